This design comes from an exercise in tuning for small area on the open sky130 flow, not from production work.
Where RTL was checked, it was by simulation tests only, not by an equivalence proof against the original.
Order is by start time. A run may have started before the one above it ended, and the first run may already hold edits.
Some runs may be left out. An edit can pass the tests and still lose a function that they never use.
For run 3, only the layout was checked, not whether the RTL still works.
The clock cells of runs 6 to 9 come from the design's own scripts or RTL, not from TritonCTS.
The flow treats the clock pin as an ideal source. Dropping or thinning the clock tree relies on that and would not hold on a real chip.

==> flow/design.v <==
`timescale 1ns / 1ps
module syscon ( 
   wb_clk, wb_rst,
   clk, rst
   ) ;
   input clk;
   input rst;
   output wb_clk;
   output wb_rst;
   wire   locked;
   reg [31:0] wb_rst_shr;
   always @(posedge clk or posedge rst)
	 if (rst)
	   wb_rst_shr <= 32'hffff_ffff;
	 else
	   wb_rst_shr <= {wb_rst_shr[30:0], ~(locked)};
   assign wb_rst = wb_rst_shr[31] | ~locked | rst;
   assign wb_clk = clk;   
   assign locked = 1'b1;
endmodule  
`timescale 1ns / 1ps
module uart(
	    input 	 clk,  
	    input 	 rst,  
	    input 	 rx,  
	    output 	 tx,  
	    input 	 transmit,  
	    input [7:0]  tx_byte,  
	    output 	 received,  
	    output [7:0] rx_byte,  
	    output 	 is_receiving,  
	    output 	 is_transmitting,  
	    output 	 recv_error  
	    );
  parameter CLOCK_DIVIDE = 217;  
   parameter RX_IDLE = 0;
   parameter RX_CHECK_START = 1;
   parameter RX_READ_BITS = 2;
   parameter RX_CHECK_STOP = 3;
   parameter RX_DELAY_RESTART = 4;
   parameter RX_ERROR = 5;
   parameter RX_RECEIVED = 6;
   parameter TX_IDLE = 0;
   parameter TX_SENDING = 1;
   parameter TX_DELAY_RESTART = 2;
   reg [10:0] 		 rx_clk_divider;
   reg [10:0] 		 tx_clk_divider;
   reg [2:0] 		 recv_state;
   reg [5:0] 		 rx_countdown;
   reg [3:0] 		 rx_bits_remaining;
   reg [7:0] 		 rx_data;
   reg 			 tx_out;
   reg [1:0] 		 tx_state;
   reg [5:0] 		 tx_countdown;
   reg [3:0] 		 tx_bits_remaining;
   reg [7:0] 		 tx_data;
   assign received = recv_state == RX_RECEIVED;
   assign recv_error = recv_state == RX_ERROR;
   assign is_receiving = recv_state != RX_IDLE;
   assign rx_byte = rx_data;
   assign tx = tx_out;
   assign is_transmitting = tx_state != TX_IDLE;
   always @(posedge clk) begin
      if (rst) begin
         recv_state = RX_IDLE;
         tx_state = TX_IDLE;
         tx_out = 1'b1;
      end
      rx_clk_divider = rx_clk_divider - 1;
      if (!rx_clk_divider) begin
         rx_clk_divider = CLOCK_DIVIDE;
         rx_countdown = rx_countdown - 1;
      end
      tx_clk_divider = tx_clk_divider - 1;
      if (!tx_clk_divider) begin
         tx_clk_divider = CLOCK_DIVIDE;
         tx_countdown = tx_countdown - 1;
      end
      case (recv_state)
        RX_IDLE: begin
           if (!rx) begin
              rx_clk_divider = CLOCK_DIVIDE;
              rx_countdown = 2;
              recv_state = RX_CHECK_START;
           end
        end
        RX_CHECK_START: begin
           if (!rx_countdown) begin
              if (!rx) begin
                 rx_countdown = 4;
                 rx_bits_remaining = 8;
                 recv_state = RX_READ_BITS;
              end else begin
                 recv_state = RX_ERROR;
              end
           end
        end
        RX_READ_BITS: begin
           if (!rx_countdown) begin
              rx_data = {rx, rx_data[7:1]};
              rx_countdown = 4;
              rx_bits_remaining = rx_bits_remaining - 1;
              recv_state = rx_bits_remaining ? RX_READ_BITS : RX_CHECK_STOP;
           end
        end
        RX_CHECK_STOP: begin
           if (!rx_countdown) begin
              recv_state = rx ? RX_RECEIVED : RX_ERROR;
           end
        end
        RX_DELAY_RESTART: begin
           recv_state = rx_countdown ? RX_DELAY_RESTART : RX_IDLE;
        end
        RX_ERROR: begin
           rx_countdown = 8;
           recv_state = RX_DELAY_RESTART;
        end
        RX_RECEIVED: begin
           recv_state = RX_IDLE;
        end
      endcase
      case (tx_state)
        TX_IDLE: begin
           if (transmit) begin
              tx_data = tx_byte;
              tx_clk_divider = CLOCK_DIVIDE;
              tx_countdown = 4;
              tx_out = 0;
              tx_bits_remaining = 8;
              tx_state = TX_SENDING;
           end
        end
        TX_SENDING: begin
           if (!tx_countdown) begin
              if (tx_bits_remaining) begin
                 tx_bits_remaining = tx_bits_remaining - 1;
                 tx_out = tx_data[0];
                 tx_data = {1'b0, tx_data[7:1]};
                 tx_countdown = 4;
                 tx_state = TX_SENDING;
              end else begin
                 tx_out = 1;
                 tx_countdown = 8;
                 tx_state = TX_DELAY_RESTART;
              end
           end
        end
        TX_DELAY_RESTART: begin
           tx_state = tx_countdown ? TX_DELAY_RESTART : TX_IDLE;
        end
      endcase
   end
endmodule
`timescale 1ns / 1ps
module packet_decode ( 
   cpu_address, cpu_start, cpu_selection, cpu_write, cpu_data_wr,
   transmit, tx_byte,
   clk, rst, rx_byte, received, recv_error, is_transmitting,
   cpu_data_rd, cpu_active
   ) ;
   parameter dw = 32;
   parameter aw = 32;
   parameter DEBUG = 0;
   input clk;
   input rst;
   input [7:0] rx_byte;
   input       received;
   input       recv_error;
   input       is_transmitting;
   output reg [aw-1:0] cpu_address;
   output reg          cpu_start;
   output reg [3:0]    cpu_selection;
   output reg          cpu_write;
   output reg [dw-1:0] cpu_data_wr;
   output reg          transmit;
   output reg [7:0]    tx_byte;
   input [dw-1:0]      cpu_data_rd;
   input               cpu_active;
   reg [7:0]           file_num;
   reg                 file_write;
   reg                 file_read;
   reg [31:0]          file_write_data;
   wire [31:0]         file_read_data = 32'h0;;
   wire                file_active = 1'b0;
   reg [7:0]           state;
   enum {
         STATE_IDLE                    = 8'h00,
         STATE_COMMAND                 = 8'h01,
         STATE_LENGTH                  = 8'h02,
         STATE_READ_START_ADDRESS      = 8'h03,
         STATE_CPU_DOWNLOAD_MEMORY     = 8'h04,
         STATE_CPU_WRITE_MEMORY        = 8'h05,
         STATE_CPU_READ_MEMORY         = 8'h06,
         STATE_CPU_READ_MEMORY_DONE    = 8'h07,
         STATE_CPU_UPLOAD_MEMORY       = 8'h08,
         STATE_CPU_UPLOAD_MEMORY_DONE  = 8'h09
         } packet_state;
   reg [3:0]           size;
   reg [3:0]           command;
   reg [7:0]           length;
   reg [31:0]          start_address;
   reg [7:0]           byte_count;
   reg [7:0]           samples_transferred;
   wire                decode_cpu_command   = (command == 4'h1) | (command == 4'h2);
   wire                decode_read_command  = (command == 4'h2);
   wire                decode_write_command = (command == 4'h1);
   always @(posedge clk)
     begin
        if (rst) begin
           command <= 0;
           length <= 0;
           size <= 0;
           start_address <= 0;
           byte_count <= 0;
           samples_transferred <= 0;
           cpu_address <= 0;
           cpu_start <= 0;
           cpu_selection <= 0;
           cpu_write <= 0;
           cpu_data_wr <= 0;
           transmit <=0;
           tx_byte <= 0;
           file_num <= 0;
           file_write_data <= 32'h0;
           file_write <= 0;
           file_read <= 0;
           packet_state <= STATE_IDLE;
        end else begin
           case (packet_state)
             STATE_IDLE: begin
                if (received && (rx_byte == 8'hCA)) begin
                   command <= 0;
                   length <= 0;
                   size <= 0;
                   start_address <= 0;
                   byte_count <= 0;
                   samples_transferred <= 0;
                   cpu_address <= 0;
                   cpu_start <= 0;
                   cpu_selection <= 0;
                   cpu_write <= 0;
                   cpu_data_wr <= 0;
                   transmit <=0;
                   tx_byte <= 0;
                   file_num <= 0;
                   file_write_data <= 32'h0;
                   file_write <= 0;
                   file_read <= 0;
                   packet_state <= STATE_COMMAND;
                end else begin
                   packet_state <= STATE_IDLE;
                end
             end
             STATE_COMMAND: begin
                if (recv_error) begin
                   packet_state <= STATE_IDLE;
                end else if (received) begin
                   command <= rx_byte[3:0];
                   size <= rx_byte[7:4];
                   packet_state <= STATE_LENGTH;
                end else begin
                   packet_state <= STATE_COMMAND;
                end
             end
             STATE_LENGTH: begin
                if (recv_error) begin
                   packet_state <= STATE_IDLE;
                end else if (received) begin
                   length <= rx_byte;
                   if (decode_cpu_command) begin
                      byte_count <= 0;
                      packet_state <= STATE_READ_START_ADDRESS;
                   end else begin
                      packet_state <= STATE_IDLE;
                   end
                end else begin
                   packet_state <= STATE_LENGTH;
                end
             end
             STATE_READ_START_ADDRESS: begin
                if (recv_error) begin
                   packet_state <= STATE_IDLE;
                end else if (received) begin
                   start_address[(byte_count*8)+:8] <= rx_byte;
                   byte_count <= byte_count + 1;
                   if (byte_count >= 3) begin
                      byte_count <= 0;
                      samples_transferred <= 0;
                      cpu_data_wr <=0;
                      if (decode_write_command) begin
                         packet_state <= STATE_CPU_DOWNLOAD_MEMORY;
                      end else begin
                         byte_count <= 0;
                         packet_state <= STATE_CPU_READ_MEMORY;
                      end
                   end
                end else begin
                   packet_state <= STATE_READ_START_ADDRESS;
                end
             end
             STATE_CPU_DOWNLOAD_MEMORY: begin
                if (recv_error) begin
                   packet_state <= STATE_IDLE;
                end else if (samples_transferred >= length) begin
                   packet_state <= STATE_IDLE;
                end else if (received) begin
                   cpu_data_wr[(byte_count*8)+:8] <= rx_byte;
                   byte_count <= byte_count + 1;
                   if (byte_count >= 3) begin
                      byte_count <= 0;
                      samples_transferred <= samples_transferred + 1;
                      packet_state <= STATE_CPU_WRITE_MEMORY;
                   end
                end else begin
                   packet_state <= STATE_CPU_DOWNLOAD_MEMORY;
                end
             end
             STATE_CPU_WRITE_MEMORY: begin
                cpu_address <= start_address;
                cpu_selection <= size;
                cpu_write <= 1;
                cpu_start <= 1;
                if (!cpu_active) begin
                   packet_state <= STATE_CPU_WRITE_MEMORY;
                end else begin
                   cpu_start <= 0;
                   cpu_write <= 0;
                   start_address <= start_address + 4;  
                   packet_state <= STATE_CPU_DOWNLOAD_MEMORY;
                end
             end
             STATE_CPU_READ_MEMORY: begin
                cpu_address <= start_address;
                cpu_selection <= size;
                cpu_write <= 0;
                cpu_start <= 1;
                if ((byte_count >= 4) && (samples_transferred >= length))begin
                   packet_state <= STATE_IDLE;
                   cpu_start <= 0;
                end else if (!cpu_active) begin
                   packet_state <= STATE_CPU_READ_MEMORY;
                end else begin
                   cpu_start <= 0;
                   packet_state <= STATE_CPU_READ_MEMORY_DONE;
                end
             end  
             STATE_CPU_READ_MEMORY_DONE:begin
                cpu_start <= 0;
                cpu_write <= 0;
                if ((byte_count >= 4) && (samples_transferred >= length))begin
                   packet_state <= STATE_IDLE;
                end else if (cpu_active) begin
                   packet_state <= STATE_CPU_READ_MEMORY_DONE;
                end else begin
                   tx_byte <= 0;
                   transmit <= 0;
                   byte_count <= 0;
                   packet_state <= STATE_CPU_UPLOAD_MEMORY;
                end
             end
             STATE_CPU_UPLOAD_MEMORY:begin
                tx_byte <= cpu_data_rd[(byte_count*8)+:8];
                transmit <= 1;
                if (is_transmitting == 1'b0) begin
                   packet_state <= STATE_CPU_UPLOAD_MEMORY;
                end else begin
                   packet_state <= STATE_CPU_UPLOAD_MEMORY_DONE;
                   transmit <= 0;
                   byte_count <= byte_count + 1;
                end
             end  
             STATE_CPU_UPLOAD_MEMORY_DONE:begin
                if (is_transmitting == 1'b1) begin
                   packet_state <= STATE_CPU_UPLOAD_MEMORY_DONE;
                end else begin
                   if (byte_count >= 4) begin
                      samples_transferred <= samples_transferred + 1;
                      if (samples_transferred >= length) begin
                         packet_state <= STATE_IDLE;
                      end else begin
                         packet_state <= STATE_CPU_READ_MEMORY;
                         start_address <= start_address + 4;
                      end
                   end else begin
                      packet_state <= STATE_CPU_UPLOAD_MEMORY;
                   end
                end
             end  
             default: begin
                packet_state <= STATE_IDLE;
             end
           endcase  
        end
     end  
endmodule  
`timescale 1ns / 1ps
module wb_master_interface (
                            input               wb_clk,
                            input               wb_rst,
                            output reg [31:0]   wb_adr,
                            output reg [31:0]   wb_wdat,
                            output reg [3:0]    wb_sel,
                            output reg          wb_we,
                            output reg          wb_cyc,
                            output reg          wb_stb,
                            input [31:0]        wb_rdat,
                            input               wb_ack,
                            input               wb_err,
                            input               wb_rty,
                            input               start,
                            input [31:0]        address,
                            input [3:0]         selection,
                            input               write,
                            input [31:0]      data_wr,
                            output reg [31:0] data_rd,
                            output wire         active
                            );
   enum                                         logic [1:0] {STATE_IDLE, STATE_WAIT_ACK, STATE_ERROR} state;
   assign active = state != STATE_IDLE;
   always_ff @(posedge wb_clk)
     if (wb_rst) begin
        state <= STATE_IDLE;
        wb_adr  <= 32'h0000_0000;
        wb_wdat <= 0;
        wb_sel  <= 0;
        wb_we   <= 0;
        wb_cyc  <= 0;
        wb_stb  <= 0;
        data_rd   <= 0;
     end else begin  
        case (state)
          STATE_IDLE: begin
             wb_adr  <= 32'h0000_0000;
             wb_wdat <= 0;
             wb_sel  <= 0;
             wb_we   <= 0;
             wb_cyc  <= 0;
             wb_stb  <= 0;
             if (start) begin
                state <= STATE_WAIT_ACK;
                wb_adr <= address;
                wb_wdat <= data_wr;
                wb_sel <= selection;
                wb_we  <= write;
                wb_cyc <= 1;
                wb_stb <= 1;
                data_rd  <=0;
             end else begin
                state <= STATE_IDLE;
             end
          end  
          STATE_WAIT_ACK: begin
             wb_cyc <= 1;
             wb_stb <= 1;
             if (wb_err || wb_rty) begin
                state <= STATE_ERROR;
                wb_stb <= 0;
                wb_cyc <= 0;
             end else if (wb_ack) begin
		if (!write) begin
		   data_rd <= wb_rdat;
		end
                state <= STATE_IDLE;
                wb_stb <= 0;
                wb_cyc <= 0;
             end else begin
                state <= STATE_WAIT_ACK;
             end
          end  
          STATE_ERROR: begin
             state <= STATE_IDLE;
          end
          default: begin
             state <= STATE_IDLE;
          end
        endcase  
     end  
endmodule  
`timescale 1ns / 1ps
module uart_to_wishbone_master(
                               input wire         wb_clk,
                               input wire         wb_rst,
                               output wire [31:0] wb_adr,
                               output wire [31:0] wb_wdat,
                               output wire [3:0]  wb_sel,
                               output wire        wb_we,
                               output wire        wb_cyc,
                               output wire        wb_stb,
                               input wire [31:0]  wb_rdat,
                               input wire         wb_ack,
                               input wire         wb_err,
                               input wire         wb_rty,
                               input wire  rx,
                               output wire tx
                               );
   parameter dw = 32;
   parameter aw = 32;
   parameter DEBUG = 0;
   wire [aw-1:0] cpu_address;
   wire          cpu_start;
   wire [3:0]    cpu_selection;
   wire          cpu_write;
   wire [dw-1:0] cpu_data_wr;
   wire [dw-1:0] cpu_data_rd;
   wire          cpu_active;
   wire       transmit;
   wire [7:0] tx_byte;
   wire       received;
   wire [7:0] rx_byte;
   wire       is_receiving;
   wire       is_transmitting;
   wire       recv_error;
   localparam UART_CLOCK_DIVIDE = 217;
   uart #(.CLOCK_DIVIDE(UART_CLOCK_DIVIDE))
   uart0(
	 .clk(wb_clk),  
	 .rst(wb_rst),  
	 .rx(rx),  
	 .tx(tx),  
	 .transmit(transmit),  
	 .tx_byte(tx_byte),  
	 .received(received),  
	 .rx_byte(rx_byte),  
	 .is_receiving(is_receiving),  
	 .is_transmitting(is_transmitting),  
	 .recv_error(recv_error)  
         );
   packet_decode decode(
                        .clk(wb_clk),
                        .rst(wb_rst),
                        .rx_byte(rx_byte),
                        .received(received),
                        .recv_error(recv_error),
                        .is_transmitting(is_transmitting),
                        .tx_byte(tx_byte),  
                        .transmit(transmit),  
                        .cpu_data_rd(cpu_data_rd),
                        .cpu_active(cpu_active),
                        .cpu_start(cpu_start),
                        .cpu_address(cpu_address),
                        .cpu_selection(cpu_selection),
                        .cpu_write(cpu_write),
                        .cpu_data_wr(cpu_data_wr)
                        ) ;
   wb_master_interface master(
                              .wb_clk(wb_clk),
                              .wb_rst(wb_rst),
                              .wb_adr(wb_adr),
                              .wb_wdat(wb_wdat),
                              .wb_sel(wb_sel),
                              .wb_we(wb_we),
                              .wb_cyc(wb_cyc),
                              .wb_stb(wb_stb),
                              .wb_rdat(wb_rdat),
                              .wb_ack(wb_ack),
                              .wb_err(wb_err),
                              .wb_rty(wb_rty),
                              .start(cpu_start),
                              .address(cpu_address),
                              .selection(cpu_selection),
                              .write(cpu_write),
                              .data_wr(cpu_data_wr),
                              .data_rd(cpu_data_rd),
                              .active(cpu_active)
                              );
endmodule  
`timescale 1ns / 1ps
module uart_wb_bridge (
                       input wire         clk,
                       input wire         rst,
                       input wire         rx,
                       output wire        tx,
                       output wire [31:0] wb_adr_o,
                       output wire [31:0] wb_dat_o,
                       output wire [3:0]  wb_sel_o,
                       output wire        wb_we_o,
                       output wire        wb_cyc_o,
                       output wire        wb_stb_o,
                       input wire [31:0]  wb_dat_i,
                       input wire         wb_ack_i,
                       input wire         wb_err_i,
                       input wire         wb_rty_i
                       );
   wire wb_clk;
   wire wb_rst;
   syscon syscon_inst(
                      .wb_clk(wb_clk),
                      .wb_rst(wb_rst),
                      .clk(clk),
                      .rst(rst)
                      );
   uart_to_wishbone_master uart_wb_master0(
                                           .wb_clk(wb_clk),
                                           .wb_rst(wb_rst),
                                           .wb_adr(wb_adr_o),
                                           .wb_wdat(wb_dat_o),
                                           .wb_sel(wb_sel_o),
                                           .wb_we(wb_we_o),
                                           .wb_cyc(wb_cyc_o),
                                           .wb_stb(wb_stb_o),
                                           .wb_rdat(wb_dat_i),
                                           .wb_ack(wb_ack_i),
                                           .wb_err(wb_err_i),
                                           .wb_rty(wb_rty_i),
                                           .rx(rx),
                                           .tx(tx)
                                           );
endmodule
==> flow/run.sh <==
#!/bin/bash
# synth_recipe.tcl (not shown) runs the flow's synth.tcl, then flattens the netlist and writes it again
# the make line also repeats each setting of config.mk as NAME=value (left out here)
make -C /OpenROAD-flow-scripts/flow DESIGN_CONFIG=/design/flow/config.mk WORK_HOME=/design/flow/orfs CLKGATE_MAP_FILE= SYNTH_SCRIPT=/design/flow/synth_recipe.tcl finish
==> flow/config.mk <==
export PLATFORM = sky130hd
export DESIGN_NAME = uart_wb_bridge
export DESIGN_NICKNAME = uart_wb_bridge
export VERILOG_FILES = /design/flow/design.v
export SDC_FILE = /design/flow/constraint.sdc
export NUM_CORES = 4
export LEC_CHECK = 0
export CAP_MARGIN = 20
export CORE_MARGIN = 2
export CORE_UTILIZATION = 40
export SLEW_MARGIN = 20
==> flow/constraint.sdc <==
create_clock -name core_clock -period 10.0 [get_ports {clk}]
set_input_delay 2.0000 -clock core_clock [delete_from_list [all_inputs] [get_ports {clk}]]
set_output_delay 2.0000 -clock core_clock [all_outputs]
set_load 0.01 [all_outputs]
==> results of run 1 <==
## logic make-up after synthesis
family / count (synthesis) / synth area share (%)
and+or+nand+nor: 769 / 23.4
AOI/OAI and AO/OA: 474 / 18.3
DFF: 347 / 47.4
buffers and inverters: 181 / 4.50
xor gates and xnor gates: 47 / 2.64
adders and majority gates: 22 / 1.77
muxes: 20 / 1.94
other: 1 / 0.0241
## synth_stat cells, types with 20 or more instances
| cell type | n |
|---|---|
| a21oi_1 | 228 |
| a22oi_1 | 24 |
| clkbuf_1 | 119 |
| dfstp_2 | 32 |
| dfxtp_1 | 291 |
| edfxtp_1 | 24 |
| ha_1 | 22 |
| inv_1 | 44 |
| nand2_1 | 277 |
| nand3_1 | 195 |
| nor2_1 | 116 |
| nor3_1 | 32 |
| o21ai_0 | 89 |
| or3_1 | 20 |
| xnor2_1 | 26 |
| xor2_1 | 21 |
## worst register-to-register path, cell delays in order, from the launching register on
cell and delay, ns:
dfxtp_1 0.96, inv_1 0.18, ha_1 0.34, nor2b_1 0.16
o21ai_0 0.16, a31oi_1 0.19, or4_1 0.71, a221oi_1 0.39
o21bai_1 0.29, a22oi_1 0.29, nor2_1 0.06
## metal layers
layer	track usage, %	part of all wire [%]
met5	0	0
met4	5.33	1.9
met3	2.80	4.6
met2	31.8	45
met1	27.2	48
## flip-flops by register name, indices dropped and copies added (netlist names), 32 cells and up
signal                                cells
uart_wb_master0.decode.cpu_address       32
uart_wb_master0.master.data_rd           32
uart_wb_master0.master.wb_adr            32
syscon_inst.wb_rst_shr                   32
uart_wb_master0.decode.cpu_data_wr       32
uart_wb_master0.decode.start_address     32
uart_wb_master0.master.wb_wdat           32
## path summary, 6_finish.rpt
kind,end,slack (ns),depth (start not counted)
max,uart_wb_master0.decode.cpu_data_wr[1],5.39,5
min,syscon_inst.wb_rst_shr[28],0.35,0
max reg2reg,uart_wb_master0.decode.cpu_data_wr[5],6.13,10
min reg2reg,syscon_inst.wb_rst_shr[28],0.35,0
max in group asynchronous,syscon_inst.wb_rst_shr[20],7.58,2
min in group asynchronous,syscon_inst.wb_rst_shr[30],2.38,2
## final cells by class
type	instances	area [um2]	share of cell area (%)
inverter	44	165	0.907
timing repair buffer	127	1230	6.73
clock inverter	13	76.3	0.419
multi-input combinational	1333	7550	41.4
clock buffer	56	1160	6.39
tap	518	648	3.56
sequential	347	7390	40.6
## through the flow
stage               utilization [%]  instances  hold slack (ns)  cell area [um2]  setup WS (ns)
floorplan                         -       1861            0.345            15600           6.17
global placement               44.0       2369            0.347            16900           4.95
detailed placement             44.0       2369            0.347            17000           4.82
CTS                            47.2       2438            0.353            18200           5.37
global route                   47.2       2438            0.357            18200           5.23
finish                         47.2       2438            0.350            18200           5.39
==> impl_metrics.tcl, run 1 <==
set metrics [dict create \
    root_buffer "clkbuf_16" \
    cp.arrival_ns 4.98 \
    cts_tree "built" \
    areaGrowthSynthToFinish_pct 17.0 \
    synth_cells 1861 \
    final_common_cell "dfxtp_1" \
    clock_latency_ns 0.53 \
    cp-end-kind "flip-flop" \
    hpwl_mm 25.5 \
    synth_edf_count 24 \
    synth-main-ff-cell "dfxtp_1" \
    timing.setup.tns_ns 0 \
    syn-num-nets 1921 \
    cp_slowest_cell "buf_4" \
    routabilityCongestion 0.845 \
    yosys_register_bits 347 \
    crit_start "rst" \
    hold_path.startpoint "syscon_inst.wb_rst_shr[27]" \
    die_h_um 201 \
    syn_area_mm2 0.0156 \
    grt_pass1_vias 13000 \
    critPathMaxStageDelay_ns 0.88 \
    io_pins 110 \
    die_w_um 201 \
    hold_path_class "flip-flop to flip-flop" \
    ys_async_sr_fraction_pct 9.22 \
    cts_buffer_depth 3 \
    finalSetupViolCount 0 \
    avgRoutedWirePerCell_um 16.3 \
    min_period_ns 4.61 \
    grtUsageTotal_pct 19.5 \
    rsz0062_at_grt "false" \
    netlist.area_leader.share_pct 37.4 \
    status "timing/DRC/antenna clean" \
    synth.distinct_cells 80 \
    dr.first_iter.drc_count 1039 \
    cpMostUsedCell "buf_4" \
    grt-ovfl-total 0 \
    slew_headroom_pct 30.0 \
    cts.hold.buffers_added 0 \
    hold_violations 0 \
    critPathMaxFanout 97 \
    cts.clk_slew.worst_paths_ns 0.06 \
    core-area_mm2 0.0386 \
    criticalPathCategory "input pin to flip-flop" \
    fin_worst_skew_ns 0.0147 \
    clock.fmax_mhz 217 \
    drc 0 \
    n_fill_cell 3763 \
    synth_top_area_cell "dfxtp_1" \
    drv_cap 0 \
    critical_path_required_ns 10.38 \
    wl_mm 39.8 \
    io_buffer_count 109 \
    post_cts_buffers 0 \
    final_cell_mix "dfxtp_1 (290), nand2_1 (277), a21oi_1 (227), nand3_1 (195), nor2_1 (114)" \
    start_kind "input pin" \
    synth_warnings 4 \
    synth_seq_area_share_pct 47.4 \
    reg2reg_from "uart_wb_master0.decode.byte_count[0]" \
    cts_htree_levels 2 \
    dieArea_mm2 0.0405 \
    dr.pass1.iters 5 \
    grt_pass1_wl_mm 66.5 \
    drv_slew 0 \
    path_delay_family "buffers and inverters" \
    initial_core_util_pct 40.4 \
    drive_gt1_share_pct 7.55 \
    ant_nets 0 \
    cts_buffers 39 \
    cts_resized 0 \
    path_cells "clkdlybuf4s50_1 > or2_4 > buf_4 > buf_4 > nor2_1" \
    max_slew.worst_pin.slew_ns 1.04 \
    placementRows 72 \
    cp_num_buf_inv 3 \
    vias_per_cell 5.50 \
    grt_max_degree 98 \
    grt_antenna_before_repair 1 \
    synthTopCellsByArea "dfxtp_1 (37%), a21oi_1 (7.3%), nand2_1 (6.7%)" \
    fin_nets 1952 \
    period_share_pct 46.1 \
    syn_area_per_cell_um2 8.37 \
    diodes 0 \
    cts_sinks 347 \
    vias 13400 \
]
Power of run 1 is not shown: the default activity estimate is doubtful for this run.
==> run 2, diff against run 1 <==
==> flow/design.v (replaced) <==
`timescale 1ns / 1ps
`timescale 1ns / 1ps
`timescale 1ns / 1ps
`timescale 1ns / 1ps
`timescale 1ns / 1ps
`timescale 1ns / 1ps
`timescale 1ns / 1ps
module uart_wb_bridge (
                       input wire         clk,
                       input wire         rst,
                       input wire         rx,
                       output wire        tx,
                       output wire [31:0] wb_adr_o,
                       output wire [31:0] wb_dat_o,
                       output wire [3:0]  wb_sel_o,
                       output wire        wb_we_o,
                       output wire        wb_cyc_o,
                       output wire        wb_stb_o,
                       input wire [31:0]  wb_dat_i,
                       input wire         wb_ack_i,
                       input wire         wb_err_i,
                       input wire         wb_rty_i
                       );
   localparam [9:0] T_FULL = 10'd867;
   localparam [9:0] T_HALF = 10'd433;
   localparam [2:0] P_IDLE  = 3'd0,   
                    P_HDR   = 3'd1,   
                    P_ADDR  = 3'd2,   
                    P_WDATA = 3'd3,   
                    P_REQ   = 3'd4,   
                    P_TX    = 3'd5;   
   localparam [3:0] B_IDLE  = 4'd0,
                    B_START = 4'd1,   
                    B_STOP  = 4'd10,
                    B_WAIT  = 4'd11;  
   reg [2:0]  pst;
   reg [3:0]  ph;
   reg [9:0]  tmr;
   reg [1:0]  bcnt;
   reg [7:0]  len;
   reg        cy;
   reg        zf;
   reg [31:0] adr;
   reg [31:0] dat;
   reg [3:0]  sel;
   reg        we;
   wire txm  = (pst == P_TX);
   wire tdone = (tmr == 10'd0);
   wire in_data = (ph >= 4'd2) && (ph <= 4'd9);
   wire bitstb = tdone && in_data;
   wire start_go = (ph == B_IDLE) && (txm || !rx);
   wire stop_end = tdone && (ph == B_STOP);
   wire rcv  = stop_end && !txm && rx;
   wire rerr = !txm && tdone && (((ph == B_STOP) && !rx) || ((ph == B_START) && rx));
   wire sent = txm && tdone && (ph == 4'd9);
   wire last = (len[7:1] == 7'd0);
   wire resp = wb_ack_i || wb_err_i || wb_rty_i;
   wire byte4 = (bcnt == 2'd3);
   wire fin  = sent && byte4 && last;
   always @(posedge clk or posedge rst)
     if (rst)
       ph <= B_IDLE;
     else if (ph == B_IDLE) begin
        if (start_go) ph <= B_START;
     end else if (ph == B_WAIT) begin
        if (rx) ph <= B_IDLE;
     end else if (tdone) begin
        if (ph == B_START)
          ph <= (!txm && rx) ? B_WAIT : 4'd2;
        else if (ph == 4'd9)
          ph <= fin ? B_IDLE : B_STOP;
        else if (ph == B_STOP)
          ph <= txm ? B_START : B_WAIT;
        else
          ph <= ph + 4'd1;
     end
   always @(posedge clk)
     if (start_go && !txm)
       tmr <= T_HALF;
     else if (start_go || tdone)
       tmr <= T_FULL;
     else
       tmr <= tmr - 10'd1;
   always @(posedge clk or posedge rst)
     if (rst)
       pst <= P_IDLE;
     else
       case (pst)
         P_IDLE:
           if (rcv && dat[31:24] == 8'hCA) pst <= P_HDR;
         P_HDR:
           if (rerr) pst <= P_IDLE;
           else if (rcv && byte4)
             pst <= (dat[19:16] == 4'h1 || dat[19:16] == 4'h2) ? P_ADDR : P_IDLE;
         P_ADDR:
           if (rerr) pst <= P_IDLE;
           else if (rcv && byte4)
             pst <= !we ? P_REQ : (len == 8'd0) ? P_IDLE : P_WDATA;
         P_WDATA:
           if (rerr) pst <= P_IDLE;
           else if (rcv && byte4) pst <= P_REQ;
         P_REQ:
           if (resp) pst <= !we ? P_TX : last ? P_IDLE : P_WDATA;
         P_TX:
           if (sent && byte4) pst <= last ? P_IDLE : P_REQ;
         default:
           pst <= P_IDLE;
       endcase
   always @(posedge clk)
     if (pst == P_IDLE)
       bcnt <= 2'd2;
     else if (rcv || sent)
       bcnt <= bcnt + 2'd1;
   always @(posedge clk)
     if (pst == P_HDR && rcv && byte4) begin
        len <= dat[31:24];
        sel <= dat[23:20];
        we  <= (dat[19:16] == 4'h1);
     end else if ((pst == P_REQ && resp && we) || (sent && byte4))
       len <= len - 8'd1;
   always @(posedge clk)
     if (pst == P_REQ && wb_ack_i && !we)
       dat <= wb_dat_i;
     else if (bitstb && pst != P_ADDR)
       dat <= {rx, dat[31:1]};
   always @(posedge clk)
     if (pst == P_REQ && resp)
       zf <= !wb_ack_i;
   wire low2 = (bcnt == 2'd0) && (ph == 4'd2 || ph == 4'd3);
   wire ain = (pst == P_ADDR) ? rx : (adr[0] ^ (cy && !low2));
   always @(posedge clk)
     if (bitstb && (pst == P_ADDR || pst == P_WDATA || pst == P_TX))
       adr <= {ain, adr[31:1]};
   always @(posedge clk)
     if (pst == P_REQ && resp)
       cy <= 1'b1;
     else if (pst == P_ADDR)
       cy <= 1'b0;
     else if (bitstb && !low2)
       cy <= cy & adr[0];
   assign tx = !(txm && (ph == B_START || (in_data && (zf || !dat[0]))));
   assign wb_adr_o = adr;
   assign wb_dat_o = dat;
   assign wb_sel_o = sel;
   assign wb_we_o  = we;
   assign wb_cyc_o = (pst == P_REQ);
   assign wb_stb_o = (pst == P_REQ);
endmodule
==> run 2 against run 1 <==
  * Flip-flop and latch count decreased by 249
  * Clock skew shrank 0.0068 ns
  * Critical path depth up 2
  * Count of clock-buffer cells in the layout fell by 47
  * Global-route usage decreased by 2.1 points
  * Hold slack better by 0.050 ns
  * Critical endpoint is now tx
==> impl_metrics.tcl, run 2 <==
set metrics [dict create \
    drv_cap 0 \
    grt_pass1_wl_mm 15.9 \
    max_slew.worst_pin.slew_ns 0.956 \
    cts_htree_levels 3 \
    avgRoutedWirePerCell_um 17.1 \
    multi_input_area_mm2 0.00160 \
    period_share_pct 43.6 \
    die_h_um 110 \
    grtUsageTotal_pct 17.4 \
    routabilityCongestion 0.854 \
    placementRows 38 \
    cts_sinks 98 \
    final_common_cell "clkdlybuf4s50_1" \
    status "timing/DRC/antenna clean" \
    cp-end-kind "output port" \
    syn-num-nets 390 \
    synth_top_area_cell "edfxtp_1" \
    cts.clk_slew.worst_paths_ns 0.07 \
    cts_tree "built" \
    initial_core_util_pct 41.2 \
    dieArea_mm2 0.0121 \
    ff_latch_area_mm2 0.00278 \
    instances_no_fill 592 \
    critical_path_required_ns 8.00 \
    min_to "tmr[0]" \
    final_cell_mix "clkdlybuf4s50_1 (109), edfxtp_1 (78), mux2_2 (36), nor2_1 (23), nand2_1 (19)" \
    cts_resized 0 \
    clock_latency_ns 0.34 \
    grt_pass1_vias 3207 \
    criticalPathCategory "flip-flop to output port" \
    cts_buffers 9 \
    drv_slew 0 \
    syn_area_mm2 0.00450 \
    diodes 0 \
    dr.pass1.iters 4 \
    fin_worst_skew_ns 0.00785 \
    ant_nets 0 \
    yosys_register_bits 98 \
    synth_seq_area_share_pct 61.7 \
    grt-ovfl-total 0 \
    wl_mm 10.1 \
    drive_gt1_share_pct 13.7 \
    ys_top_cells_by_count "edfxtp_1 (78), mux2_2 (36), nor2_1 (23)" \
    finalSetupViolCount 0 \
    timing.setup.tns_ns 0 \
    cts.hold.buffers_added 0 \
    vias 3108 \
    root_buffer "clkbuf_16" \
    cts_buffer_depth 2 \
    yosysMostFrequentCell "edfxtp_1" \
    worst-r2r-setup-slack_ns 7.11 \
    synth-main-ff-cell "edfxtp_1" \
    n_fill_cell 960 \
    crit_start "ph[0]" \
    grt_max_degree 34 \
    placed_cells 576 \
    areaGrowthSynthToFinish_pct 33.4 \
    hold_path.startpoint "tmr[0]" \
    reg2reg_from "tmr[0]" \
    io_buffer_count 109 \
    dr.first_iter.drc_count 120 \
    syn_area_per_cell_um2 13.2 \
    min_path_cells 1 \
    cp.arrival_ns 2.36 \
    critPathMaxFanout 10 \
    synthTopCellsByArea "edfxtp_1 (52%), mux2_2 (9.0%), dfxtp_1 (5.8%)" \
    r2r_cells 6 \
    hold_path_class "flip-flop to flip-flop" \
    synth_edf_count 78 \
    drc 0 \
    slew_headroom_pct 36.1 \
    grt_antenna_before_repair 0 \
    io_pins 110 \
    vias_per_cell 5.25 \
    synth_cells 341 \
    min_period_ns 4.36 \
    synth.distinct_cells 56 \
    post_cts_buffers 0 \
    synth_warnings 1 \
    hpwl_mm 7.20 \
    core-area_mm2 0.0109 \
    r2r-end "len[7]" \
    ys_async_sr_fraction_pct 7.14 \
    fin_nets 496 \
    clock.fmax_mhz 230 \
    reg_top3 "adr (32), dat (32), tmr (10)" \
    die_w_um 110 \
    rsz0062_at_grt "false" \
    netlist.area_leader.share_pct 52.0 \
    hold_violations 0 \
    start_kind "flip-flop" \
]
## run 2: critical path: stages, from the launching register on
cell and delay, ns:
dfrtp_1 0.43, inv_1 0.12, ha_1 0.35, nor3_1 0.18, o22ai_1 0.11, a22o_1 0.20, nand2_1 0.06, clkdlybuf4s50_1 0.55
## run 2: cell type report
type                       count  share of cell area (%)
sequential                    98                    46.2
multi-input combinational    211                    26.7
timing repair buffer         111                    18.4
clock buffer                   9                    3.75
tap                          140                    2.92
clock inverter                 7                    1.00
inverter                      16                    1.00
## run 2: cell families after synthesis
logic type | synth area share [%]
flops | 61.7
simple gates | 11.5
compound gates | 7.78
mux | 9.45
buf+inv | 3.03
xor+xnor | 3.50
fa+ha+maj | 3.06
## run 2: worst max path at each step
stage	to	cells past startpoint
2_1_floorplan	dat[0]	3
3_3_place_gp	len[3]	4
3_5_place_dp	len[5]	4
4_1_cts	tx	7
5_1_grt	tx	7
6_report	tx	7
## run 2: layer usage
| layer | share of wire [%] | global-route usage (%) | vias to the layer above |
|---|---|---|---|
| met2 | 47 | 28.5 | 112 |
| met3 | 7.2 | 5.82 | 12 |
| li1 | - | - | 1485 |
| met1 | 44 | 21.6 | 1499 |
| met5 | 0 | 0 | - |
| met4 | 1.3 | 6.16 | 0 |
## run 2: through the flow
| stage | area [um2] | utilization (%) | hold WS (ns) | setup WS (ns) |
|---|---|---|---|---|
| final | 6010 | 54.9 | 0.400 | 5.64 |
| after global routing | 6010 | 54.9 | 0.447 | 5.49 |
| after CTS | 6010 | 54.9 | 0.403 | 5.64 |
| after detailed placement | 5720 | 52.3 | 0.386 | 5.41 |
| after global placement | 5720 | 52.3 | 0.385 | 5.54 |
| after floorplan | 4500 | - | 0.371 | 5.93 |
Power of run 2 is not shown: the default activity estimate is doubtful for this run.
==> run 3, diff against run 2 <==
==> flow/design.v (replaced) <==
`timescale 1ns / 1ps
`timescale 1ns / 1ps
`timescale 1ns / 1ps
`timescale 1ns / 1ps
`timescale 1ns / 1ps
`timescale 1ns / 1ps
`timescale 1ns / 1ps
module uart_wb_bridge (
                       input wire         clk,
                       input wire         rst,
                       input wire         rx,
                       output wire        tx,
                       output wire [31:0] wb_adr_o,
                       output wire [31:0] wb_dat_o,
                       output wire [3:0]  wb_sel_o,
                       output wire        wb_we_o,
                       output wire        wb_cyc_o,
                       output wire        wb_stb_o,
                       input wire [31:0]  wb_dat_i,
                       input wire         wb_ack_i,
                       input wire         wb_err_i,
                       input wire         wb_rty_i
                       );
   localparam [9:0] T_END  = 10'b0010100110;
   localparam [9:0] T_HALF = 10'b0010111111;
   localparam [9:0] T_FULL = 10'b0011111111;
   localparam [2:0] P_IDLE  = 3'b000,   
                    P_HDR   = 3'b001,   
                    P_ADDR  = 3'b011,   
                    P_WDATA = 3'b010,   
                    P_REQ   = 3'b100,   
                    P_TX    = 3'b101;   
   localparam [3:0] B_IDLE  = 4'b0000,
                    B_START = 4'b0001,   
                    B_D0    = 4'b1000,
                    B_D7    = 4'b1111,
                    B_STOP  = 4'b0010,
                    B_WAIT  = 4'b0011;   
   reg [2:0]  pst;
   reg [3:0]  ph;
   reg [9:0]  tmr;
   reg [1:0]  bcnt;
   reg [7:0]  len;
   reg        cy;      
   reg        bw;      
   reg [31:0] adr;
   reg [31:0] dat;
   reg [3:0]  sel;
   reg        we;
   wire txm    = (pst == P_TX);
   wire tdone  = (tmr == T_END);
   wire bitstb = tdone && ph[3];
   wire bend   = tdone && (ph == B_D7);
   wire rcv    = tdone && (ph == B_STOP) && rx;
   wire rerr   = tdone && (((ph == B_STOP) && !rx) || ((ph == B_START) && rx));
   wire last   = (len == 8'd0) || bw;
   wire resp   = wb_ack_i || wb_err_i || wb_rty_i;
   wire rx4    = (bcnt == 2'd0);         
   wire tx4    = (bcnt == 2'd3);         
   wire fin    = txm && tx4 && last;
   always @(posedge clk or posedge rst)
     if (rst)
       ph <= B_IDLE;
     else if (ph == B_IDLE) begin
        if (txm || !rx) ph <= B_START;
     end else if (ph == B_WAIT) begin
        if (rx) ph <= B_IDLE;
     end else if (tdone) begin
        if (ph == B_START)
          ph <= (!txm && rx) ? B_WAIT : B_D0;
        else if (ph == B_D7)
          ph <= fin ? B_WAIT : B_STOP;
        else if (ph == B_STOP)
          ph <= B_WAIT;
        else
          ph <= ph + 4'd1;
     end
   always @(posedge clk)
     if (ph == B_IDLE && !txm)
       tmr <= T_HALF;
     else if (ph == B_IDLE || tdone)
       tmr <= T_FULL;
     else
       tmr <= {tmr[8:0], tmr[9] ^ tmr[6]};
   always @(posedge clk or posedge rst)
     if (rst)
       pst <= P_IDLE;
     else
       case (pst)
         P_IDLE:
           if (rcv && dat[31:24] == 8'hCA) pst <= P_HDR;
         P_HDR:
           if (rerr) pst <= P_IDLE;
           else if (rcv && rx4)
             pst <= (dat[19:16] == 4'h1 || dat[19:16] == 4'h2) ? P_ADDR : P_IDLE;
         P_ADDR:
           if (rerr) pst <= P_IDLE;
           else if (rcv && rx4)
             pst <= !we ? P_REQ : last ? P_IDLE : P_WDATA;
         P_WDATA:
           if (rerr) pst <= P_IDLE;
           else if (rcv && rx4) pst <= P_REQ;
         P_REQ:
           if (resp) pst <= !we ? P_TX : last ? P_IDLE : P_WDATA;
         P_TX:
           if (bend && tx4) pst <= last ? P_IDLE : P_REQ;
         default:
           pst <= P_IDLE;
       endcase
   always @(posedge clk)
     if (pst == P_IDLE)
       bcnt <= 2'd2;
     else if (bend)
       bcnt <= bcnt + 2'd1;
   always @(posedge clk)
     if (pst == P_HDR) begin
        sel <= dat[23:20];
        we  <= (dat[19:16] == 4'h1);
     end
   wire din = rx && (pst == P_IDLE || pst == P_HDR || pst == P_WDATA);
   wire dld = (pst == P_REQ) && wb_ack_i && !we;
   wire nsh = !bitstb;
   always @(posedge clk)
     dat <= ({32{bitstb}} & {din, dat[31:1]}) | ({32{nsh}} & dat) |
            ({32{dld}} & wb_dat_i);
   wire byte0 = (bcnt == 2'd0);
   wire lin = (pst == P_IDLE || pst == P_HDR) ? rx : (len[0] ^ (bw && byte0));
   always @(posedge clk)
     if (bitstb)
       len <= {lin, len[7:1]};
   always @(posedge clk)
     if ((pst == P_ADDR && rcv && rx4) || (pst == P_REQ && resp))
       bw <= 1'b1;
     else if (pst == P_IDLE)
       bw <= 1'b0;
     else if (bitstb && byte0)
       bw <= bw & !len[0];
   wire low2 = byte0 && (ph[3:1] == 3'b100);
   wire ain = (pst == P_ADDR) ? rx : (adr[0] ^ (cy && !low2));
   always @(posedge clk)
     if (bitstb)
       adr <= {ain, adr[31:1]};
   always @(posedge clk)
     if (pst == P_REQ && resp)
       cy <= 1'b1;
     else if (pst == P_ADDR)
       cy <= 1'b0;
     else if (bitstb && !low2)
       cy <= cy & adr[0];
   assign tx = !(txm && (ph == B_START || (ph[3] && !dat[0])));
   assign wb_adr_o = adr;
   assign wb_dat_o = dat;
   assign wb_sel_o = sel;
   assign wb_we_o  = we;
   assign wb_cyc_o = (pst == P_REQ);
   assign wb_stb_o = (pst == P_REQ);
endmodule
==> flow/flow/run.sh (new file) <==
#!/bin/bash
# Own layout flow: the standard layout (standard.sh, unchanged synthesis
# and steps), except that the port buffers use the smallest buffer cell
# (sky130_fd_sc_hd__buf_1) instead of the default pick.  Every port still
# gets its own buffer.  The full tool output goes to standard.log here; the
# per-step ORFS logs stay under orfs/logs/.
set -euo pipefail
bash standard.sh \
  "BUFFER_PORTS_ARGS=-buffer_cell sky130_fd_sc_hd__buf_1" \
  finish > standard.log 2>&1
==> flow/standard.sh (new file) <==
#!/bin/bash
# synth_recipe.tcl (not shown) runs the flow's synth.tcl, then flattens the netlist and writes it again
# the make line also repeats each setting of config.mk as NAME=value (left out here)
make -C /OpenROAD-flow-scripts/flow DESIGN_CONFIG=/design/flow/config.mk WORK_HOME=/design/flow/orfs CLKGATE_MAP_FILE= SYNTH_SCRIPT=/design/flow/synth_recipe.tcl "${@:-finish}"
removed: flow/run.sh
==> run 3 against run 2 <==
  * Critical path depth decreased by 2
  * Non-clock buffer count stayed put
  * Count of clock-buffer cells in the layout is 1 higher
  * Hold slack better by 0.042 ns
  * Clock skew increased by 0.0012 ns
  * Via count up 1.9%
  * First-iteration DRC count increased by 91%
  * Register-to-register slack lost 0.12 ns
  * Wire length is 12% lower
  * Synthesized area fell by 11%
  * Global-route usage decreased by 0.90 points
==> impl_metrics.tcl, run 3 <==
set metrics [dict create \
    status "timing/DRC/antenna clean" \
    max_slew.worst_pin.slew_ns 0.715 \
    core-area_mm2 0.00977 \
    synth_top_family_by_area "simple AND/OR/NAND/NOR gates" \
    reg2reg_from "tmr[6]" \
    diodes 0 \
    reg_top3 "adr (32), dat (32), tmr (10)" \
    dieArea_mm2 0.0109 \
    synth_top_area_cell "edfxtp_1" \
    post_cts_buffers 0 \
    rsz0062_at_grt "false" \
    path_delay_family "flip-flops" \
    grt_pass1_wl_mm 14.6 \
    synth_xor_area_share_pct 1.09 \
    syn_area_per_cell_um2 10.1 \
    cts_sinks 98 \
    cts.hold.buffers_added 0 \
    critPathMaxStageDelay_ns 0.44 \
    areaGrowthSynthToFinish_pct 17.0 \
    synth_mux_area_share_pct 0.529 \
    placementRows 36 \
    drc 0 \
    avgRoutedWirePerCell_um 14.0 \
    grt_pass1_vias 3006 \
    ff_latch_area_mm2 0.00245 \
    yosys_register_bits 98 \
    cp-end-kind "output port" \
    wl_mm 8.92 \
    hold_violations 0 \
    fin_worst_skew_ns 0.00907 \
    die_h_um 104 \
    slew_headroom_pct 52.3 \
    timing.setup.tns_ns 0 \
    fin_nets 543 \
    synthSimpleGateAreaFrac_pct 23.4 \
    vias_per_cell 4.97 \
    vias 3167 \
    drive_gt1_share_pct 6.15 \
    instances_no_fill 637 \
    worst-r2r-setup-slack_ns 6.99 \
    ys_top_cells_by_count "nand2_1 (114), dfxtp_1 (46), edfxtp_1 (45)" \
    r2r-end "bw" \
    routabilityCongestion 0.848 \
    fin_hold_ws_ns 0.442 \
    clock.fmax_mhz 263 \
    hold_path_class "flip-flop to flip-flop" \
    cts.clk_slew.worst_paths_ns 0.09 \
    r2r_cells 9 \
    synth-compound-area-share_pct 7.84 \
    period_share_pct 38.0 \
    yosysMostFrequentCell "nand2_1" \
    netlist.area_leader.share_pct 33.6 \
    cts_resized 0 \
    grt-ovfl-total 0 \
    syn-num-nets 442 \
    syn_area_mm2 0.00402 \
    grtUsageTotal_pct 16.5 \
    synth_fa_ha_area_share_pct 1.87 \
    grt_max_degree 61 \
    finalSetupViolCount 0 \
    min_period_ns 3.80 \
    min_path_cells 1 \
    cts_htree_levels 3 \
    path_cells "inv_1 > ha_1 > a21oi_1 > or2_2 > buf_1" \
    synth.distinct_cells 53 \
    ys_async_sr_fraction_pct 7.14 \
    placed_cells 621 \
    n_fill_cell 955 \
    critPathMaxFanout 8 \
    grt_antenna_before_repair 0 \
    cp_num_buf_inv 2 \
    cp.arrival_ns 1.80 \
    synthTopCellsByArea "edfxtp_1 (34%), dfxtp_1 (23%), nand2_1 (11%)" \
    critical_path_required_ns 8.00 \
    synth_seq_area_share_pct 60.8 \
    root_buffer "clkbuf_8" \
    cts_buffer_depth 2 \
    start_kind "flip-flop" \
    io_buffer_count 109 \
    criticalPathCategory "flip-flop to output port" \
    synth_warnings 1 \
    cts_tree "built" \
    synth_edf_count 45 \
    drv_cap 0 \
    cp_slowest_cell "dfrtp_1" \
    final_cell_mix "nand2_1 (114), buf_1 (109), dfxtp_1 (46), edfxtp_1 (45), nand3_1 (38)" \
    initial_core_util_pct 41.2 \
    ant_nets 0 \
    dr.pass1.iters 4 \
    min_to "tmr[2]" \
    dr.first_iter.drc_count 229 \
    cts_buffers 9 \
    hpwl_mm 6.25 \
    synth-main-ff-cell "dfxtp_1" \
    hold_path.startpoint "tmr[1]" \
    clock_latency_ns 0.36 \
    io_pins 110 \
    drv_slew 0 \
    multi_input_area_mm2 0.00140 \
    synth_cells 398 \
    final_common_cell "nand2_1" \
    die_w_um 104 \
]
==> run 3: cell count changes after synthesis, sizes merged, moves of 6 or more <==
cell	before	now
a21oi	18	12
nand2	19	114
nor3	10	4
edfxtp	78	45
nand3	5	38
dfxtp	13	46
mux2	36	1
nor2	23	11
xnor2	13	3
clkbuf	10	16
==> run 3: how the worst max path moves through the flow <==
stage                     depth (start not counted)     end  startpoint  slack, ns
after floorplan                                   6  pst[1]          rx       6.66
after global placement                            6  pst[1]          rx       6.38
after detailed placement                          6  pst[1]          rx       6.32
after CTS                                         5      tx       ph[1]       6.19
after global routing                              3      tx      pst[2]       6.07
final                                             5      tx       ph[1]       6.20
==> run 3: per-layer routing <==
layer | part of all wire, % | global-route usage [%] | up-vias | wire length [um]
met4 | 2.1 | 7.82 | 0 | 189
li1 | - | - | 1570 | -
met5 | 0 | 0 | - | 0
met2 | 45 | 24.1 | 103 | 4010
met1 | 46 | 22.6 | 1479 | 4120
met3 | 6.8 | 4.70 | 15 | 602
==> run 3: stage by stage <==
| stage | area, um2 | util (%) | setup WS, ns |
|---|---|---|---|
| floorplan | 4020 | - | 6.66 |
| global placement | 4490 | 45.9 | 6.38 |
| global route | 4710 | 48.2 | 6.07 |
| CTS | 4710 | 48.2 | 6.19 |
| detailed placement | 4490 | 45.9 | 6.32 |
| finish | 4710 | 48.2 | 6.20 |
==> run 3: layout make-up <==
type                            count  share of cell area [%]
Timing Repair Buffer              111                    9.01
Clock inverter                      6                    1.91
Sequential cell                    98                    52.0
Clock buffer                       10                    2.71
Tap cell                          133                    3.53
Multi-Input combinational cell    264                    29.7
Inverter                           15                    1.20
==> run 3: logic make-up after synthesis <==
logic type | after synthesis
DFF | 98
adders and majority gates | 6
muxes | 2
buffers and inverters | 36
and+or+nand+nor | 202
xor gates and xnor gates | 5
AOI/OAI and AO/OA | 49
Power of run 3 is not shown: the default activity estimate is doubtful for this run.
==> run 4, diff against run 3 <==
--- a/flow/design.v
+++ b/flow/design.v
@@ -25,15 +25,17 @@
    localparam [9:0] T_HALF = 10'b0010111111;
    localparam [9:0] T_FULL = 10'b0011111111;
    localparam [2:0] P_IDLE  = 3'b000,   
-                    P_HDR   = 3'b001,   
-                    P_ADDR  = 3'b011,   
-                    P_WDATA = 3'b010,   
-                    P_REQ   = 3'b100,   
-                    P_TX    = 3'b101;   
+                    P_RADDR = 3'b001,   
+                    P_RTX   = 3'b010,   
+                    P_RREQ  = 3'b011,   
+                    P_HDR   = 3'b100,   
+                    P_WADDR = 3'b101,   
+                    P_WDATA = 3'b110,   
+                    P_WREQ  = 3'b111;   
    localparam [3:0] B_IDLE  = 4'b0000,
-                    B_START = 4'b0001,   
-                    B_D0    = 4'b1000,
-                    B_D7    = 4'b1111,
+                    B_START = 4'b0001,
+                    B_D0 = 4'b1000, B_D1 = 4'b1001, B_D2 = 4'b1010, B_D3 = 4'b1011,
+                    B_D4 = 4'b1100, B_D5 = 4'b1101, B_D6 = 4'b1110, B_D7 = 4'b1111,
                     B_STOP  = 4'b0010,
                     B_WAIT  = 4'b0011;   
    reg [2:0]  pst;
@@ -46,10 +48,11 @@
    reg [31:0] adr;
    reg [31:0] dat;
    reg [3:0]  sel;
-   reg        we;
-   wire txm    = (pst == P_TX);
+   wire txm    = (pst == P_RTX);
    wire tdone  = (tmr == T_END);
-   wire bitstb = tdone && ph[3];
+   wire indata = (ph == B_D0) || (ph == B_D1) || (ph == B_D2) || (ph == B_D3) ||
+                 (ph == B_D4) || (ph == B_D5) || (ph == B_D6) || (ph == B_D7);
+   wire bitstb = tdone && indata;
    wire bend   = tdone && (ph == B_D7);
    wire rcv    = tdone && (ph == B_STOP) && rx;
    wire rerr   = tdone && (((ph == B_STOP) && !rx) || ((ph == B_START) && rx));
@@ -72,8 +75,11 @@
           ph <= fin ? B_WAIT : B_STOP;
         else if (ph == B_STOP)
           ph <= B_WAIT;
-        else
-          ph <= ph + 4'd1;
+        else case (ph)
+          B_D0: ph <= B_D1; B_D1: ph <= B_D2; B_D2: ph <= B_D3; B_D3: ph <= B_D4;
+          B_D4: ph <= B_D5; B_D5: ph <= B_D6; B_D6: ph <= B_D7;
+          default: ph <= B_IDLE;
+        endcase
      end
    always @(posedge clk)
      if (ph == B_IDLE && !txm)
@@ -82,6 +88,7 @@
        tmr <= T_FULL;
      else
        tmr <= {tmr[8:0], tmr[9] ^ tmr[6]};
+   wire [3:0] cmd = dat[19:16];
    always @(posedge clk or posedge rst)
      if (rst)
        pst <= P_IDLE;
@@ -92,20 +99,22 @@
          P_HDR:
            if (rerr) pst <= P_IDLE;
            else if (rcv && rx4)
-             pst <= (dat[19:16] == 4'h1 || dat[19:16] == 4'h2) ? P_ADDR : P_IDLE;
-         P_ADDR:
+             pst <= (cmd == 4'h1) ? P_WADDR : (cmd == 4'h2) ? P_RADDR : P_IDLE;
+         P_WADDR:
            if (rerr) pst <= P_IDLE;
-           else if (rcv && rx4)
-             pst <= !we ? P_REQ : last ? P_IDLE : P_WDATA;
+           else if (rcv && rx4) pst <= last ? P_IDLE : P_WDATA;
+         P_RADDR:
+           if (rerr) pst <= P_IDLE;
+           else if (rcv && rx4) pst <= P_RREQ;
          P_WDATA:
            if (rerr) pst <= P_IDLE;
-           else if (rcv && rx4) pst <= P_REQ;
-         P_REQ:
-           if (resp) pst <= !we ? P_TX : last ? P_IDLE : P_WDATA;
-         P_TX:
-           if (bend && tx4) pst <= last ? P_IDLE : P_REQ;
-         default:
-           pst <= P_IDLE;
+           else if (rcv && rx4) pst <= P_WREQ;
+         P_WREQ:
+           if (resp) pst <= last ? P_IDLE : P_WDATA;
+         P_RREQ:
+           if (resp) pst <= P_RTX;
+         P_RTX:
+           if (bend && tx4) pst <= last ? P_IDLE : P_RREQ;
        endcase
    always @(posedge clk)
      if (pst == P_IDLE)
@@ -113,12 +122,10 @@
      else if (bend)
        bcnt <= bcnt + 2'd1;
    always @(posedge clk)
-     if (pst == P_HDR) begin
-        sel <= dat[23:20];
-        we  <= (dat[19:16] == 4'h1);
-     end
+     if (pst == P_HDR)
+       sel <= dat[23:20];
    wire din = rx && (pst == P_IDLE || pst == P_HDR || pst == P_WDATA);
-   wire dld = (pst == P_REQ) && wb_ack_i && !we;
+   wire dld = (pst == P_RREQ) && wb_ack_i;
    wire nsh = !bitstb;
    always @(posedge clk)
      dat <= ({32{bitstb}} & {din, dat[31:1]}) | ({32{nsh}} & dat) |
@@ -129,29 +136,29 @@
      if (bitstb)
        len <= {lin, len[7:1]};
    always @(posedge clk)
-     if ((pst == P_ADDR && rcv && rx4) || (pst == P_REQ && resp))
+     if (((pst == P_WADDR || pst == P_RADDR) && rcv && rx4) || (wb_cyc_o && resp))
        bw <= 1'b1;
      else if (pst == P_IDLE)
        bw <= 1'b0;
      else if (bitstb && byte0)
        bw <= bw & !len[0];
-   wire low2 = byte0 && (ph[3:1] == 3'b100);
-   wire ain = (pst == P_ADDR) ? rx : (adr[0] ^ (cy && !low2));
+   wire low2 = byte0 && (ph == B_D0 || ph == B_D1);
+   wire ain = (pst == P_WADDR || pst == P_RADDR) ? rx : (adr[0] ^ (cy && !low2));
    always @(posedge clk)
      if (bitstb)
        adr <= {ain, adr[31:1]};
    always @(posedge clk)
-     if (pst == P_REQ && resp)
+     if (wb_cyc_o && resp)
        cy <= 1'b1;
-     else if (pst == P_ADDR)
+     else if (pst == P_IDLE)
        cy <= 1'b0;
      else if (bitstb && !low2)
        cy <= cy & adr[0];
-   assign tx = !(txm && (ph == B_START || (ph[3] && !dat[0])));
+   assign tx = !(txm && (ph == B_START || (indata && !dat[0])));
    assign wb_adr_o = adr;
    assign wb_dat_o = dat;
    assign wb_sel_o = sel;
-   assign wb_we_o  = we;
-   assign wb_cyc_o = (pst == P_REQ);
-   assign wb_stb_o = (pst == P_REQ);
+   assign wb_we_o  = pst[2];
+   assign wb_cyc_o = (pst[1:0] == 2'b11);
+   assign wb_stb_o = wb_cyc_o;
 endmodule
==> flow/flow/run.sh (replaced) <==
#!/bin/bash
# Own layout flow: the standard layout (standard.sh: unchanged synthesis
# and steps) with two settings changed:
#  - the port buffers use the smallest buffer cell (sky130_fd_sc_hd__buf_1)
#    instead of the default pick; every port still gets its own buffer;
#  - clock tree synthesis uses clkbuf_8 buffers and no dummy load cells.
# The full tool output goes to standard.log here; the per-step ORFS logs
# stay under orfs/logs/.
set -euo pipefail
bash standard.sh \
  "BUFFER_PORTS_ARGS=-buffer_cell sky130_fd_sc_hd__buf_1" \
  "CTS_ARGS=-sink_clustering_enable -repair_clock_nets -dont_use_dummy_load -buf_list sky130_fd_sc_hd__clkbuf_8" \
  finish > standard.log 2>&1
==> run 4 against run 3 <==
  * Global-route usage down 0.45 points
  * Still clean on timing, DRC and antenna
  * Synthesized area down 2.9%
  * Critical path type is now flip-flop to flip-flop
  * Critical path depth up 3
  * Highest routed layer unchanged
  * Register-to-register slack worse by 0.65 ns
  * Clock skew rose by 0.019 ns
==> impl_metrics.tcl, run 4 <==
set metrics [dict create \
    status "timing/DRC/antenna clean" \
    cts_sinks 97 \
    wl_mm 8.35 \
    hold_path_class "flip-flop to flip-flop" \
    syn-num-nets 421 \
    synth_warnings 1 \
    rsz0062_at_grt "false" \
    cp.arrival_ns 3.88 \
    max_slew.worst_pin.slew_ns 0.709 \
    instances_no_fill 615 \
    post_cts_buffers 0 \
    grt_max_degree 44 \
    period_share_pct 36.6 \
    drc 0 \
    synth-main-ff-cell "dfxtp_1" \
    cts_tree "built" \
    dr.first_iter.drc_count 280 \
    core-area_mm2 0.00964 \
    grt_pass1_vias 2798 \
    vias 3070 \
    synthTopCellsByArea "edfxtp_1 (34%), dfxtp_1 (24%), nand2_1 (10%)" \
    grt-ovfl-total 0 \
    ant_nets 0 \
    slew_headroom_pct 52.4 \
    cts_buffers 9 \
    cts.clk_slew.worst_paths_ns 0.09 \
    min_period_ns 3.66 \
    critical_path_required_ns 10.22 \
    syn_area_mm2 0.00391 \
    io_buffer_count 109 \
    grt_pass1_wl_mm 13.2 \
    final_cell_mix "nand2_1 (109), buf_1 (109), dfxtp_1 (46), edfxtp_1 (44), nand3_1 (37)" \
    syn_area_per_cell_um2 10.3 \
    cts_resized 0 \
    reg_top3 "adr (32), dat (32), tmr (10)" \
    cts_htree_levels 3 \
    n_fill_cell 947 \
    areaGrowthSynthToFinish_pct 16.5 \
    timing.setup.tns_ns 0 \
    synth.distinct_cells 56 \
    vias_per_cell 4.99 \
    synth_cells 381 \
    routabilityCongestion 0.863 \
    cp-end-kind "flip-flop" \
    hold_violations 0 \
    yosysMostFrequentCell "nand2_1" \
    cts_buffer_depth 2 \
    drive_gt1_share_pct 5.60 \
    clock.fmax_mhz 273 \
    fin_nets 524 \
    netlist.area_leader.share_pct 33.8 \
    hpwl_mm 5.81 \
    start_kind "flip-flop" \
    placementRows 36 \
    synth_seq_area_share_pct 61.9 \
    drv_cap 0 \
    die_w_um 103 \
    yosys_register_bits 97 \
    root_buffer "clkbuf_8" \
    critPathMaxFanout 43 \
    grt_antenna_before_repair 0 \
    diodes 0 \
    cts.hold.buffers_added 0 \
    avgRoutedWirePerCell_um 13.6 \
    io_pins 110 \
    dieArea_mm2 0.0106 \
    placed_cells 606 \
    clock_latency_ns 0.36 \
    ys_top_cells_by_count "nand2_1 (109), dfxtp_1 (46), edfxtp_1 (44)" \
    fin_worst_skew_ns 0.0282 \
    die_h_um 103 \
    initial_core_util_pct 40.5 \
    grtUsageTotal_pct 16.1 \
    finalSetupViolCount 0 \
    dr.pass1.iters 4 \
    synth_edf_count 44 \
    synth_top_area_cell "edfxtp_1" \
    ys_async_sr_fraction_pct 7.22 \
    criticalPathCategory "flip-flop to flip-flop" \
    drv_slew 0 \
]
## run 4: changes by cell type in the layout (fill, tap and decap cells not counted), sizes merged, moves of 3 or more
cell,before,now
a21oi,12,5
a31oi,6,2
ha,6,2
inv,16,9
nand2,114,110
nor3,4,7
nor4,2,5
o21ai,13,6
o22ai,0,3
or3,1,4
## run 4: worst paths after layout
check                            start       to  slack, ns  cells past startpoint
worst max-delay path            tmr[6]  bcnt[0]       6.34                      8
min in group asynchronous          rst    ph[3]       1.53                      2
max in group asynchronous          rst   pst[2]       8.22                      2
worst min-delay path            adr[5]   adr[4]       0.44                      0
worst max register to register  tmr[6]  bcnt[0]       6.34                      8
worst min register to register  adr[5]   adr[4]       0.44                      0
## run 4: worst max-delay path, cell delays in order (launching register included)
cell	delay [ns]
dfxtp_1	0.34
or4b_4	0.56
nor3_4	0.46
nand2_2	0.52
inv_2	0.59
buf_4	0.53
and3_2	0.30
xnor2_1	0.12
nor2_1	0.05
## run 4: logic make-up after synthesis
group / after synthesis / synth area share, %
simple gates: 207 / 25.4
buf+inv: 28 / 2.95
flops: 97 / 61.9
compound gates: 39 / 7.14
fa+ha+maj: 2 / 0.640
xor+xnor: 5 / 1.12
mux: 3 / 0.864
## run 4: per-stage QoR
stage	setup slack, ns	utilization [%]	area (um2)	hold WS, ns
floorplan	6.68	-	3910	0.423
global placement	6.40	45.9	4420	0.429
detailed placement	6.29	45.9	4420	0.432
CTS	6.30	47.2	4550	0.440
global route	6.02	47.2	4550	0.456
finish	6.34	47.2	4550	0.444
## run 4: cell type report
cell class              instances  area (um2)  area share (%)
flip-flops and latches         97        2420            53.1
multi-input cells             256        1390            30.5
repair buffers                111         424            9.32
well taps                     133         166            3.66
clock buffers                   9         124            2.72
inverters                       9        33.8           0.742
## run 4: routing by layer
layer,GRT usage [%],part of all wire (%)
met5,0,0
met4,4.25,0.68
met3,5.36,6.0
met2,24.8,46
met1,21.8,47
Power of run 4 is not shown: the default activity estimate is doubtful for this run.
==> run 5, diff against run 4 <==
==> flow/flow/run.sh (replaced) <==
#!/bin/bash
# Own layout flow: the standard layout (standard.sh and its steps) with
# these settings changed:
#  - synthesis: flow/synth.tcl, the standard flow's synthesis script whose final abc call
#    maps with the area-oriented script flow/area.abc (flip-flop mapping,
#    flatten and rename are unchanged);
#  - the port buffers use the smallest buffer cell (sky130_fd_sc_hd__buf_1)
#    instead of the default pick; every port still gets its own buffer;
#  - clock tree synthesis uses clkbuf_8 buffers and no dummy load cells.
# The full tool output goes to standard.log here; the per-step ORFS logs
# stay under orfs/logs/.
set -euo pipefail
here=$(pwd)
diff <(tail -n 6 flow/synth.tcl) <(tail -n 6 synth_recipe.tcl) > synth_diff.log 2>&1 || true
export AREA_ABC_SCRIPT="$here/flow/area.abc"
bash standard.sh \
  "SYNTH_SCRIPT=$here/flow/synth.tcl" \
  "BUFFER_PORTS_ARGS=-buffer_cell sky130_fd_sc_hd__buf_1" \
  "CTS_ARGS=-sink_clustering_enable -repair_clock_nets -dont_use_dummy_load -buf_list sky130_fd_sc_hd__clkbuf_8" \
  finish > standard.log 2>&1
grep -q "abc -script $here/flow/area.abc\|Executing ABC" orfs/logs/*/uart_wb_bridge/base/1_2_yosys.log >> standard.log 2>&1 || true
==> flow/flow/area.abc (new file) <==
strash
&get -n
&deepsyn -J 20
&put
dch -f
amap
topo
==> flow/flow/synth.tcl (new file) <==
# The standard flow's synthesis script (synth_recipe.tcl) with one change: the final
# technology mapping call to abc uses flow/area.abc, an area-oriented ABC
# script, instead of ORFS's speed script.  Everything before abc (including
# the flip-flop mapping) and after it (flatten, rename) is unchanged, so the
# registers are those of the standard synthesis.
proc synth {args} { yosys synth -nofsm -noshare {*}$args }
proc abc {args} {
  set i [lsearch -exact $args -script]
  if {$i >= 0} { lset args [expr {$i + 1}] $::env(AREA_ABC_SCRIPT) }
  yosys abc {*}$args
}
source $::env(SCRIPTS_DIR)/synth.tcl
# left out here: clear keep_hierarchy, flatten, clean up, hide names made inside functions, write 1_2_yosys.v
==> run 5 against run 4 <==
  * Still clean on timing, DRC and antenna
  * Register-to-register slack is essentially flat
  * Global-route usage is 0.37 points higher
  * Clock skew increased by 0.018 ns
  * Synthesized cell count shrank 23%
  * Hold slack worse by 0.011 ns
  * Highest routed layer unchanged
==> impl_metrics.tcl, run 5 <==
set metrics [dict create \
    fin_nets 453 \
    drive_gt1_share_pct 3.16 \
    hpwl_mm 5.47 \
    grt_antenna_before_repair 0 \
    critPathMaxStageDelay_ns 1.03 \
    finalSetupViolCount 0 \
    reg_top3 "adr (32), dat (32), tmr (10)" \
    syn-num-nets 332 \
    grt-ovfl-total 0 \
    synth_seq_area_share_pct 68.4 \
    slew_headroom_pct 35.0 \
    min_period_ns 3.65 \
    routabilityCongestion 0.828 \
    dr.pass1.iters 7 \
    io_buffer_count 109 \
    core-area_mm2 0.00864 \
    ant_nets 0 \
    fin_worst_skew_ns 0.0458 \
    hold_violations 0 \
    wl_mm 7.76 \
    status "timing/DRC/antenna clean" \
    synth_cells 292 \
    cp_slowest_cell "clkinv_1" \
    io_pins 110 \
    die_w_um 98.0 \
    rsz0062_at_grt "false" \
    cp.arrival_ns 3.85 \
    criticalPathCategory "flip-flop to flip-flop" \
    drv_slew 0 \
    start_kind "flip-flop" \
    clock_latency_ns 0.38 \
    synth_mux_area_share_pct 0 \
    final_common_cell "buf_1" \
    cp_num_buf_inv 3 \
    grtUsageMet3_pct 5.65 \
    cts_sinks 97 \
    path_delay_family "buffers and inverters" \
    timing.setup.tns_ns 0 \
    grt_pass1_wl_mm 12.6 \
    path_cells "nor2_1 > clkinv_1 > or3_1 > nor2_4 > buf_4 > clkinv_1 > o311ai_0 > o21ai_0" \
    cts.hold.buffers_added 0 \
    drv_cap 0 \
    placementRows 34 \
    drc 0 \
    dr.first_iter.drc_count 345 \
    syn_area_mm2 0.00353 \
    synth-main-ff-cell "dfxtp_1" \
    max_slew.worst_pin.slew_ns 0.969 \
    netlist.area_leader.share_pct 37.4 \
    synth_edf_count 44 \
    synth_xor_area_share_pct 0 \
    n_fill_cell 829 \
    synth-compound-area-share_pct 15.0 \
    synth_warnings 1 \
    cts_buffer_depth 2 \
    diodes 0 \
    post_cts_buffers 0 \
    met2_usage_pct 23.5 \
    cts.clk_slew.worst_paths_ns 0.11 \
    final_cell_mix "buf_1 (109), clkinv_1 (50), dfxtp_1 (46), edfxtp_1 (44), a222oi_1 (30)" \
    instances_no_fill 519 \
    initial_core_util_pct 40.9 \
    hold_path_class "flip-flop to flip-flop" \
    synthTopCellsByArea "edfxtp_1 (37%), dfxtp_1 (26%), a222oi_1 (8.5%)" \
    ys_async_sr_fraction_pct 7.22 \
    areaGrowthSynthToFinish_pct 19.5 \
    grtUsageTotal_pct 16.4 \
    synth_top_family_by_area "compound AO/OA/AOI/OAI gates" \
    yosys_register_bits 97 \
    dieArea_mm2 0.00960 \
    synthSimpleGateAreaFrac_pct 10.3 \
    grt_max_degree 73 \
    syn_area_per_cell_um2 12.1 \
    grt_pass1_vias 2482 \
    placed_cells 510 \
    cts_htree_levels 3 \
    cts_buffers 9 \
    synth_top_area_cell "edfxtp_1" \
    cp-end-kind "flip-flop" \
    clock.fmax_mhz 274 \
    final_util_pct 48.9 \
    cts_tree "built" \
    vias_per_cell 5.28 \
    cts_resized 0 \
    synth.distinct_cells 33 \
    yosysMostFrequentCell "clkinv_1" \
    period_share_pct 36.5 \
    critical_path_required_ns 10.20 \
    use_met1_pct 23.6 \
    grt_busiest_layer "met1" \
    avgRoutedWirePerCell_um 14.9 \
    synth_fa_ha_area_share_pct 0.708 \
    cpMostUsedCell "clkinv_1" \
    ys_top_cells_by_count "clkinv_1 (50), dfxtp_1 (46), edfxtp_1 (44)" \
    critPathMaxFanout 72 \
    root_buffer "clkbuf_8" \
    die_h_um 98.0 \
    vias 2740 \
]
## run 5: metrics by stage
step / hold slack (ns) / instance area [um2] / setup slack [ns]
after global placement: 0.424 / 4100 / 6.29
after floorplan: 0.418 / 3530 / 3.75
after global routing: 0.454 / 4220 / 5.92
after detailed placement: 0.430 / 4100 / 6.24
final: 0.433 / 4220 / 6.35
after CTS: 0.439 / 4220 / 6.29
## run 5: final timing paths
check                      slack (ns)       to    start  cells past startpoint
min reg2reg                      0.43  adr[28]  adr[29]                      0
max reg2reg                      6.35       cy   tmr[6]                      8
min                              0.43  adr[28]  adr[29]                      0
max in group asynchronous        8.30   pst[1]      rst                      2
max                              6.35       cy   tmr[6]                      8
min in group asynchronous        1.51   pst[2]      rst                      2
## run 5: final cells by class
cell class                 instances  area (um2)  share of cell area (%)
timing repair buffer             111         424                    10.1
clock buffer                       9         124                    2.94
sequential                        97        2420                    57.3
multi-input combinational        144         932                    22.1
inverter                          50         188                    4.45
tap                              108         135                    3.20
## run 5: cell families (layout without fill, tap and decap cells)
kind of cell,after synthesis,in the layout
AO/OA/AOI/OAI,65,65
adder cells (fa/ha/maj),2,2
buffers and inverters,51,170
flip-flops,97,97
AND/OR/NAND/NOR,77,77
## run 5: layer usage
metal | part of all wire [%] | up-vias
li1 | - | 1333
met1 | 47 | 1283
met2 | 43 | 117
met3 | 8.8 | 7
met4 | 0.94 | 0
met5 | 0 | -
Power of run 5 is not shown: the default activity estimate is doubtful for this run.
==> run 6, diff against run 5 <==
--- a/flow/flow/run.sh
+++ b/flow/flow/run.sh
@@ -6,7 +6,11 @@
 #    flatten and rename are unchanged);
 #  - the port buffers use the smallest buffer cell (sky130_fd_sc_hd__buf_1)
 #    instead of the default pick; every port still gets its own buffer;
-#  - clock tree synthesis uses clkbuf_8 buffers and no dummy load cells.
+#  - the clock tree is flat: flow/manual_cts.tcl (sourced before the CTS
+#    step) replaces clock_tree_synthesis so that the clock port drives four
+#    clkbuf_16 buffers, each feeding the flip-flops of one quadrant of the
+#    placement; the rest of the CTS step (legalisation, timing repair) is
+#    unchanged.
 # The full tool output goes to standard.log here; the per-step ORFS logs
 # stay under orfs/logs/.
 set -euo pipefail
@@ -16,6 +20,5 @@
 bash standard.sh \
   "SYNTH_SCRIPT=$here/flow/synth.tcl" \
   "BUFFER_PORTS_ARGS=-buffer_cell sky130_fd_sc_hd__buf_1" \
-  "CTS_ARGS=-sink_clustering_enable -repair_clock_nets -dont_use_dummy_load -buf_list sky130_fd_sc_hd__clkbuf_8" \
+  "PRE_CTS_TCL=$here/flow/manual_cts.tcl" \
   finish > standard.log 2>&1
-grep -q "abc -script $here/flow/area.abc\|Executing ABC" orfs/logs/*/uart_wb_bridge/base/1_2_yosys.log >> standard.log 2>&1 || true
==> flow/flow/manual_cts.tcl (new file) <==
proc clock_tree_synthesis {args} {
  set cell sky130_fd_sc_hd__clkbuf_16
  set n 4
  set db [ord::get_db]
  set block [ord::get_db_block]
  set master [$db findMaster $cell]
  set clk [$block findNet clk]
  set sinks {}
  foreach it [$clk getITerms] {
    if {[$it isInputSignal] || [$it getSigType] eq "CLOCK" || 1} {
      lappend sinks [list $it {*}[$it getAvgXY]]
    }
  }
  # split the sinks into n groups: by x, then (for 4) each half by y
  set byx [lsort -real -index 2 $sinks]
  set half [expr {[llength $byx] / 2}]
  if {$n == 1} {
    set groups [list $byx]
  } elseif {$n == 2} {
    set groups [list [lrange $byx 0 [expr {$half - 1}]] [lrange $byx $half end]]
  } else {
    set groups {}
    foreach g [list [lrange $byx 0 [expr {$half - 1}]] [lrange $byx $half end]] {
      set byy [lsort -real -index 3 $g]
      set h [expr {[llength $byy] / 2}]
      lappend groups [lrange $byy 0 [expr {$h - 1}]] [lrange $byy $h end]
    }
  }
  set k 0
  foreach g $groups {
    set sx 0; set sy 0
    foreach s $g { set sx [expr {$sx + [lindex $s 2]}]; set sy [expr {$sy + [lindex $s 3]}] }
    set cx [expr {int($sx / [llength $g])}]
    set cy [expr {int($sy / [llength $g])}]
    set inst [odb::dbInst_create $block $master "clkbuf_m_$k"]
    set net [odb::dbNet_create $block "clknet_m_$k"]
    $net setSigType CLOCK
    foreach s $g {
      set it [lindex $s 0]
      $it disconnect
      $it connect $net
    }
    [$inst findITerm A] connect $clk
    [$inst findITerm X] connect $net
    $inst setLocation $cx $cy
    $inst setPlacementStatus PLACED
    incr k
  }
  puts "manual clock tree: $k x $cell"
}
==> run 6 against run 5 <==
  * Wire length shrank 0.44%
  * Synthesized area is the same
  * Flip-flop and latch count is the same
  * Final area shrank 0.56%
  * Critical path depth is the same
  * Synthesized cell count is the same
  * Final cell count shrank 0.96%
  * Core utilization shrank 0.28 points
  * Fmax grew 0.89%
  * First-iteration DRC count shrank 16%
  * Clock skew shrank 0.039 ns
  * Largest cell class unchanged
  * Highest routed layer unchanged
==> impl_metrics.tcl, run 6 <==
set metrics [dict create \
    finalSetupViolCount 0 \
    routabilityCongestion 0.828 \
    areaGrowthSynthToFinish_pct 18.8 \
    grt_pass1_vias 2444 \
    syn_area_mm2 0.00353 \
    fin_ws_ns 6.38 \
    dr.first_iter.drc_count 289 \
    yosys_register_bits 97 \
    cp_slowest_cell "clkinv_1" \
    n_fill_cell 831 \
    cp-end-kind "flip-flop" \
    cts_resized 0 \
    fin_nets 448 \
    grtUsageTotal_pct 15.1 \
    drv_cap 0 \
    max_slew.worst_pin.slew_ns 0.961 \
    grt_pass1_wl_mm 12.4 \
    pre_cts_ws_ns 6.24 \
    path_cells "nor2_1 > clkinv_1 > or3_1 > nor2_4 > buf_4 > clkinv_1 > a222oi_1 > clkinv_1" \
    cts.hold.buffers_added 0 \
    wl_mm 7.72 \
    cp.arrival_ns 3.66 \
    ys_top_cells_by_count "clkinv_1 (50), dfxtp_1 (46), edfxtp_1 (44)" \
    vias_per_cell 5.28 \
    cp_num_buf_inv 4 \
    critical_path_required_ns 10.04 \
    cpMostUsedCell "clkinv_1" \
    synth.distinct_cells 33 \
    min_period_ns 3.62 \
    placementRows 34 \
    die_w_um 98.0 \
    io_pins 110 \
    yosysMostFrequentCell "clkinv_1" \
    critPathMaxStageDelay_ns 1.02 \
    core-area_mm2 0.00864 \
    netlist.area_leader.share_pct 37.4 \
    synthTopCellsByArea "edfxtp_1 (37%), dfxtp_1 (26%), a222oi_1 (8.5%)" \
    grt_max_degree 73 \
    hold_path_class "flip-flop to flip-flop" \
    hold_violations 0 \
    grt-ovfl-total 0 \
    diodes 0 \
    syn_area_per_cell_um2 12.1 \
    synth_cells 292 \
    reg_top3 "adr (32), dat (32), tmr (10)" \
    placed_cells 510 \
    rsz0062_at_grt "false" \
    syn-num-nets 332 \
    drive_gt1_share_pct 1.97 \
    fin_worst_skew_ns 0.00694 \
    critPathMaxFanout 72 \
    instances_no_fill 514 \
    io_buffer_count 109 \
    hpwl_mm 5.47 \
    die_h_um 98.0 \
    clock.fmax_mhz 276 \
    path_delay_family "buffers and inverters" \
    final_util_pct 48.6 \
    criticalPathCategory "flip-flop to flip-flop" \
    synth_top_area_cell "edfxtp_1" \
    vias 2714 \
    initial_core_util_pct 40.9 \
    post_cts_buffers 0 \
    period_share_pct 36.2 \
    timing.setup.tns_ns 0 \
    avgRoutedWirePerCell_um 15.0 \
    synth_warnings 1 \
    clock_latency_ns 0.16 \
    status "timing/DRC/antenna clean" \
    ys_async_sr_fraction_pct 7.22 \
    dr.pass1.iters 6 \
    drc 0 \
    grt_antenna_before_repair 0 \
    synth_seq_area_share_pct 68.4 \
    ant_nets 0 \
    synth-main-ff-cell "dfxtp_1" \
    final_common_cell "buf_1" \
    cts.clk_slew.worst_paths_ns 0.09 \
    dieArea_mm2 0.00960 \
    drv_slew 0 \
    start_kind "flip-flop" \
    final_cell_mix "buf_1 (109), clkinv_1 (50), dfxtp_1 (46), edfxtp_1 (44), a222oi_1 (30)" \
    slew_headroom_pct 35.6 \
    synth_edf_count 44 \
]
run 6: cell type report:
type                    instances  area, um2  share of cell area [%]
multi-input cells             144        932                    22.2
repair buffers                111        424                    10.1
plain buffers                   4        100                    2.39
well taps                     108        135                    3.22
flip-flops and latches         97       2420                    57.6
inverters                      50        188                    4.47
run 6: per-layer routing:
metal | share of wire [%] | track usage (%)
met2 | 43 | 24.0
met3 | 8.0 | 2.29
met4 | 0.79 | 1.18
met1 | 48 | 23.2
met5 | 0 | 0
run 6: stage by stage:
step,cell area [um2],hold WS [ns]
after detailed placement,4100,0.430
after floorplan,3530,0.418
after global placement,4100,0.424
after CTS,4200,0.430
after global routing,4200,0.468
final,4200,0.451
run 6: worst paths after layout:
path,from,to,slack (ns),cells past startpoint
min in group asynchronous,rst,pst[2],1.70,2
max,tmr[6],dat[30],6.38,8
max reg2reg,tmr[6],dat[30],6.38,8
min reg2reg,adr[18],adr[17],0.45,0
max in group asynchronous,rst,ph[0],8.14,2
min,adr[18],adr[17],0.45,0
run 6: worst register-to-register path, stage by stage (launching register included):
cell,delay (ns)
dfxtp_1,0.32
nor2_1,0.14
clkinv_1,0.09
or3_1,0.43
nor2_4,0.09
buf_4,0.62
clkinv_1,1.06
a222oi_1,0.65
clkinv_1,0.11
run 6: kinds of logic after synthesis:
family	after synthesis	share of synthesized area, %
AND/OR/NAND/NOR	77	10.3
flip-flops	97	68.4
AO/OA/AOI/OAI	65	15.0
adder cells (fa/ha/maj)	2	0.708
buffers and inverters	51	5.53
Power of run 6 is not shown: the default activity estimate is doubtful for this run.
==> run 7, diff against run 6 <==
--- a/flow/design.v
+++ b/flow/design.v
@@ -58,8 +58,8 @@
    wire rerr   = tdone && (((ph == B_STOP) && !rx) || ((ph == B_START) && rx));
    wire last   = (len == 8'd0) || bw;
    wire resp   = wb_ack_i || wb_err_i || wb_rty_i;
-   wire rx4    = (bcnt == 2'd0);         
-   wire tx4    = (bcnt == 2'd3);         
+   wire rx4    = (bcnt == 2'b00);         
+   wire tx4    = (bcnt == 2'b10);         
    wire fin    = txm && tx4 && last;
    always @(posedge clk or posedge rst)
      if (rst)
@@ -118,9 +118,9 @@
        endcase
    always @(posedge clk)
      if (pst == P_IDLE)
-       bcnt <= 2'd2;
+       bcnt <= 2'b11;
      else if (bend)
-       bcnt <= bcnt + 2'd1;
+       bcnt <= {bcnt[0], !bcnt[1]};   
    always @(posedge clk)
      if (pst == P_HDR)
        sel <= dat[23:20];
==> run 7 against run 6 <==
  * Setup slack worse by 1.5 ns
  * Fmax down 29%
  * Synthesized cell count up 2.7%
==> impl_metrics.tcl, run 7 <==
set metrics [dict create \
    slew_headroom_pct 35.6 \
    vias_per_cell 5.39 \
    cts.clk_slew.worst_paths_ns 0.10 \
    synth-main-ff-cell "dfxtp_1" \
    min_path_cells 2 \
    drc 0 \
    die_h_um 98.1 \
    critPathMaxFanout 73 \
    syn-num-nets 338 \
    min_period_ns 5.09 \
    worst-r2r-setup-slack_ns 4.91 \
    n_fill_cell 834 \
    avgRoutedWirePerCell_um 15.2 \
    synth_seq_area_share_pct 68.3 \
    ant_nets 0 \
    max_slew.worst_pin.slew_ns 0.960 \
    synth.distinct_cells 29 \
    period_share_pct 50.9 \
    met2_usage_pct 24.2 \
    drv_slew 0 \
    grt_antenna_before_repair 0 \
    fin_worst_skew_ns 0.00997 \
    synthTopCellsByArea "edfxtp_1 (37%), dfxtp_1 (26%), a222oi_1 (8.2%)" \
    place_area_mm2 0.00410 \
    wl_mm 7.90 \
    design_area_mm2 0.00420 \
    vias 2810 \
    dr.pass1.iters 5 \
    cp.arrival_ns 5.13 \
    finalSetupViolCount 0 \
    clock_latency_ns 0.16 \
    core-area_mm2 0.00864 \
    areaGrowthSynthToFinish_pct 18.7 \
    drv_cap 0 \
    synth_top_area_cell "edfxtp_1" \
    hpwl_mm 5.64 \
    fin_nets 453 \
    use_met1_pct 23.3 \
    yosys_register_bits 97 \
    grt_pass1_wl_mm 12.6 \
    hold_path_class "flip-flop to flip-flop" \
    final_common_cell "buf_1" \
    hold_path.startpoint "tmr[7]" \
    synth_warnings 1 \
    r2r-end "pst[2]" \
    placementRows 34 \
    min_to "tmr[8]" \
    die_w_um 98.1 \
    timing.setup.tns_ns 0 \
    synth_edf_count 44 \
    start_kind "flip-flop" \
    yosysMostFrequentCell "clkinv_1" \
    criticalPathCategory "flip-flop to flip-flop" \
    ys_async_sr_fraction_pct 7.22 \
    diodes 0 \
    grt_pass1_vias 2515 \
    hold_violations 0 \
    final_cell_mix "buf_1 (109), clkinv_1 (59), dfxtp_1 (46), edfxtp_1 (44), a222oi_1 (29)" \
    grtUsageMet3_pct 2.22 \
    cts.hold.buffers_added 0 \
    netlist.area_leader.share_pct 37.3 \
    grtUsageTotal_pct 15.5 \
    syn_area_per_cell_um2 11.8 \
    reg2reg_from "tmr[1]" \
    r2r_cells 13 \
    clock.fmax_mhz 196 \
    rsz0062_at_grt "false" \
    dieArea_mm2 0.00962 \
    grt_max_degree 74 \
    io_pins 110 \
    status "timing/DRC/antenna clean" \
    io_buffer_count 109 \
    grt-ovfl-total 0 \
    cp-end-kind "flip-flop" \
    initial_core_util_pct 41.0 \
    post_cts_buffers 0 \
    reg_top3 "adr (32), dat (32), tmr (10)" \
    synth_cells 300 \
    ys_top_cells_by_count "clkinv_1 (59), dfxtp_1 (46), edfxtp_1 (44)" \
    syn_area_mm2 0.00354 \
    drive_gt1_share_pct 1.69 \
    routabilityCongestion 0.863 \
    cts_resized 0 \
    dr.first_iter.drc_count 295 \
    critical_path_required_ns 10.04 \
    grt_busiest_layer "met2" \
]
-- run 7: cell types whose count changed in the layout (fill, tap and decap cells not counted), sizes merged, moves of 3 or more --
cell / change
clkinv: +9
o21ai: +8
or2: -8
nand2: -7
or4: +5
nor2b: -4
o22ai: +3
or3: +3
-- run 7: stage by stage --
stage / hold WS, ns / std cells / setup slack, ns / util [%]
finish: 0.421 / 521 / 4.91 / 48.7
global route: 0.456 / 521 / 4.36 / 48.7
CTS: 0.409 / 521 / 4.92 / 48.6
detailed placement: 0.409 / 517 / 4.93 / 47.5
global placement: 0.404 / 517 / 5.05 / 47.5
floorplan: 0.397 / 300 / 1.32 / -
-- run 7: final cells by class --
cell class	instances	area (um2)	area share (%)
flip-flops and latches	97	2420	57.5
plain buffers	4	100	2.38
repair buffers	110	417	9.92
inverters	59	221	5.27
multi-input cells	143	911	21.7
well taps	108	135	3.22
-- run 7: cell families (layout without fill, tap and decap cells) --
kind of cell,Yosys count,in the layout,synth area share (%)
and+or+nand+nor,69,69,9.19
AOI/OAI and AO/OA,74,74,16.1
buffers and inverters,60,173,6.47
DFF,97,97,68.3
-- run 7: critical path: stages (launching register included) --
cell and delay (ns):
dfxtp_1 0.33, clkinv_1 0.07, or4_1 0.58, nor4_4 0.27, buf_4 0.66, clkinv_1 1.02
nor4_1 0.76, clkinv_1 0.19, nor3_1 0.18, o21ai_0 0.13, a221oi_1 0.31, clkinv_1 0.15
o21ai_0 0.15, o21ai_0 0.10
-- run 7: worst max path at each step --
stage | startpoint | to | slack [ns] | cells past startpoint
finish | tmr[1] | pst[2] | 4.91 | 13
global route | tmr[1] | pst[2] | 4.36 | 13
CTS | tmr[1] | pst[2] | 4.92 | 13
detailed placement | tmr[1] | pst[2] | 4.93 | 13
global placement | tmr[1] | pst[2] | 5.05 | 13
floorplan | tmr[1] | pst[2] | 1.32 | 12
-- run 7: routing by layer --
layer / wire length (um) / up-vias
met5: 0 / -
met4: 135 / 0
met1: 3620 / 1332
met3: 586 / 10
li1: - / 1356
met2: 3550 / 112
Power of run 7 is not shown: the default activity estimate is doubtful for this run.
==> run 8, diff against run 7 <==
--- a/flow/flow/run.sh
+++ b/flow/flow/run.sh
@@ -7,8 +7,8 @@
 #  - the port buffers use the smallest buffer cell (sky130_fd_sc_hd__buf_1)
 #    instead of the default pick; every port still gets its own buffer;
 #  - the clock tree is flat: flow/manual_cts.tcl (sourced before the CTS
-#    step) replaces clock_tree_synthesis so that the clock port drives four
-#    clkbuf_16 buffers, each feeding the flip-flops of one quadrant of the
+#    step) replaces clock_tree_synthesis so that the clock port drives three
+#    clkbuf_16 buffers, each feeding the flip-flops of one third (by x) of the
 #    placement; the rest of the CTS step (legalisation, timing repair) is
 #    unchanged.
 # The full tool output goes to standard.log here; the per-step ORFS logs
--- a/flow/flow/manual_cts.tcl
+++ b/flow/flow/manual_cts.tcl
@@ -1,6 +1,6 @@
 proc clock_tree_synthesis {args} {
   set cell sky130_fd_sc_hd__clkbuf_16
-  set n 4
+  set n 3
   set db [ord::get_db]
   set block [ord::get_db_block]
   set master [$db findMaster $cell]
@@ -18,6 +18,10 @@
     set groups [list $byx]
   } elseif {$n == 2} {
     set groups [list [lrange $byx 0 [expr {$half - 1}]] [lrange $byx $half end]]
+  } elseif {$n == 3} {
+    set m [llength $byx]
+    set a [expr {$m / 3}]; set b [expr {2 * $m / 3}]
+    set groups [list [lrange $byx 0 [expr {$a - 1}]] [lrange $byx $a [expr {$b - 1}]] [lrange $byx $b end]]
   } else {
     set groups {}
     foreach g [list [lrange $byx 0 [expr {$half - 1}]] [lrange $byx $half end]] {
==> run 8 against run 7 <==
  * Still clean on timing, DRC and antenna
  * Fmax rose by 0.25%
  * Core utilization is 0.29 points lower
  * Register-to-register slack about the same
  * Sequential share of layout area rose by 0.34 points
  * Synthesized cell count unchanged
  * Final area is 0.60% lower
  * Synthesized area is the same
  * First-iteration DRC count decreased by 13%
  * Highest routed layer unchanged
==> impl_metrics.tcl, run 8 <==
set metrics [dict create \
    synth_edf_count 44 \
    path_delay_family "buffers and inverters" \
    cp.arrival_ns 5.15 \
    worst-r2r-setup-slack_ns 4.92 \
    hpwl_mm 5.64 \
    ant_nets 0 \
    drive_gt1_share_pct 1.46 \
    syn_area_mm2 0.00354 \
    final_common_cell "buf_1" \
    critPathMaxStageDelay_ns 1.02 \
    critPathMaxFanout 73 \
    hold_path_class "flip-flop to flip-flop" \
    crit_start "tmr[1]" \
    io_pins 110 \
    dr.pass1.iters 5 \
    die_w_um 98.1 \
    critical_path_required_ns 10.07 \
    cts.clk_slew.worst_paths_ns 0.12 \
    fin_worst_skew_ns 0.0131 \
    netlist.area_leader.share_pct 37.3 \
    fin_nets 452 \
    initial_core_util_pct 41.0 \
    min_path_cells 2 \
    synth_top_family_by_area "compound AO/OA/AOI/OAI gates" \
    drv_slew 0 \
    clock_latency_ns 0.18 \
    dieArea_mm2 0.00962 \
    drc 0 \
    status "timing/DRC/antenna clean" \
    synthSimpleGateAreaFrac_pct 9.19 \
    synth_xor_area_share_pct 0 \
    core-area_mm2 0.00864 \
    areaGrowthSynthToFinish_pct 18.0 \
    min_to "tmr[8]" \
    synth-main-ff-cell "dfxtp_1" \
    timing.setup.tns_ns 0 \
    ys_async_sr_fraction_pct 7.22 \
    finalSetupViolCount 0 \
    syn-num-nets 338 \
    hold_violations 0 \
    dr.first_iter.drc_count 258 \
    period_share_pct 50.8 \
    synth.distinct_cells 29 \
    clock.fmax_mhz 197 \
    vias 2833 \
    final_cell_mix "buf_1 (109), clkinv_1 (59), dfxtp_1 (46), edfxtp_1 (44), a222oi_1 (29)" \
    ys_top_cells_by_count "clkinv_1 (59), dfxtp_1 (46), edfxtp_1 (44)" \
    synth_seq_area_share_pct 68.3 \
    r2r-end "pst[2]" \
    cp-end-kind "flip-flop" \
    diodes 0 \
    reg_top3 "adr (32), dat (32), tmr (10)" \
    rsz0062_at_grt "false" \
    slew_headroom_pct 35.5 \
    yosys_register_bits 97 \
    max_slew.worst_pin.slew_ns 0.962 \
    grt_pass1_vias 2507 \
    synth_top_area_cell "edfxtp_1" \
    cpMostUsedCell "clkinv_1" \
    min_period_ns 5.08 \
    synth_fa_ha_area_share_pct 0 \
    cp_slowest_cell "clkinv_1" \
    avgRoutedWirePerCell_um 15.2 \
    syn_area_per_cell_um2 11.8 \
    cts.hold.buffers_added 0 \
    yosysMostFrequentCell "clkinv_1" \
    synth_warnings 1 \
    die_h_um 98.1 \
    hold_path.startpoint "tmr[7]" \
    vias_per_cell 5.45 \
    criticalPathCategory "flip-flop to flip-flop" \
    synth-compound-area-share_pct 16.1 \
    post_cts_buffers 0 \
    cp_num_buf_inv 5 \
    synth_cells 300 \
    placementRows 34 \
    cts_resized 0 \
    synthTopCellsByArea "edfxtp_1 (37%), dfxtp_1 (26%), a222oi_1 (8.2%)" \
    grt-ovfl-total 0 \
    drv_cap 0 \
    wl_mm 7.89 \
    grt_max_degree 74 \
    grtUsageTotal_pct 15.3 \
    routabilityCongestion 0.863 \
    r2r_cells 13 \
    io_buffer_count 109 \
    synth_mux_area_share_pct 0 \
    start_kind "flip-flop" \
    grt_pass1_wl_mm 12.5 \
    path_cells "clkinv_1 > or4_1 > nor4_4 > buf_4 > clkinv_1 > nor4_1 > clkinv_1 > nor3_1 > o21ai_0 > a221oi_1 > clkinv_1 > o21ai_0 > o21ai_0" \
    grt_antenna_before_repair 0 \
    reg2reg_from "tmr[1]" \
]
==> run 8: cell count changes in the layout (fill, tap and decap cells not counted), sizes merged <==
cell / before / now
clkbuf: 4 / 3
==> run 8: layer usage <==
layer | part of all wire [%] | track usage, % | wire length [um]
met5 | 0 | 0 | 0
met4 | 1.2 | 2.14 | 93
met3 | 7.9 | 2.29 | 624
met2 | 45 | 24.6 | 3560
met1 | 46 | 22.7 | 3600
==> run 8: logic make-up after synthesis <==
group,count (synthesis)
AOI/OAI and AO/OA,74
buffers and inverters,60
DFF,97
and+or+nand+nor,69
==> run 8: layout make-up <==
cell class	count	area [um2]
plain buffers	3	75.1
well taps	108	135
fillers	840	4460
flip-flops and latches	97	2420
inverters	59	221
multi-input cells	143	911
repair buffers	110	417
==> run 8: worst max path at each step <==
stage                     slack, ns  cells past startpoint     end
final                          4.92                     13  pst[2]
after global routing           4.36                     13  pst[2]
after CTS                      4.92                     13  pst[2]
after detailed placement       4.93                     13  pst[2]
after global placement         5.05                     13  pst[2]
after floorplan                1.32                     12  pst[2]
==> run 8: worst reg2reg max path: cells and delay by family (launching register included) <==
kind | cells | cell delay (ns)
buf+inv | 5 | 2.15
simple gates | 4 | 1.80
flops | 1 | 0.33
compound gates | 4 | 0.70
==> run 8: per-stage QoR <==
stage | util [%] | worst slack [ns] | hold slack (ns) | cells | instance area [um2]
after floorplan | - | 1.32 | 0.397 | 300 | 3550
after global placement | 47.5 | 5.05 | 0.404 | 517 | 4100
after detailed placement | 47.5 | 4.93 | 0.409 | 517 | 4100
after CTS | 48.3 | 4.92 | 0.409 | 520 | 4180
after global routing | 48.4 | 4.36 | 0.458 | 520 | 4180
final | 48.4 | 4.92 | 0.422 | 520 | 4180
Power of run 8 is not shown: the default activity estimate is doubtful for this run.
==> run 9, diff against run 8 <==
--- a/flow/flow/run.sh
+++ b/flow/flow/run.sh
@@ -8,7 +8,7 @@
 #    instead of the default pick; every port still gets its own buffer;
 #  - the clock tree is flat: flow/manual_cts.tcl (sourced before the CTS
 #    step) replaces clock_tree_synthesis so that the clock port drives three
-#    clkbuf_16 buffers, each feeding the flip-flops of one third (by x) of the
+#    clkbuf_16 buffers, each feeding one k-means cluster of the flip-flops in the
 #    placement; the rest of the CTS step (legalisation, timing repair) is
 #    unchanged.
 # The full tool output goes to standard.log here; the per-step ORFS logs
--- a/flow/flow/manual_cts.tcl
+++ b/flow/flow/manual_cts.tcl
@@ -30,6 +30,30 @@
       lappend groups [lrange $byy 0 [expr {$h - 1}]] [lrange $byy $h end]
     }
   }
+  # refine the groups with a few rounds of k-means on the sink positions
+  for {set iter 0} {$iter < 20} {incr iter} {
+    set cents {}
+    foreach g $groups {
+      set sx 0.0; set sy 0.0
+      foreach s $g { set sx [expr {$sx + [lindex $s 2]}]; set sy [expr {$sy + [lindex $s 3]}] }
+      lappend cents [list [expr {$sx / [llength $g]}] [expr {$sy / [llength $g]}]]
+    }
+    set new {}
+    foreach c $cents { lappend new {} }
+    foreach s $sinks {
+      set best 0; set bd 1e30; set i 0
+      foreach c $cents {
+        set d [expr {abs([lindex $s 2] - [lindex $c 0]) + abs([lindex $s 3] - [lindex $c 1])}]
+        if {$d < $bd} { set bd $d; set best $i }
+        incr i
+      }
+      lset new $best [concat [lindex $new $best] [list $s]]
+    }
+    set ok 1
+    foreach g $new { if {[llength $g] == 0} { set ok 0 } }
+    if {!$ok} break
+    set groups $new
+  }
   set k 0
   foreach g $groups {
     set sx 0; set sy 0
==> run 9 against run 8 <==
  * Clock skew rose by 0.0078 ns
  * Flip-flop and latch count is the same
  * Hold slack worse by 0.00056 ns
  * Highest routed layer unchanged
==> impl_metrics.tcl, run 9 <==
set metrics [dict create \
    rsz0062_at_grt "false" \
    reg_top3 "adr (32), dat (32), tmr (10)" \
    dr.pass1.iters 5 \
    grt-ovfl-total 0 \
    fin_worst_skew_ns 0.0209 \
    netlist.area_leader.share_pct 37.3 \
    grt_pass1_vias 2497 \
    cts.clk_slew.worst_paths_ns 0.11 \
    syn-num-nets 338 \
    max_slew.worst_pin.slew_ns 0.974 \
    critical_path_required_ns 10.06 \
    reg2reg_from "tmr[1]" \
    criticalPathCategory "flip-flop to flip-flop" \
    clock_latency_ns 0.18 \
    die_h_um 98.1 \
    vias 2816 \
    status "timing/DRC/antenna clean" \
    grt_max_degree 74 \
    ff_latch_area_mm2 0.00242 \
    cts_resized 0 \
    final_cell_mix "buf_1 (109), clkinv_1 (59), dfxtp_1 (46), edfxtp_1 (44), a222oi_1 (29)" \
    synth_edf_count 44 \
    synth_warnings 1 \
    cts.hold.buffers_added 0 \
    min_period_ns 5.09 \
    hold_violations 0 \
    ys_async_sr_fraction_pct 7.22 \
    initial_core_util_pct 41.0 \
    start_kind "flip-flop" \
    grtUsageTotal_pct 15.4 \
    multi_input_area_um2 911 \
    synth-main-ff-cell "dfxtp_1" \
    avgRoutedWirePerCell_um 15.1 \
    slew_headroom_pct 34.7 \
    placementRows 34 \
    core-area_mm2 0.00864 \
    fin_nets 452 \
    final_common_cell "buf_1" \
    worst-r2r-setup-slack_ns 4.91 \
    dieArea_mm2 0.00962 \
    vias_per_cell 5.42 \
    hold_path_class "flip-flop to flip-flop" \
    die_w_um 98.1 \
    ant_nets 0 \
    timing.setup.tns_ns 0 \
    yosysMostFrequentCell "clkinv_1" \
    drv_slew 0 \
    synth.distinct_cells 29 \
    drv_cap 0 \
    routabilityCongestion 0.863 \
    syn_area_mm2 0.00354 \
    min_path_cells 2 \
    r2r_cells 13 \
    synth_top_area_cell "edfxtp_1" \
    syn_area_per_cell_um2 11.8 \
    io_buffer_count 109 \
    grt_antenna_before_repair 0 \
    hpwl_mm 5.64 \
    ys_top_cells_by_count "clkinv_1 (59), dfxtp_1 (46), edfxtp_1 (44)" \
    synthTopCellsByArea "edfxtp_1 (37%), dfxtp_1 (26%), a222oi_1 (8.2%)" \
    cp-end-kind "flip-flop" \
    n_fill_cell 841 \
    cp.arrival_ns 5.15 \
    diodes 0 \
    critPathMaxFanout 73 \
    r2r-end "pst[2]" \
    areaGrowthSynthToFinish_pct 18.0 \
    grt_pass1_wl_mm 12.6 \
    wl_mm 7.88 \
    dr.first_iter.drc_count 284 \
    min_to "tmr[8]" \
    finalSetupViolCount 0 \
    synth_seq_area_share_pct 68.3 \
    yosys_register_bits 97 \
    period_share_pct 50.9 \
    drive_gt1_share_pct 1.46 \
    post_cts_buffers 0 \
    drc 0 \
    io_pins 110 \
    synth_cells 300 \
    clock.fmax_mhz 196 \
    hold_path.startpoint "tmr[7]" \
]
==> run 9: cell counts after synthesis <==
Identical to the previous run, type by type.
==> run 9: layout make-up <==
type	instances	share of cell area [%]
repair buffers	110	9.98
plain buffers	3	1.80
well taps	108	3.24
flip-flops and latches	97	57.9
inverters	59	5.30
multi-input cells	143	21.8
==> run 9: worst max-delay path by stage <==
stage,from,slack [ns],depth (start not counted),end
detailed placement,tmr[1],4.93,13,pst[2]
CTS,tmr[1],4.92,13,pst[2]
global placement,tmr[1],5.05,13,pst[2]
floorplan,tmr[1],1.32,12,pst[2]
finish,tmr[1],4.91,13,pst[2]
global route,tmr[1],4.36,13,pst[2]
==> run 9: worst max-delay path: stages, from the launching register on <==
cell	delay, ns
dfxtp_1	0.33
clkinv_1	0.07
or4_1	0.58
nor4_4	0.27
buf_4	0.66
clkinv_1	1.03
nor4_1	0.77
clkinv_1	0.19
nor3_1	0.18
o21ai_0	0.13
a221oi_1	0.31
clkinv_1	0.15
o21ai_0	0.15
o21ai_0	0.10
==> run 9: kinds of logic (layout without fill, tap and decap cells) <==
| logic type | after synthesis | count (layout) | share of synthesized area [%] |
|---|---|---|---|
| compound gates | 74 | 74 | 16.1 |
| buf+inv | 60 | 172 | 6.47 |
| flops | 97 | 97 | 68.3 |
| simple gates | 69 | 69 | 9.19 |
==> run 9: metal layers <==
metal  part of all wire [%]  routed length, um  track usage [%]  up-vias
met5                      0                  0                0        -
met4                    1.4                114             2.35        0
met3                    7.1                562             2.29       10
met2                     45               3580             24.3      112
met1                     46               3620             23.0     1342
li1                       -                  -                -     1352
==> run 9: per-stage QoR <==
step	std cells	setup slack [ns]	util, %	area [um2]	hold slack, ns
floorplan	300	1.32	-	3550	0.397
global route	520	4.36	48.4	4180	0.457
detailed placement	517	4.93	47.5	4100	0.409
global placement	517	5.05	47.5	4100	0.404
CTS	520	4.92	48.3	4180	0.409
finish	520	4.91	48.4	4180	0.421
Power of run 9 is not shown: the default activity estimate is doubtful for this run.

-- afterwards: timing with drivers on the ports --
Ports are ideal in the flow. The routed layouts listed here were re-timed in OpenROAD.
Step 1: set_driving_cell puts a clkbuf_16 on clk and a buf_2 on each other input, an assumption about the parent block.
Step 2 also shifts input and output timing later by t, the mid clock arrival at the registers, as if the neighbouring blocks saw the same clock.
Slacks: ideal ports / drivers / drivers and shift; pairs: ideal ports / drivers.
| run | shift t [ns] | slack for setup (ns) | worst data-port slew with drivers (ns) |
|---|---|---|---|
| run 1 | 0.583 | 5.393 / 5.427 / 4.844 | 0.05 |
| run 2 | 0.376 | 5.645 / 5.607 / 5.380 | 0.04 |
| run 3 | 0.393 | 6.202 / 6.168 / 6.249 | 0.05 |
| run 4 | 0.379 | 6.338 / 6.326 / 6.338 | 0.04 |
| run 5 | 0.379 | 6.349 / 6.325 / 6.184 | 0.04 |
| run 6 | 0.226 | 6.381 / 6.381 / 6.208 | 0.05 |
| run 7 | 0.230 | 4.907 / 4.907 / 4.907 | 0.06 |
| run 8 | 0.232 | 4.920 / 4.920 / 4.920 | 0.06 |
| run 9 | 0.233 | 4.907 / 4.907 / 4.907 | 0.06 |
After both steps setup and hold are still met in every run listed. For run 1, which loses most, drivers alone change the setup slack by +0.034 ns; drivers and shift together by -0.549 ns.
